This design comes from an exercise in tuning for small area, a short achievable clock period and few clock cycles per item on the open sky130 flow, not from production work. In this exercise RTL edits were held to simulation tests only and were not proved equivalent to the original. Order is by start time. A run may have started before the one above it ended, and the first run may already hold edits. Some runs may be left out. An edit can pass the tests and still lose a function that they never use.

==> design/flow/design.v <==
module GSIM (                        
	input          i_clk,
	input          i_reset,
	input          i_module_en,
	input  [  4:0] i_matrix_num,
	output         o_proc_done,
	output         o_mem_rreq,
	output [  9:0] o_mem_addr,
	input          i_mem_rrdy,
	input  [255:0] i_mem_dout,
	input          i_mem_dout_vld,
	output 	       o_x_wen,
	output reg [  8:0] o_x_addr,
	output reg [ 31:0] o_x_data  
);
reg  [255:0]	Matrix_Data [15:0];		 
reg  signed[31:0]	X_Data [15:0];
reg  signed[255:0]	B_Data;
reg [4:0]			curr_state, next_state;
reg [9:0]			o_mem_addr_r;
wire				read_finish;
reg [4:0]			index;
wire signed[31:0]	low;
wire signed[31:0]	high;
reg	 signed[47:0] 	AX;
reg  signed[31:0]	aX_1, aX_2, aX_3, aX_4, aX_5, aX_6, aX_7, aX_8, aX_9, aX_10, aX_11, aX_12, aX_13, aX_14, aX_15;
reg  signed[35:0]	B_minus;	 
reg  signed[31:0]	b_minus;	 
reg  signed[15:0]	B_factor;	 
reg [3:0]			counter;
reg [4:0]			counter2;	
wire signed[31:0]	B_factor_16;	
wire [4:0]			matrix_num;
reg	 [5:0]			count_matrix;
reg signed [15:0]	A;
reg signed [31:0]	X;
reg signed [31:0]	set_X;
reg signed [15:0]	aX_X;	
reg signed [15:0]	a16_1, a15_1, a14_1, a13_1, a12_1, a11_1, a10_1, a9_1, a8_1, a7_1, a6_1, a5_1, a4_1, a3_1, a2_1, a1_1;
reg signed [15:0]	a16_2, a15_2, a14_2, a13_2, a12_2, a11_2, a10_2, a9_2, a8_2, a7_2, a6_2, a5_2, a4_2, a3_2, a2_2, a1_2;
reg signed [15:0]	a16_3, a15_3, a14_3, a13_3, a12_3, a11_3, a10_3, a9_3, a8_3, a7_3, a6_3, a5_3, a4_3, a3_3, a2_3, a1_3;
reg signed [15:0]	a16_4, a15_4, a14_4, a13_4, a12_4, a11_4, a10_4, a9_4, a8_4, a7_4, a6_4, a5_4, a4_4, a3_4, a2_4, a1_4;
reg signed [15:0]	a16_5, a15_5, a14_5, a13_5, a12_5, a11_5, a10_5, a9_5, a8_5, a7_5, a6_5, a5_5, a4_5, a3_5, a2_5, a1_5;
reg signed [15:0]	a16_6, a15_6, a14_6, a13_6, a12_6, a11_6, a10_6, a9_6, a8_6, a7_6, a6_6, a5_6, a4_6, a3_6, a2_6, a1_6;
reg signed [15:0]	a16_7, a15_7, a14_7, a13_7, a12_7, a11_7, a10_7, a9_7, a8_7, a7_7, a6_7, a5_7, a4_7, a3_7, a2_7, a1_7;
reg signed [15:0]	a16_8, a15_8, a14_8, a13_8, a12_8, a11_8, a10_8, a9_8, a8_8, a7_8, a6_8, a5_8, a4_8, a3_8, a2_8, a1_8;
reg signed [15:0]	a16_9, a15_9, a14_9, a13_9, a12_9, a11_9, a10_9, a9_9, a8_9, a7_9, a6_9, a5_9, a4_9, a3_9, a2_9, a1_9;
reg signed [15:0]	a16_10, a15_10, a14_10, a13_10, a12_10, a11_10, a10_10, a9_10, a8_10, a7_10, a6_10, a5_10, a4_10, a3_10, a2_10, a1_10;
reg signed [15:0]	a16_11, a15_11, a14_11, a13_11, a12_11, a11_11, a10_11, a9_11, a8_11, a7_11, a6_11, a5_11, a4_11, a3_11, a2_11, a1_11;
reg signed [15:0]	a16_12, a15_12, a14_12, a13_12, a12_12, a11_12, a10_12, a9_12, a8_12, a7_12, a6_12, a5_12, a4_12, a3_12, a2_12, a1_12;
reg signed [15:0]	a16_13, a15_13, a14_13, a13_13, a12_13, a11_13, a10_13, a9_13, a8_13, a7_13, a6_13, a5_13, a4_13, a3_13, a2_13, a1_13;
reg signed [15:0]	a16_14, a15_14, a14_14, a13_14, a12_14, a11_14, a10_14, a9_14, a8_14, a7_14, a6_14, a5_14, a4_14, a3_14, a2_14, a1_14;
reg signed [15:0]	a16_15, a15_15, a14_15, a13_15, a12_15, a11_15, a10_15, a9_15, a8_15, a7_15, a6_15, a5_15, a4_15, a3_15, a2_15, a1_15;
reg signed [15:0]	a16_16, a15_16, a14_16, a13_16, a12_16, a11_16, a10_16, a9_16, a8_16, a7_16, a6_16, a5_16, a4_16, a3_16, a2_16, a1_16;
reg signed [15:0]	b16, b15, b14, b13, b12, b11, b10, b9, b8, b7, b6, b5, b4, b3, b2, b1;
assign	o_mem_rreq  = 	(curr_state == 1 & index != 5'd16)? 1 : 0;
assign	o_mem_addr  = 	o_mem_addr_r;
assign	read_finish	=	(index == 5'd16)?	1 : 0;	 
assign	low			=	32'b1000_0000_0000_0000_0000_0000_0000_0000;	 
assign	high		=	32'b0111_1111_1111_1111_1111_1111_1111_1111;	 
assign	B_factor_16	=	(B_factor << 16);
assign	matrix_num	=	i_matrix_num;
assign	o_proc_done =	(count_matrix != matrix_num)? 0 : (i_module_en)? 1 : 0;
assign	o_x_wen		=	(curr_state == 20 || curr_state == 21)? 1 : 0;
always@(*) begin
    a16_1	=	Matrix_Data[0][255:240];
    a15_1	=	Matrix_Data[0][239:224];
    a14_1	=	Matrix_Data[0][223:208];
    a13_1	=	Matrix_Data[0][207:192];
    a12_1	=	Matrix_Data[0][191:176];
    a11_1	=	Matrix_Data[0][175:160];
    a10_1	=	Matrix_Data[0][159:144];
    a9_1	=	Matrix_Data[0][143:128];
    a8_1	=	Matrix_Data[0][127:112];
    a7_1	=	Matrix_Data[0][111:96];
    a6_1	=	Matrix_Data[0][95:80];
    a5_1	=	Matrix_Data[0][79:64];
    a4_1	=	Matrix_Data[0][63:48];
    a3_1	=	Matrix_Data[0][47:32];
    a2_1	=	Matrix_Data[0][31:16];
    a1_1	=	Matrix_Data[0][15:0];
    a16_2	=	Matrix_Data[1][255:240];
    a15_2	=	Matrix_Data[1][239:224];
    a14_2	=	Matrix_Data[1][223:208];
    a13_2	=	Matrix_Data[1][207:192];
    a12_2	=	Matrix_Data[1][191:176];
    a11_2	=	Matrix_Data[1][175:160];
    a10_2	=	Matrix_Data[1][159:144];
    a9_2	=	Matrix_Data[1][143:128];
    a8_2	=	Matrix_Data[1][127:112];
    a7_2	=	Matrix_Data[1][111:96];
    a6_2	=	Matrix_Data[1][95:80];
    a5_2	=	Matrix_Data[1][79:64];
    a4_2	=	Matrix_Data[1][63:48];
    a3_2	=	Matrix_Data[1][47:32];
    a2_2	=	Matrix_Data[1][31:16];
    a1_2	=	Matrix_Data[1][15:0];
    a16_3	=	Matrix_Data[2][255:240];
    a15_3	=	Matrix_Data[2][239:224];
    a14_3	=	Matrix_Data[2][223:208];
    a13_3	=	Matrix_Data[2][207:192];
    a12_3	=	Matrix_Data[2][191:176];
    a11_3	=	Matrix_Data[2][175:160];
    a10_3	=	Matrix_Data[2][159:144];
    a9_3	=	Matrix_Data[2][143:128];
    a8_3	=	Matrix_Data[2][127:112];
    a7_3	=	Matrix_Data[2][111:96];
    a6_3	=	Matrix_Data[2][95:80];
    a5_3	=	Matrix_Data[2][79:64];
    a4_3	=	Matrix_Data[2][63:48];
    a3_3	=	Matrix_Data[2][47:32];
    a2_3	=	Matrix_Data[2][31:16];
    a1_3	=	Matrix_Data[2][15:0];
    a16_4	=	Matrix_Data[3][255:240];
    a15_4	=	Matrix_Data[3][239:224];
    a14_4	=	Matrix_Data[3][223:208];
    a13_4	=	Matrix_Data[3][207:192];
    a12_4	=	Matrix_Data[3][191:176];
    a11_4	=	Matrix_Data[3][175:160];
    a10_4	=	Matrix_Data[3][159:144];
    a9_4	=	Matrix_Data[3][143:128];
    a8_4	=	Matrix_Data[3][127:112];
    a7_4	=	Matrix_Data[3][111:96];
    a6_4	=	Matrix_Data[3][95:80];
    a5_4	=	Matrix_Data[3][79:64];
    a4_4	=	Matrix_Data[3][63:48];
    a3_4	=	Matrix_Data[3][47:32];
    a2_4	=	Matrix_Data[3][31:16];
    a1_4	=	Matrix_Data[3][15:0];
    a16_5	=	Matrix_Data[4][255:240];
    a15_5	=	Matrix_Data[4][239:224];
    a14_5	=	Matrix_Data[4][223:208];
    a13_5	=	Matrix_Data[4][207:192];
    a12_5	=	Matrix_Data[4][191:176];
    a11_5	=	Matrix_Data[4][175:160];
    a10_5	=	Matrix_Data[4][159:144];
    a9_5	=	Matrix_Data[4][143:128];
    a8_5	=	Matrix_Data[4][127:112];
    a7_5	=	Matrix_Data[4][111:96];
    a6_5	=	Matrix_Data[4][95:80];
    a5_5	=	Matrix_Data[4][79:64];
    a4_5	=	Matrix_Data[4][63:48];
    a3_5	=	Matrix_Data[4][47:32];
    a2_5	=	Matrix_Data[4][31:16];
    a1_5	=	Matrix_Data[4][15:0];
    a16_6	=	Matrix_Data[5][255:240];
    a15_6	=	Matrix_Data[5][239:224];
    a14_6	=	Matrix_Data[5][223:208];
    a13_6	=	Matrix_Data[5][207:192];
    a12_6	=	Matrix_Data[5][191:176];
    a11_6	=	Matrix_Data[5][175:160];
    a10_6	=	Matrix_Data[5][159:144];
    a9_6	=	Matrix_Data[5][143:128];
    a8_6	=	Matrix_Data[5][127:112];
    a7_6	=	Matrix_Data[5][111:96];
    a6_6	=	Matrix_Data[5][95:80];
    a5_6	=	Matrix_Data[5][79:64];
    a4_6	=	Matrix_Data[5][63:48];
    a3_6	=	Matrix_Data[5][47:32];
    a2_6	=	Matrix_Data[5][31:16];
    a1_6	=	Matrix_Data[5][15:0];
    a16_7	=	Matrix_Data[6][255:240];
    a15_7	=	Matrix_Data[6][239:224];
    a14_7	=	Matrix_Data[6][223:208];
    a13_7	=	Matrix_Data[6][207:192];
    a12_7	=	Matrix_Data[6][191:176];
    a11_7	=	Matrix_Data[6][175:160];
    a10_7	=	Matrix_Data[6][159:144];
    a9_7	=	Matrix_Data[6][143:128];
    a8_7	=	Matrix_Data[6][127:112];
    a7_7	=	Matrix_Data[6][111:96];
    a6_7	=	Matrix_Data[6][95:80];
    a5_7	=	Matrix_Data[6][79:64];
    a4_7	=	Matrix_Data[6][63:48];
    a3_7	=	Matrix_Data[6][47:32];
    a2_7	=	Matrix_Data[6][31:16];
    a1_7	=	Matrix_Data[6][15:0];
    a16_8	=	Matrix_Data[7][255:240];
    a15_8	=	Matrix_Data[7][239:224];
    a14_8	=	Matrix_Data[7][223:208];
    a13_8	=	Matrix_Data[7][207:192];
    a12_8	=	Matrix_Data[7][191:176];
    a11_8	=	Matrix_Data[7][175:160];
    a10_8	=	Matrix_Data[7][159:144];
    a9_8	=	Matrix_Data[7][143:128];
    a8_8	=	Matrix_Data[7][127:112];
    a7_8	=	Matrix_Data[7][111:96];
    a6_8	=	Matrix_Data[7][95:80];
    a5_8	=	Matrix_Data[7][79:64];
    a4_8	=	Matrix_Data[7][63:48];
    a3_8	=	Matrix_Data[7][47:32];
    a2_8	=	Matrix_Data[7][31:16];
    a1_8	=	Matrix_Data[7][15:0];
    a16_9	=	Matrix_Data[8][255:240];
    a15_9	=	Matrix_Data[8][239:224];
    a14_9	=	Matrix_Data[8][223:208];
    a13_9	=	Matrix_Data[8][207:192];
    a12_9	=	Matrix_Data[8][191:176];
    a11_9	=	Matrix_Data[8][175:160];
    a10_9	=	Matrix_Data[8][159:144];
    a9_9	=	Matrix_Data[8][143:128];
    a8_9	=	Matrix_Data[8][127:112];
    a7_9	=	Matrix_Data[8][111:96];
    a6_9	=	Matrix_Data[8][95:80];
    a5_9	=	Matrix_Data[8][79:64];
    a4_9	=	Matrix_Data[8][63:48];
    a3_9	=	Matrix_Data[8][47:32];
    a2_9	=	Matrix_Data[8][31:16];
    a1_9	=	Matrix_Data[8][15:0];
    a16_10	=	Matrix_Data[9][255:240];
    a15_10	=	Matrix_Data[9][239:224];
    a14_10	=	Matrix_Data[9][223:208];
    a13_10	=	Matrix_Data[9][207:192];
    a12_10	=	Matrix_Data[9][191:176];
    a11_10	=	Matrix_Data[9][175:160];
    a10_10	=	Matrix_Data[9][159:144];
    a9_10	=	Matrix_Data[9][143:128];
    a8_10	=	Matrix_Data[9][127:112];
    a7_10	=	Matrix_Data[9][111:96];
    a6_10	=	Matrix_Data[9][95:80];
    a5_10	=	Matrix_Data[9][79:64];
    a4_10	=	Matrix_Data[9][63:48];
    a3_10	=	Matrix_Data[9][47:32];
    a2_10	=	Matrix_Data[9][31:16];
    a1_10	=	Matrix_Data[9][15:0];
    a16_11	=	Matrix_Data[10][255:240];
    a15_11	=	Matrix_Data[10][239:224];
    a14_11	=	Matrix_Data[10][223:208];
    a13_11	=	Matrix_Data[10][207:192];
    a12_11	=	Matrix_Data[10][191:176];
    a11_11	=	Matrix_Data[10][175:160];
    a10_11	=	Matrix_Data[10][159:144];
    a9_11	=	Matrix_Data[10][143:128];
    a8_11	=	Matrix_Data[10][127:112];
    a7_11	=	Matrix_Data[10][111:96];
    a6_11	=	Matrix_Data[10][95:80];
    a5_11	=	Matrix_Data[10][79:64];
    a4_11	=	Matrix_Data[10][63:48];
    a3_11	=	Matrix_Data[10][47:32];
    a2_11	=	Matrix_Data[10][31:16];
    a1_11	=	Matrix_Data[10][15:0];
    a16_12	=	Matrix_Data[11][255:240];
    a15_12	=	Matrix_Data[11][239:224];
    a14_12	=	Matrix_Data[11][223:208];
    a13_12	=	Matrix_Data[11][207:192];
    a12_12	=	Matrix_Data[11][191:176];
    a11_12	=	Matrix_Data[11][175:160];
    a10_12	=	Matrix_Data[11][159:144];
    a9_12	=	Matrix_Data[11][143:128];
    a8_12	=	Matrix_Data[11][127:112];
    a7_12	=	Matrix_Data[11][111:96];
    a6_12	=	Matrix_Data[11][95:80];
    a5_12	=	Matrix_Data[11][79:64];
    a4_12	=	Matrix_Data[11][63:48];
    a3_12	=	Matrix_Data[11][47:32];
    a2_12	=	Matrix_Data[11][31:16];
    a1_12	=	Matrix_Data[11][15:0];
    a16_13	=	Matrix_Data[12][255:240];
    a15_13	=	Matrix_Data[12][239:224];
    a14_13	=	Matrix_Data[12][223:208];
    a13_13	=	Matrix_Data[12][207:192];
    a12_13	=	Matrix_Data[12][191:176];
    a11_13	=	Matrix_Data[12][175:160];
    a10_13	=	Matrix_Data[12][159:144];
    a9_13	=	Matrix_Data[12][143:128];
    a8_13	=	Matrix_Data[12][127:112];
    a7_13	=	Matrix_Data[12][111:96];
    a6_13	=	Matrix_Data[12][95:80];
    a5_13	=	Matrix_Data[12][79:64];
    a4_13	=	Matrix_Data[12][63:48];
    a3_13	=	Matrix_Data[12][47:32];
    a2_13	=	Matrix_Data[12][31:16];
    a1_13	=	Matrix_Data[12][15:0];
    a16_14	=	Matrix_Data[13][255:240];
    a15_14	=	Matrix_Data[13][239:224];
    a14_14	=	Matrix_Data[13][223:208];
    a13_14	=	Matrix_Data[13][207:192];
    a12_14	=	Matrix_Data[13][191:176];
    a11_14	=	Matrix_Data[13][175:160];
    a10_14	=	Matrix_Data[13][159:144];
    a9_14	=	Matrix_Data[13][143:128];
    a8_14	=	Matrix_Data[13][127:112];
    a7_14	=	Matrix_Data[13][111:96];
    a6_14	=	Matrix_Data[13][95:80];
    a5_14	=	Matrix_Data[13][79:64];
    a4_14	=	Matrix_Data[13][63:48];
    a3_14	=	Matrix_Data[13][47:32];
    a2_14	=	Matrix_Data[13][31:16];
    a1_14	=	Matrix_Data[13][15:0];
    a16_15	=	Matrix_Data[14][255:240];
    a15_15	=	Matrix_Data[14][239:224];
    a14_15	=	Matrix_Data[14][223:208];
    a13_15	=	Matrix_Data[14][207:192];
    a12_15	=	Matrix_Data[14][191:176];
    a11_15	=	Matrix_Data[14][175:160];
    a10_15	=	Matrix_Data[14][159:144];
    a9_15	=	Matrix_Data[14][143:128];
    a8_15	=	Matrix_Data[14][127:112];
    a7_15	=	Matrix_Data[14][111:96];
    a6_15	=	Matrix_Data[14][95:80];
    a5_15	=	Matrix_Data[14][79:64];
    a4_15	=	Matrix_Data[14][63:48];
    a3_15	=	Matrix_Data[14][47:32];
    a2_15	=	Matrix_Data[14][31:16];
    a1_15	=	Matrix_Data[14][15:0];
    a16_16	=	Matrix_Data[15][255:240];
    a15_16	=	Matrix_Data[15][239:224];
    a14_16	=	Matrix_Data[15][223:208];
    a13_16	=	Matrix_Data[15][207:192];
    a12_16	=	Matrix_Data[15][191:176];
    a11_16	=	Matrix_Data[15][175:160];
    a10_16	=	Matrix_Data[15][159:144];
    a9_16	=	Matrix_Data[15][143:128];
    a8_16	=	Matrix_Data[15][127:112];
    a7_16	=	Matrix_Data[15][111:96];
    a6_16	=	Matrix_Data[15][95:80];
    a5_16	=	Matrix_Data[15][79:64];
    a4_16	=	Matrix_Data[15][63:48];
    a3_16	=	Matrix_Data[15][47:32];
    a2_16	=	Matrix_Data[15][31:16];
    a1_16	=	Matrix_Data[15][15:0];
end
always@(*) begin
    b16		=	B_Data[255:240];
    b15		=	B_Data[239:224];
    b14		=	B_Data[223:208];
    b13		=	B_Data[207:192];
    b12		=	B_Data[191:176];
    b11		=	B_Data[175:160];
    b10 	=	B_Data[159:144];
    b9 		=	B_Data[143:128];
    b8 		=	B_Data[127:112];
    b7 		=	B_Data[111:96];
    b6 		=	B_Data[95:80];
    b5 		=	B_Data[79:64];
    b4		=	B_Data[63:48];
    b3		=	B_Data[47:32];
    b2		=	B_Data[31:16];
    b1		=	B_Data[15:0];
end
always@(*) begin
	case(curr_state)
		0		:	next_state = (i_module_en)? 1 : 0;
		1		:	next_state = (read_finish)? 2	: 1;
		2		:	next_state = (counter == 4'd15)? 3 : 2;
		3	:	next_state = 4;
		4	:	next_state = (counter2 != 5'd17)? 4 : 5;
		5 :	next_state = (counter2 != 5'd17)? 5 : 6;
		6 :	next_state = (counter2 != 5'd17)? 6 : 7;
		7 :	next_state = (counter2 != 5'd17)? 7 : 8;
		8 :	next_state = (counter2 != 5'd17)? 8 : 9;
		9 :	next_state = (counter2 != 5'd17)? 9 : 10;
		10 :	next_state = (counter2 != 5'd17)? 10 : 11;
		11 :	next_state = (counter2 != 5'd17)? 11 : 12;
		12 :	next_state = (counter2 != 5'd17)? 12 : 13;
		13 :	next_state = (counter2 != 5'd17)? 13 : 14;
		14:	next_state = (counter2 != 5'd17)? 14: 15;
		15:	next_state = (counter2 != 5'd17)? 15: 16;
		16:	next_state = (counter2 != 5'd17)? 16: 17;
		17:	next_state = (counter2 != 5'd17)? 17: 18;
		18:	next_state = (counter2 != 5'd17)? 18: 19;
		19:	next_state = (counter2 != 5'd17)? 19: (counter == 0)? 20 : 4;		 
		20 :	next_state = 21;  
		21 :	next_state = (counter == 4'd15)? 0		 : 21;  
		default		:	next_state = 0;
	endcase
end
always@(*) begin
	if(curr_state == 20 | curr_state == 21)
		o_x_data		=	X_Data[counter];
	else 
		o_x_data		=	0;
end
always@(*) begin
	if(curr_state == 2) 
		set_X	=	B_factor * aX_X;
	else 
		set_X	=	0;
end
always@(*)begin
	B_minus	= (counter2 != 5'd15)? 0 : B_factor_16 - ((((aX_1 + aX_2) + (aX_3 + aX_4)) + ((aX_5 + aX_6) + (aX_7 + aX_8))) + ((aX_9 + (aX_10 + aX_11)) + ((aX_12 + aX_13) + (aX_14 + aX_15))));
end
always@(*) begin
	case(curr_state)
		2	: begin
			case(counter)
			0		:	aX_X = 	a1_1;
			1		:	aX_X = 	a2_2;
			2		:	aX_X = 	a3_3;
			3		:	aX_X = 	a4_4;
			4		:	aX_X = 	a5_5;
			5		:	aX_X = 	a6_6;
			6		:	aX_X = 	a7_7;
			7		:	aX_X = 	a8_8;
			8		:	aX_X = 	a9_9;
			9		:	aX_X = 	a10_10;
			10		:	aX_X = 	a11_11;
			11		:	aX_X = 	a12_12;
			12		:	aX_X = 	a13_13;
			13		:	aX_X = 	a14_14;
			14		:	aX_X = 	a15_15;
			15		:	aX_X = 	a16_16;
			endcase
		end
		4	:	aX_X =	a1_1;
		5	:	aX_X =	a2_2;
		6	:	aX_X =	a3_3;
		7	:	aX_X =	a4_4;
		8	:	aX_X =	a5_5;
		9	:	aX_X =	a6_6;
		10	:	aX_X =	a7_7;
		11	:	aX_X =	a8_8;
		12	:	aX_X =	a9_9;
		13	:	aX_X =	a10_10;
		14:	aX_X =	a11_11;
		15:	aX_X =	a12_12;
		16:	aX_X =	a13_13;
		17:	aX_X =	a14_14;
		18:	aX_X =	a15_15;
		19:	aX_X =	a16_16;
		default		:	aX_X =	0;
	endcase
end
always@(*) begin
	if(counter2 != 5'd16)
		AX		=	A * X;
	else
		AX		=	A * b_minus;
end
always@(posedge i_clk or posedge i_reset) begin
	if(i_reset)	begin
		aX_1  <=  0;  aX_2  <=  0;  aX_3  <=  0;  aX_4  <=  0;  aX_5  <=  0;  aX_6  <=  0;  
		aX_7  <=  0;  aX_8  <=  0;  aX_9  <=  0;  aX_10 <=  0;  aX_11 <=  0;  aX_12 <=  0;
		aX_13 <=  0;  aX_14 <=  0;  aX_15 <=  0;  b_minus <=  0;
	end
	else if(i_module_en) begin
		case(counter2)
		5'd0	:	aX_1 <= ((AX[47:31] == {17{1'b1}}) || (AX[47:31] == {17{1'b0}}))? $signed(AX[31:0]) : (AX[47])? low : high;
		5'd1	:	aX_2 <= ((AX[47:31] == {17{1'b1}}) || (AX[47:31] == {17{1'b0}}))? $signed(AX[31:0]) : (AX[47])? low : high;
		5'd2	:	aX_3 <= ((AX[47:31] == {17{1'b1}}) || (AX[47:31] == {17{1'b0}}))? $signed(AX[31:0]) : (AX[47])? low : high;
		5'd3	:	aX_4 <= ((AX[47:31] == {17{1'b1}}) || (AX[47:31] == {17{1'b0}}))? $signed(AX[31:0]) : (AX[47])? low : high;
		5'd4	:	aX_5 <= ((AX[47:31] == {17{1'b1}}) || (AX[47:31] == {17{1'b0}}))? $signed(AX[31:0]) : (AX[47])? low : high;
		5'd5	:	aX_6 <= ((AX[47:31] == {17{1'b1}}) || (AX[47:31] == {17{1'b0}}))? $signed(AX[31:0]) : (AX[47])? low : high;
		5'd6	:	aX_7 <= ((AX[47:31] == {17{1'b1}}) || (AX[47:31] == {17{1'b0}}))? $signed(AX[31:0]) : (AX[47])? low : high;
		5'd7	:	aX_8 <= ((AX[47:31] == {17{1'b1}}) || (AX[47:31] == {17{1'b0}}))? $signed(AX[31:0]) : (AX[47])? low : high;
		5'd8	:	aX_9 <= ((AX[47:31] == {17{1'b1}}) || (AX[47:31] == {17{1'b0}}))? $signed(AX[31:0]) : (AX[47])? low : high;
		5'd9	:	aX_10 <= ((AX[47:31] == {17{1'b1}}) || (AX[47:31] == {17{1'b0}}))? $signed(AX[31:0]) : (AX[47])? low : high;
		5'd10	:	aX_11 <= ((AX[47:31] == {17{1'b1}}) || (AX[47:31] == {17{1'b0}}))? $signed(AX[31:0]) : (AX[47])? low : high;
		5'd11	:	aX_12 <= ((AX[47:31] == {17{1'b1}}) || (AX[47:31] == {17{1'b0}}))? $signed(AX[31:0]) : (AX[47])? low : high;
		5'd12	:	aX_13 <= ((AX[47:31] == {17{1'b1}}) || (AX[47:31] == {17{1'b0}}))? $signed(AX[31:0]) : (AX[47])? low : high;
		5'd13	:	aX_14 <= ((AX[47:31] == {17{1'b1}}) || (AX[47:31] == {17{1'b0}}))? $signed(AX[31:0]) : (AX[47])? low : high;
		5'd14	:	aX_15 <= ((AX[47:31] == {17{1'b1}}) || (AX[47:31] == {17{1'b0}}))? $signed(AX[31:0]) : (AX[47])? low : high;
		5'd15	:	b_minus <=	((B_minus[35:31] == {5{1'b1}}) || (B_minus[35:31] == {5{1'b0}}))? $signed(B_minus[31:0]) : (B_minus[35])? low : high;
		default : 	begin end
		endcase
	end
	else begin
		aX_1  <=  aX_1;  aX_2  <=  aX_2;  aX_3  <=  aX_3;  aX_4  <=  aX_4;  aX_5  <=  aX_5;  aX_6  <=  aX_6;  
		aX_7  <=  aX_7;  aX_8  <=  aX_8;  aX_9  <=  aX_9;  aX_10 <=  aX_10;  aX_11 <=  aX_11;  aX_12 <=  aX_12;
		aX_13 <=  aX_13;  aX_14 <=  aX_14;  aX_15 <=  aX_15;  b_minus <=  b_minus;
	end
end
always@(posedge i_clk or posedge i_reset) begin
	if(i_reset) begin
		counter2	<=	0;
	end
	else if(i_module_en) begin
		case(curr_state)
		4, 5, 6, 7, 8, 9, 10, 11, 12, 13, 14, 15, 16, 17, 18, 19: counter2	<=	(counter2 != 5'd17)? counter2 + 1 : 5'd0;
		default: begin	end
		endcase
	end
	else begin
		counter2	<=	counter2;
	end
end
always@(posedge i_clk or posedge i_reset) begin
	if(i_reset) begin
		A	<=	0;	X	<=	0;
	end
	else if(i_module_en) begin
		case(curr_state)
		3: begin
			A	<=	a1_2;	X	<=	X_Data[1];
		end
		4 : begin
			case(counter2)
			0:  begin	A <= a1_3;  X <= X_Data[2]; end
			1:  begin	A <= a1_4;  X <= X_Data[3]; end
			2:  begin	A <= a1_5;  X <= X_Data[4]; end
			3:  begin	A <= a1_6;  X <= X_Data[5]; end
			4:  begin	A <= a1_7;  X <= X_Data[6]; end
			5:  begin	A <= a1_8;  X <= X_Data[7]; end
			6:  begin	A <= a1_9;  X <= X_Data[8]; end
			7:  begin	A <= a1_10; X <= X_Data[9]; end
			8:  begin	A <= a1_11; X <= X_Data[10]; end
			9:  begin	A <= a1_12; X <= X_Data[11]; end
			10: begin	A <= a1_13; X <= X_Data[12]; end
			11: begin	A <= a1_14; X <= X_Data[13]; end
			12: begin	A <= a1_15; X <= X_Data[14]; end
			13: begin	A <= a1_16; X <= X_Data[15]; end
			15: begin	A <= a1_1;	end
			17: begin	A <= a2_1;  X <= X_Data[0]; end
			default: begin	end
			endcase
		end
		5 : begin
			case(counter2)
			0:  begin	A <= a2_3;  X <= X_Data[2]; end
			1:  begin	A <= a2_4;  X <= X_Data[3]; end
			2:  begin	A <= a2_5;  X <= X_Data[4]; end
			3:  begin	A <= a2_6;  X <= X_Data[5]; end
			4:  begin	A <= a2_7;  X <= X_Data[6]; end
			5:  begin	A <= a2_8;  X <= X_Data[7]; end
			6:  begin	A <= a2_9;  X <= X_Data[8]; end
			7:  begin	A <= a2_10; X <= X_Data[9]; end
			8:  begin	A <= a2_11; X <= X_Data[10]; end
			9:  begin	A <= a2_12; X <= X_Data[11]; end
			10: begin	A <= a2_13; X <= X_Data[12]; end
			11: begin	A <= a2_14; X <= X_Data[13]; end
			12: begin	A <= a2_15; X <= X_Data[14]; end
			13: begin	A <= a2_16; X <= X_Data[15]; end
			15: begin	A <= a2_2;	end
			17: begin	A <= a3_1;  X <= X_Data[0]; end
			default: begin	end
			endcase
		end
		6 : begin
			case(counter2)
			0:  begin	A <= a3_2;  X <= X_Data[1]; end
			1:  begin	A <= a3_4;  X <= X_Data[3]; end
			2:  begin	A <= a3_5;  X <= X_Data[4]; end
			3:  begin	A <= a3_6;  X <= X_Data[5]; end
			4:  begin	A <= a3_7;  X <= X_Data[6]; end
			5:  begin	A <= a3_8;  X <= X_Data[7]; end
			6:  begin	A <= a3_9;  X <= X_Data[8]; end
			7:  begin	A <= a3_10; X <= X_Data[9]; end
			8:  begin	A <= a3_11; X <= X_Data[10]; end
			9:  begin	A <= a3_12; X <= X_Data[11]; end
			10: begin	A <= a3_13; X <= X_Data[12]; end
			11: begin	A <= a3_14; X <= X_Data[13]; end
			12: begin	A <= a3_15; X <= X_Data[14]; end
			13: begin	A <= a3_16; X <= X_Data[15]; end
			15: begin	A <= a3_3;	end
			17: begin	A <= a4_1;  X <= X_Data[0]; end
			default: begin	end
			endcase
		end
		7 : begin
			case(counter2)
			0:  begin	A <= a4_2;  X <= X_Data[1]; end
			1:  begin	A <= a4_3;  X <= X_Data[2]; end
			2:  begin	A <= a4_5;  X <= X_Data[4]; end
			3:  begin	A <= a4_6;  X <= X_Data[5]; end
			4:  begin	A <= a4_7;  X <= X_Data[6]; end
			5:  begin	A <= a4_8;  X <= X_Data[7]; end
			6:  begin	A <= a4_9;  X <= X_Data[8]; end
			7:  begin	A <= a4_10; X <= X_Data[9]; end
			8:  begin	A <= a4_11; X <= X_Data[10]; end
			9:  begin	A <= a4_12; X <= X_Data[11]; end
			10: begin	A <= a4_13; X <= X_Data[12]; end
			11: begin	A <= a4_14; X <= X_Data[13]; end
			12: begin	A <= a4_15; X <= X_Data[14]; end
			13: begin	A <= a4_16; X <= X_Data[15]; end
			15: begin	A <= a4_4;	end
			17: begin	A <= a5_1;  X <= X_Data[0]; end
			default: begin	end
			endcase
		end
		8 : begin
			case(counter2)
			0:  begin	A <= a5_2;  X <= X_Data[1]; end
			1:  begin	A <= a5_3;  X <= X_Data[2]; end
			2:  begin	A <= a5_4;  X <= X_Data[3]; end
			3:  begin	A <= a5_6;  X <= X_Data[5]; end
			4:  begin	A <= a5_7;  X <= X_Data[6]; end
			5:  begin	A <= a5_8;  X <= X_Data[7]; end
			6:  begin	A <= a5_9;  X <= X_Data[8]; end
			7:  begin	A <= a5_10; X <= X_Data[9]; end
			8:  begin	A <= a5_11; X <= X_Data[10]; end
			9:  begin	A <= a5_12; X <= X_Data[11]; end
			10: begin	A <= a5_13; X <= X_Data[12]; end
			11: begin	A <= a5_14; X <= X_Data[13]; end
			12: begin	A <= a5_15; X <= X_Data[14]; end
			13: begin	A <= a5_16; X <= X_Data[15]; end
			15: begin	A <= a5_5;	end
			17: begin	A <= a6_1;  X <= X_Data[0]; end
			default: begin	end
			endcase
		end
		9 : begin
			case(counter2)
			0:  begin	A <= a6_2;  X <= X_Data[1]; end
			1:  begin	A <= a6_3;  X <= X_Data[2]; end
			2:  begin	A <= a6_4;  X <= X_Data[3]; end
			3:  begin	A <= a6_5;  X <= X_Data[4]; end
			4:  begin	A <= a6_7;  X <= X_Data[6]; end
			5:  begin	A <= a6_8;  X <= X_Data[7]; end
			6:  begin	A <= a6_9;  X <= X_Data[8]; end
			7:  begin	A <= a6_10; X <= X_Data[9]; end
			8:  begin	A <= a6_11; X <= X_Data[10]; end
			9:  begin	A <= a6_12; X <= X_Data[11]; end
			10: begin	A <= a6_13; X <= X_Data[12]; end
			11: begin	A <= a6_14; X <= X_Data[13]; end
			12: begin	A <= a6_15; X <= X_Data[14]; end
			13: begin	A <= a6_16; X <= X_Data[15]; end
			15: begin	A <= a6_6;	end
			17: begin	A <= a7_1;  X <= X_Data[0]; end
			default: begin	end
			endcase
		end
		10 : begin
			case(counter2)
			0:  begin	A <= a7_2;  X <= X_Data[1]; end
			1:  begin	A <= a7_3;  X <= X_Data[2]; end
			2:  begin	A <= a7_4;  X <= X_Data[3]; end
			3:  begin	A <= a7_5;  X <= X_Data[4]; end
			4:  begin	A <= a7_6;  X <= X_Data[5]; end
			5:  begin	A <= a7_8;  X <= X_Data[7]; end
			6:  begin	A <= a7_9;  X <= X_Data[8]; end
			7:  begin	A <= a7_10; X <= X_Data[9]; end
			8:  begin	A <= a7_11; X <= X_Data[10]; end
			9:  begin	A <= a7_12; X <= X_Data[11]; end
			10: begin	A <= a7_13; X <= X_Data[12]; end
			11: begin	A <= a7_14; X <= X_Data[13]; end
			12: begin	A <= a7_15; X <= X_Data[14]; end
			13: begin	A <= a7_16; X <= X_Data[15]; end
			15: begin	A <= a7_7;	end
			17: begin	A <= a8_1;  X <= X_Data[0]; end
			default: begin	end
			endcase
		end
		11 : begin
			case(counter2)
			0:  begin	A <= a8_2;  X <= X_Data[1]; end
			1:  begin	A <= a8_3;  X <= X_Data[2]; end
			2:  begin	A <= a8_4;  X <= X_Data[3]; end
			3:  begin	A <= a8_5;  X <= X_Data[4]; end
			4:  begin	A <= a8_6;  X <= X_Data[5]; end
			5:  begin	A <= a8_7;  X <= X_Data[6]; end
			6:  begin	A <= a8_9;  X <= X_Data[8]; end
			7:  begin	A <= a8_10; X <= X_Data[9]; end
			8:  begin	A <= a8_11; X <= X_Data[10]; end
			9:  begin	A <= a8_12; X <= X_Data[11]; end
			10: begin	A <= a8_13; X <= X_Data[12]; end
			11: begin	A <= a8_14; X <= X_Data[13]; end
			12: begin	A <= a8_15; X <= X_Data[14]; end
			13: begin	A <= a8_16; X <= X_Data[15]; end
			15: begin	A <= a8_8;	end
			17: begin	A <= a9_1;  X <= X_Data[0]; end
			default: begin	end
			endcase
		end
		12 : begin
			case(counter2)
			0:  begin	A <= a9_2;  X <= X_Data[1]; end
			1:  begin	A <= a9_3;  X <= X_Data[2]; end
			2:  begin	A <= a9_4;  X <= X_Data[3]; end
			3:  begin	A <= a9_5;  X <= X_Data[4]; end
			4:  begin	A <= a9_6;  X <= X_Data[5]; end
			5:  begin	A <= a9_7;  X <= X_Data[6]; end
			6:  begin	A <= a9_8;  X <= X_Data[7]; end
			7:  begin	A <= a9_10; X <= X_Data[9]; end
			8:  begin	A <= a9_11; X <= X_Data[10]; end
			9:  begin	A <= a9_12; X <= X_Data[11]; end
			10: begin	A <= a9_13; X <= X_Data[12]; end
			11: begin	A <= a9_14; X <= X_Data[13]; end
			12: begin	A <= a9_15; X <= X_Data[14]; end
			13: begin	A <= a9_16; X <= X_Data[15]; end
			15: begin	A <= a9_9;	end
			17: begin	A <= a10_1; X <= X_Data[0]; end
			default: begin	end
			endcase
		end
		13 : begin
			case(counter2)
			0:  begin	A <= a10_2;  X <= X_Data[1]; end
			1:  begin	A <= a10_3;  X <= X_Data[2]; end
			2:  begin	A <= a10_4;  X <= X_Data[3]; end
			3:  begin	A <= a10_5;  X <= X_Data[4]; end
			4:  begin	A <= a10_6;  X <= X_Data[5]; end
			5:  begin	A <= a10_7;  X <= X_Data[6]; end
			6:  begin	A <= a10_8;  X <= X_Data[7]; end
			7:  begin	A <= a10_9;  X <= X_Data[8]; end
			8:  begin	A <= a10_11; X <= X_Data[10]; end
			9:  begin	A <= a10_12; X <= X_Data[11]; end
			10: begin	A <= a10_13; X <= X_Data[12]; end
			11: begin	A <= a10_14; X <= X_Data[13]; end
			12: begin	A <= a10_15; X <= X_Data[14]; end
			13: begin	A <= a10_16; X <= X_Data[15]; end
			15: begin	A <= a10_10;	end
			17: begin	A <= a11_1; X <= X_Data[0]; end
			default: begin	end
			endcase
		end
		14 : begin
			case(counter2)
			0:  begin	A <= a11_2;  X <= X_Data[1]; end
			1:  begin	A <= a11_3;  X <= X_Data[2]; end
			2:  begin	A <= a11_4;  X <= X_Data[3]; end
			3:  begin	A <= a11_5;  X <= X_Data[4]; end
			4:  begin	A <= a11_6;  X <= X_Data[5]; end
			5:  begin	A <= a11_7;  X <= X_Data[6]; end
			6:  begin	A <= a11_8;  X <= X_Data[7]; end
			7:  begin	A <= a11_9;  X <= X_Data[8]; end
			8:  begin	A <= a11_10; X <= X_Data[9]; end
			9:  begin	A <= a11_12; X <= X_Data[11]; end
			10: begin	A <= a11_13; X <= X_Data[12]; end
			11: begin	A <= a11_14; X <= X_Data[13]; end
			12: begin	A <= a11_15; X <= X_Data[14]; end
			13: begin	A <= a11_16; X <= X_Data[15]; end
			15: begin	A <= a11_11;	end
			17: begin	A <= a12_1; X <= X_Data[0]; end
			default: begin	end
			endcase
		end
		15 : begin
			case(counter2)
			0:  begin	A <= a12_2;  X <= X_Data[1]; end
			1:  begin	A <= a12_3;  X <= X_Data[2]; end
			2:  begin	A <= a12_4;  X <= X_Data[3]; end
			3:  begin	A <= a12_5;  X <= X_Data[4]; end
			4:  begin	A <= a12_6;  X <= X_Data[5]; end
			5:  begin	A <= a12_7;  X <= X_Data[6]; end
			6:  begin	A <= a12_8;  X <= X_Data[7]; end
			7:  begin	A <= a12_9;  X <= X_Data[8]; end
			8:  begin	A <= a12_10; X <= X_Data[9]; end
			9:  begin	A <= a12_11; X <= X_Data[10]; end
			10: begin	A <= a12_13; X <= X_Data[12]; end
			11: begin	A <= a12_14; X <= X_Data[13]; end
			12: begin	A <= a12_15; X <= X_Data[14]; end
			13: begin	A <= a12_16; X <= X_Data[15]; end
			15: begin	A <= a12_12;	end
			17: begin	A <= a13_1; X <= X_Data[0]; end
			default: begin	end
			endcase
		end
		16 : begin
			case(counter2)
			0:  begin	A <= a13_2;  X <= X_Data[1]; end
			1:  begin	A <= a13_3;  X <= X_Data[2]; end
			2:  begin	A <= a13_4;  X <= X_Data[3]; end
			3:  begin	A <= a13_5;  X <= X_Data[4]; end
			4:  begin	A <= a13_6;  X <= X_Data[5]; end
			5:  begin	A <= a13_7;  X <= X_Data[6]; end
			6:  begin	A <= a13_8;  X <= X_Data[7]; end
			7:  begin	A <= a13_9;  X <= X_Data[8]; end
			8:  begin	A <= a13_10; X <= X_Data[9]; end
			9:  begin	A <= a13_11; X <= X_Data[10]; end
			10: begin	A <= a13_12; X <= X_Data[11]; end
			11: begin	A <= a13_14; X <= X_Data[13]; end
			12: begin	A <= a13_15; X <= X_Data[14]; end
			13: begin	A <= a13_16; X <= X_Data[15]; end
			15: begin	A <= a13_13;	end
			17: begin	A <= a14_1; X <= X_Data[0]; end
			default: begin	end
			endcase
		end
		17 : begin
			case(counter2)
			0:  begin	A <= a14_2;  X <= X_Data[1]; end
			1:  begin	A <= a14_3;  X <= X_Data[2]; end
			2:  begin	A <= a14_4;  X <= X_Data[3]; end
			3:  begin	A <= a14_5;  X <= X_Data[4]; end
			4:  begin	A <= a14_6;  X <= X_Data[5]; end
			5:  begin	A <= a14_7;  X <= X_Data[6]; end
			6:  begin	A <= a14_8;  X <= X_Data[7]; end
			7:  begin	A <= a14_9;  X <= X_Data[8]; end
			8:  begin	A <= a14_10; X <= X_Data[9]; end
			9:  begin	A <= a14_11; X <= X_Data[10]; end
			10: begin	A <= a14_12; X <= X_Data[11]; end
			11: begin	A <= a14_13; X <= X_Data[12]; end
			12: begin	A <= a14_15; X <= X_Data[14]; end
			13: begin	A <= a14_16; X <= X_Data[15]; end
			15: begin	A <= a14_14;	end
			17: begin	A <= a15_1; X <= X_Data[0]; end
			default: begin	end
			endcase
		end
		18 : begin
			case(counter2)
			0:  begin	A <= a15_2;  X <= X_Data[1]; end
			1:  begin	A <= a15_3;  X <= X_Data[2]; end
			2:  begin	A <= a15_4;  X <= X_Data[3]; end
			3:  begin	A <= a15_5;  X <= X_Data[4]; end
			4:  begin	A <= a15_6;  X <= X_Data[5]; end
			5:  begin	A <= a15_7;  X <= X_Data[6]; end
			6:  begin	A <= a15_8;  X <= X_Data[7]; end
			7:  begin	A <= a15_9;  X <= X_Data[8]; end
			8:  begin	A <= a15_10; X <= X_Data[9]; end
			9:  begin	A <= a15_11; X <= X_Data[10]; end
			10: begin	A <= a15_12; X <= X_Data[11]; end
			11: begin	A <= a15_13; X <= X_Data[12]; end
			12: begin	A <= a15_14; X <= X_Data[13]; end
			13: begin	A <= a15_16; X <= X_Data[15]; end
			15: begin	A <= a15_15;	end
			17: begin	A <= a16_1; X <= X_Data[0]; end
			default: begin	end
			endcase
		end
		19 : begin
			case(counter2)
			0:  begin	A <= a16_2;  X <= X_Data[1]; end
			1:  begin	A <= a16_3;  X <= X_Data[2]; end
			2:  begin	A <= a16_4;  X <= X_Data[3]; end
			3:  begin	A <= a16_5;  X <= X_Data[4]; end
			4:  begin	A <= a16_6;  X <= X_Data[5]; end
			5:  begin	A <= a16_7;  X <= X_Data[6]; end
			6:  begin	A <= a16_8;  X <= X_Data[7]; end
			7:  begin	A <= a16_9;  X <= X_Data[8]; end
			8:  begin	A <= a16_10; X <= X_Data[9]; end
			9:  begin	A <= a16_11; X <= X_Data[10]; end
			10: begin	A <= a16_12; X <= X_Data[11]; end
			11: begin	A <= a16_13; X <= X_Data[12]; end
			12: begin	A <= a16_14; X <= X_Data[13]; end
			13: begin	A <= a16_15; X <= X_Data[14]; end
			15: begin	A <= a16_16;	end
			17: begin	A <= a1_2; X <= X_Data[1]; end
			default: begin	end
			endcase
		end
		default: begin end
		endcase
	end
	else begin
		A	<=	A;	X	<=	X;
	end
end
always@(posedge i_clk or posedge i_reset) begin
	if(i_reset) begin
		B_factor		<=	0;
		counter			<=	0;
		count_matrix	<=	6'b111111;
		X_Data[0]		<=	0;	X_Data[1]		<=	0;	X_Data[2]		<=	0;
		X_Data[3]		<=	0;	X_Data[4]		<=	0;	X_Data[5]		<=	0;
		X_Data[6]		<=	0;	X_Data[7]		<=	0;	X_Data[8]		<=	0;
		X_Data[9]		<=	0;	X_Data[10]		<=	0;	X_Data[11]		<=	0;
		X_Data[12]		<=	0;	X_Data[13]		<=	0;	X_Data[14]		<=	0;
		X_Data[15]		<=	0;
	end	
	else if(i_module_en) begin
		case(curr_state)
		1	: begin
			B_factor	<=	(i_mem_dout_vld && index == 5'd16)? i_mem_dout[15:0] : b1;	 
		end
		2		: begin
			counter		<=	counter	+ 1;
			case(counter)
			0 : begin 
				X_Data[0]	<=	(set_X[31:29] == {3{1'b1}} || set_X[31:29] == {3{1'b0}})? $signed({set_X[29:0], {2{1'b0}}}) : (set_X[31])? low : high;
				B_factor	<=	b2;
			end
			1 : begin
				X_Data[1]	<=	(set_X[31:29] == {3{1'b1}} || set_X[31:29] == {3{1'b0}})? $signed({set_X[29:0], {2{1'b0}}}) : (set_X[31])? low : high;
				B_factor	<=	b3;
			end
			2 : begin
				X_Data[2]	<=	(set_X[31:29] == {3{1'b1}} || set_X[31:29] == {3{1'b0}})? $signed({set_X[29:0], {2{1'b0}}}) : (set_X[31])? low : high;
				B_factor	<=	b4;
			end
			3 : begin
				X_Data[3]	<=	(set_X[31:29] == {3{1'b1}} || set_X[31:29] == {3{1'b0}})? $signed({set_X[29:0], {2{1'b0}}}) : (set_X[31])? low : high;
				B_factor	<=	b5;
			end
			4 : begin
				X_Data[4]	<=	(set_X[31:29] == {3{1'b1}} || set_X[31:29] == {3{1'b0}})? $signed({set_X[29:0], {2{1'b0}}}) : (set_X[31])? low : high;
				B_factor	<=	b6;
			end
			5 : begin
				X_Data[5]	<=	(set_X[31:29] == {3{1'b1}} || set_X[31:29] == {3{1'b0}})? $signed({set_X[29:0], {2{1'b0}}}) : (set_X[31])? low : high;
				B_factor	<=	b7;
			end
			6 : begin
				X_Data[6]	<=	(set_X[31:29] == {3{1'b1}} || set_X[31:29] == {3{1'b0}})? $signed({set_X[29:0], {2{1'b0}}}) : (set_X[31])? low : high;
				B_factor	<=	b8;
			end
			7 : begin
				X_Data[7]	<=	(set_X[31:29] == {3{1'b1}} || set_X[31:29] == {3{1'b0}})? $signed({set_X[29:0], {2{1'b0}}}) : (set_X[31])? low : high;
				B_factor	<=	b9;
			end
			8 : begin
				X_Data[8]	<=	(set_X[31:29] == {3{1'b1}} || set_X[31:29] == {3{1'b0}})? $signed({set_X[29:0], {2{1'b0}}}) : (set_X[31])? low : high;
				B_factor	<=	b10;
			end
			9 : begin
				X_Data[9]	<=	(set_X[31:29] == {3{1'b1}} || set_X[31:29] == {3{1'b0}})? $signed({set_X[29:0], {2{1'b0}}}) : (set_X[31])? low : high;
				B_factor	<=	b11;
			end
			10: begin
				X_Data[10]	<=	(set_X[31:29] == {3{1'b1}} || set_X[31:29] == {3{1'b0}})? $signed({set_X[29:0], {2{1'b0}}}) : (set_X[31])? low : high;
				B_factor	<=	b12;
			end
			11: begin
				X_Data[11]	<=	(set_X[31:29] == {3{1'b1}} || set_X[31:29] == {3{1'b0}})? $signed({set_X[29:0], {2{1'b0}}}) : (set_X[31])? low : high;
				B_factor	<=	b13;
			end
			12: begin
				X_Data[12]	<=	(set_X[31:29] == {3{1'b1}} || set_X[31:29] == {3{1'b0}})? $signed({set_X[29:0], {2{1'b0}}}) : (set_X[31])? low : high;
				B_factor	<=	b14;
			end
			13: begin
				X_Data[13]	<=	(set_X[31:29] == {3{1'b1}} || set_X[31:29] == {3{1'b0}})? $signed({set_X[29:0], {2{1'b0}}}) : (set_X[31])? low : high;
				B_factor	<=	b15;
			end
			14: begin
				X_Data[14]	<=	(set_X[31:29] == {3{1'b1}} || set_X[31:29] == {3{1'b0}})? $signed({set_X[29:0], {2{1'b0}}}) : (set_X[31])? low : high;
				B_factor	<=	b16;
			end
			15: begin
				X_Data[15]	<=	(set_X[31:29] == {3{1'b1}} || set_X[31:29] == {3{1'b0}})? $signed({set_X[29:0], {2{1'b0}}}) : (set_X[31])? low : high;
				B_factor	<=	b1;
			end
			default: begin	end
			endcase
		end
		3 : begin
			count_matrix	<=	count_matrix + 1;
		end
		4	: begin
			if(counter2 == 5'd16) begin
				X_Data[0] <=  ((AX[47:45] == {3{1'b1}}) || (AX[47:45] == {3{1'b0}}))? $signed(AX[45:14]) : (AX[47])? low : high;
				B_factor 	<=	b2;
			end
		end
		5	: begin
			if(counter2 == 5'd16) begin
				X_Data[1] <=  ((AX[47:45] == {3{1'b1}}) || (AX[47:45] == {3{1'b0}}))? $signed(AX[45:14]) : (AX[47])? low : high;
				B_factor 	<=	b3;
			end
		end
		6	: begin
			if(counter2 == 5'd16) begin
				X_Data[2] <=  ((AX[47:45] == {3{1'b1}}) || (AX[47:45] == {3{1'b0}}))? $signed(AX[45:14]) : (AX[47])? low : high;
				B_factor 	<=	b4;
			end
		end
		7	: begin
			if(counter2 == 5'd16) begin
				X_Data[3] <=  ((AX[47:45] == {3{1'b1}}) || (AX[47:45] == {3{1'b0}}))? $signed(AX[45:14]) : (AX[47])? low : high;
				B_factor 	<=	b5;
			end
		end
		8	: begin
			if(counter2 == 5'd16) begin
				X_Data[4] <=  ((AX[47:45] == {3{1'b1}}) || (AX[47:45] == {3{1'b0}}))? $signed(AX[45:14]) : (AX[47])? low : high;
				B_factor 	<=	b6;
			end
		end
		9	: begin
			if(counter2 == 5'd16) begin
				X_Data[5] <=  ((AX[47:45] == {3{1'b1}}) || (AX[47:45] == {3{1'b0}}))? $signed(AX[45:14]) : (AX[47])? low : high;
				B_factor 	<=	b7;
			end
		end
		10	: begin
			if(counter2 == 5'd16) begin
				X_Data[6] <=  ((AX[47:45] == {3{1'b1}}) || (AX[47:45] == {3{1'b0}}))? $signed(AX[45:14]) : (AX[47])? low : high;
				B_factor 	<=	b8;
			end
		end
		11	: begin
			if(counter2 == 5'd16) begin
				X_Data[7] <=  ((AX[47:45] == {3{1'b1}}) || (AX[47:45] == {3{1'b0}}))? $signed(AX[45:14]) : (AX[47])? low : high;
				B_factor 	<=	b9;
			end
		end
		12	: begin
			if(counter2 == 5'd16) begin
				X_Data[8] <=  ((AX[47:45] == {3{1'b1}}) || (AX[47:45] == {3{1'b0}}))? $signed(AX[45:14]) : (AX[47])? low : high;
				B_factor 	<=	b10;
			end
		end
		13	: begin
			if(counter2 == 5'd16) begin
				X_Data[9] <=  ((AX[47:45] == {3{1'b1}}) || (AX[47:45] == {3{1'b0}}))? $signed(AX[45:14]) : (AX[47])? low : high;
				B_factor 	<=	b11;
			end
		end
		14	: begin
			if(counter2 == 5'd16) begin
				X_Data[10] <=  ((AX[47:45] == {3{1'b1}}) || (AX[47:45] == {3{1'b0}}))? $signed(AX[45:14]) : (AX[47])? low : high;
				B_factor 	<=	b12;
			end
		end
		15	: begin	
			if(counter2 == 5'd16) begin
				X_Data[11] <=  ((AX[47:45] == {3{1'b1}}) || (AX[47:45] == {3{1'b0}}))? $signed(AX[45:14]) : (AX[47])? low : high;
				B_factor 	<=	b13;
			end
		end
		16	: begin
			if(counter2 == 5'd16) begin
				X_Data[12] <=  ((AX[47:45] == {3{1'b1}}) || (AX[47:45] == {3{1'b0}}))? $signed(AX[45:14]) : (AX[47])? low : high;
				B_factor 	<=	b14;
			end
		end
		17	: begin	
			if(counter2 == 5'd16) begin
				X_Data[13] <=  ((AX[47:45] == {3{1'b1}}) || (AX[47:45] == {3{1'b0}}))? $signed(AX[45:14]) : (AX[47])? low : high;
				B_factor 	<=	b15;
			end
		end
		18	: begin	
			if(counter2 == 5'd16) begin
				X_Data[14] <=  ((AX[47:45] == {3{1'b1}}) || (AX[47:45] == {3{1'b0}}))? $signed(AX[45:14]) : (AX[47])? low : high;
				B_factor 	<=	b16;
				counter		<=	counter + 1;
			end
		end
		19	: begin
			if(counter2 == 5'd16) begin
				X_Data[15] <=  ((AX[47:45] == {3{1'b1}}) || (AX[47:45] == {3{1'b0}}))? $signed(AX[45:14]) : (AX[47])? low : high;
				B_factor 	<=	b1;
			end
		end
		20, 21: begin
			counter		<=	counter + 1;
		end
		default			: begin
			B_factor		<=	B_factor;
		end
		endcase
	end
	else begin
		B_factor		<=	B_factor;
		counter			<=	counter;
		count_matrix	<=	count_matrix;
		X_Data[0]	<=	X_Data[0];	X_Data[1]	<=	X_Data[1];	X_Data[2]	<=	X_Data[2];
		X_Data[3]	<=	X_Data[3];	X_Data[4]	<=	X_Data[4];	X_Data[5]	<=	X_Data[5];
		X_Data[6]	<=	X_Data[6];	X_Data[7]	<=	X_Data[7];	X_Data[8]	<=	X_Data[8];
		X_Data[9]	<=	X_Data[9];	X_Data[10]	<=	X_Data[10];	X_Data[11]	<=	X_Data[11];
		X_Data[12]	<=	X_Data[12];	X_Data[13]	<=	X_Data[13];	X_Data[14]	<=	X_Data[14];
		X_Data[15]	<=	X_Data[15];
	end
end
always@(posedge i_clk or posedge i_reset) begin
	if(i_reset)	begin
		index			<=	5'b11111;
		o_mem_addr_r	<=	0;
	end
	else if(i_module_en) begin
		if(i_mem_dout_vld) begin
			if(index != 5'd16)
				Matrix_Data[index]	<=	i_mem_dout;
			else
				B_Data				<=	i_mem_dout;
		end
		if(i_mem_rrdy & o_mem_rreq) begin
			index				<=	(index == 5'd16)? 5'b11111 : index + 1;	 
			o_mem_addr_r		<=	o_mem_addr_r + 1;
		end
		else if(curr_state	==	2) begin
			index				<=	5'b11111;
		end
	end
	else begin
		index			<=	index;
		o_mem_addr_r	<=	o_mem_addr_r;
	end
end
always@(posedge i_clk or posedge i_reset) begin
	if(i_reset)	
		o_x_addr	<=	0;
	else if(i_module_en) begin
		if(curr_state == 20 | curr_state == 21)
			o_x_addr	<=	o_x_addr + 1;
	end
	else begin
		o_x_addr	<=	o_x_addr;
	end
end
always@(posedge i_clk or posedge i_reset) begin
	if(i_reset) 
		curr_state		<=	0;
	else if(i_module_en) begin
		curr_state		<=	next_state;
	end
	else begin
		curr_state		<=	curr_state;
	end
end
endmodule
==> design/flow/run.sh <==
#!/bin/bash
# synth_recipe.tcl (not shown) runs the flow's synth.tcl, then flattens the netlist and writes it again
# the make line also repeats each setting of config.mk as NAME=value (left out here)
make -C /OpenROAD-flow-scripts/flow DESIGN_CONFIG=/design/flow/config.mk WORK_HOME=/design/flow/orfs CLKGATE_MAP_FILE= SYNTH_SCRIPT=/design/flow/synth_recipe.tcl finish
==> design/flow/config.mk <==
export PLATFORM = sky130hd
export DESIGN_NAME = GSIM
export DESIGN_NICKNAME = GSIM
export VERILOG_FILES = /design/flow/design.v
export SDC_FILE = /design/flow/constraint.sdc
export NUM_CORES = 8
export LEC_CHECK = 0
export CAP_MARGIN = 20
export CORE_MARGIN = 2
export CORE_UTILIZATION = 40
export SLEW_MARGIN = 20
==> design/flow/constraint.sdc <==
create_clock -name core_clock -period 12.5 [get_ports {i_clk}]
set_input_delay 2.5000 -clock core_clock [delete_from_list [all_inputs] [get_ports {i_clk}]]
set_output_delay 2.5000 -clock core_clock [all_outputs]
set_load 0.01 [all_outputs]
==> summary.txt, run 1 <==
GRT
  • Initial antenna violation count: 219
  • Total overflow reported by the global router: 0
  • Pin count of the biggest net entering global routing: 200
  • Number of global-route vias before repair: 206245
  • Wire length of the first global-routing pass: 1610000 µm
  • Total global routing track utilization: 31.9%

STA
  • Final clock period utilization by the worst path: 97.2%
  • Worst Tran Pin Value: 1.35 ns
  • Layout Skew: 0.101 ns
  • Worst relative slew slack: 9.62%
  • Endpoints failing hold: 0
  • Setup-violating endpoint count in the final report: 0
  • Setup TNS: 0 ns
  • Clock period minus worst slack: 12.14 ns
  • Setup repair after global routing missed its margin: false
  • Final Max Tran Viols: 0
  • Maximum frequency from static timing analysis: 82.3 MHz
  • Hold_ws: 0.475 ns

Die
  • Core footprint: 698000 µm²
  • Number of placed I/O pins: 320
  • Die Width: 841 µm
  • DIE AREA: 707000 µm²
  • Starting density of the core: 40.1%
  • Floorplan row count: 307
  • Chip Height: 841 µm

Critical path
  • End point of the critical path: X_Data[12][2]
  • Endpoint of the worst-slack reg-to-reg timing path: X_Data[12][2]
  • Cell repeated most along the worst path: sky130_fd_sc_hd__fa_1
  • Timing startpoint of the critical path: curr_state[4]
  • Levels on crit path: 32
  • Worst path slowest cell: sky130_fd_sc_hd__or4_2
  • Data required time at the worst endpoint: 13.49 ns
  • Worst Reg-to-Reg Cells: 32
  • Worst R2R Start: curr_state[4]
  • Reg2Reg Setup Slack: 0.36 ns
  • WP buf/inv: 8
  • Worst Path Class, Setup: register to register
  • Crit Path Max Fanout: 21
  • Startpoint class of the critical path: register
  • Kind of cell adding the most delay to the critical path: simple AND/OR/NAND/NOR gates
  • Data arrival time of the critical path: 13.14 ns
  • Sort of element at the end of the critical path: register
  • Largest stage delay, worst path: 1.08 ns

Clocking
  • Setup repair bufs after CTS: 0
  • Post_cts resized: 0
  • Inserted Clock Buffers: 565
  • H-tree level count: 6
  • Root buffer selected by CTS: sky130_fd_sc_hd__clkbuf_16
  • Worst-Skew Late Latency: 1.14 ns
  • Clock input transition at the sequential cells of the worst setup and hold paths: 0.07 ns
  • Clock Path Buffers: 4
  • Hold_buf cts: 0
  • CTS Sinks: 5484
  • TritonCTS clock tree: done

Placement
  • Placed wire-length estimate: 719000 µm
  • Routability Congestion: 0.971
  • Placement Cell Area: 295000 µm²
  • Buffers added on ports: 319
  • Placed cell count: 30987

Route
  • Per-cell via count in the routed design: 6.56
  • Detailed Routing Iterations Pass 1: 14
  • DR vias: 211796
  • Post-route ant nets: 0
  • Total Wirelength: 1150000 µm
  • Routed wire per std cell: 35.8 µm
  • Number of design-rule violations left by the first detailed-router iteration: 34283
  • Count of unresolved DRC violations after routing: 0

Cells and area
  • Finished Layout Cells: 32264
  • Max reg flops: 4096
  • Top Registers: Matrix_Data (4096), X_Data (512), B_Data (256)
  • Fin nets: 24612
  • Register with the most flip-flops: Matrix_Data
  • Most common cell after layout, fill and taps aside: sky130_fd_sc_hd__edfxtp_1
  • Layout cell share with drive strength beyond 1: 7.74%
  • Area growth from synthesis to layout: 12.2%
  • Top library cells by usage in the layout, fill and taps aside: sky130_fd_sc_hd__edfxtp_1 (4352), sky130_fd_sc_hd__a22oi_1 (2280), sky130_fd_sc_hd__nand2_1 (1962)
  • Non-Filler Cell Area, Final: 314000 µm²

Synth
  • Share of the synthesized area in the top cell type: 46.7%
  • Top cell type by total area after synthesis: sky130_fd_sc_hd__edfxtp_1
  • Yosys synthesis warning count: 3
  • Async set-reset flop share out of synthesis: 20.6%
  • Syn avg cell area: 12.5 µm²
  • Distinct cell type count of the synthesized netlist: 91
  • Post-synthesis cell area: 280000 µm²
  • Sequential fraction of the synthesis area: 56.8%
  • Most instantiated flip-flop cell in the synthesis netlist: sky130_fd_sc_hd__edfxtp_1
  • Mapped Cells: 22467
  • Number of synthesized register bits: 5484
  • Number of synthesized flops with an enable pin: 4352
  • Net count after synthesis: 24790
  • Largest cells by area after synthesis: sky130_fd_sc_hd__edfxtp_1 (47%), sky130_fd_sc_hd__fa_1 (12%), sky130_fd_sc_hd__dfrtp_1 (10%)

Flow run
  • Number of max-cap violations: 0

Run status
  • Outcome: complete, no violations

Min path
  • Type of the tightest min-delay check: register to register
## layer usage
metal / vias to the layer above / wire length (µm) / part of all wire (%) / global-route usage (%)
li1: 83717 / - / - / -
met1: 107695 / 415000 / 36 / 40.6
met2: 16372 / 503000 / 44 / 48.1
met3: 3927 / 153000 / 13 / 10.1
met4: 85 / 82300 / 7.1 / 18.3
met5: - / 792 / 0.069 / 0.318
## cell families after synthesis
| family | synth area share [%] |
|---|---|
| AO/OA/AOI/OAI | 15.9 |
| flip-flops | 56.8 |
| AND/OR/NAND/NOR | 8.12 |
| buffers and inverters | 4.62 |
| adder cells (fa/ha/maj) | 13.7 |
| XOR/XNOR | 0.569 |
| multiplexers | 0.299 |
## synth_stat cells (all sizes together) (29+ instances only)
master	number
a21o	58
mux2	29
edfxtp	4352
a22oi	2280
nand2	1979
dfrtp	1121
a211oi	79
inv	1690
a222oi	299
o221a	34
xor2	61
a221o	35
nor4	48
a21boi	78
o21bai	34
a2111oi	60
ha	382
o21a	37
o211ai	62
a221oi	214
o22ai	500
buf	350
a21oi	554
a22o	210
and3	99
and2	528
nand3	542
nor2b	29
mux2i	51
nand2b	101
fa	1675
a31oi	558
clkbuf	1369
xnor2	121
nor3	131
nand4	454
o21ai	1112
o221ai	49
o31ai	35
nor2	790
## worst min path at each step
stage / start / to / slack, ns / cells past startpoint
after global placement: o_mem_addr_r[9] / o_mem_addr_r[9] / 0.46 / 1
after global routing: o_x_addr[8] / o_x_addr[8] / 0.50 / 1
after floorplan: X_Data[0][24] / X_Data[0][24] / 0.46 / 2
after detailed placement: o_mem_addr_r[9] / o_mem_addr_r[9] / 0.47 / 1
final: o_x_addr[8] / o_x_addr[8] / 0.47 / 1
after CTS: o_mem_addr_r[9] / o_mem_addr_r[9] / 0.48 / 1
## metrics by stage
stage	setup slack (ns)	util [%]
after detailed placement	0.665	42.3
after CTS	0.640	44.9
after global placement	0.772	42.3
final	0.355	45.0
after global routing	0.0256	45.0
after floorplan	-5.62	-
## final cells by class
class                   count  area (µm²)
inverters                1690        6350
repair buffers            974        9190
multi-input cells       13574      109000
flip-flops and latches   5484      159000
diodes                    260         651
well taps                9270       11600
fillers                 63120      384000
clock inverters           281        3170
clock buffers             731       15200
Testbench counts, summed over its fixed seeds: cycles 668,164, matrices 143.
Power of run 1 is not shown: default switching activity piles up to over one toggle a cycle in this logic, so the estimate is an artifact.
==> run 2, diff against run 1 <==
==> design/flow/design.v (replaced) <==
module GSIM (
	input          i_clk,
	input          i_reset,
	input          i_module_en,
	input  [  4:0] i_matrix_num,
	output         o_proc_done,
	output         o_mem_rreq,
	output [  9:0] o_mem_addr,
	input          i_mem_rrdy,
	input  [255:0] i_mem_dout,
	input          i_mem_dout_vld,
	output         o_x_wen,
	output [  8:0] o_x_addr,
	output [ 31:0] o_x_data
);
localparam ST_IDLE  = 3'd0;
localparam ST_BIN1  = 3'd1;    
localparam ST_BIN2  = 3'd2;    
localparam ST_RUN   = 3'd3;
localparam ST_DONE  = 3'd4;
reg  [2:0] st;
reg        ph;           
reg  [3:0] j;            
reg  [4:0] p;            
reg  [4:0] m;            
reg        wen_r;
reg  [8:0] xaddr_r;
reg        done_r;
reg  [9:0] f_addr;
reg  [4:0] f_col;        
reg  [4:0] f_pass;
reg  [4:0] f_sys;
reg        f_more;
reg        outst;        
reg        n_full;
reg  [255:0] nw;         
reg  [255:0] ww;         
reg  [255:0] bw;         
reg  signed [35:0] acc [0:15];
reg  signed [31:0] xr;
function [31:0] sat36;
	input [35:0] v;
	begin
		if (v[35:31] == 5'b00000 || v[35:31] == 5'b11111) sat36 = v[31:0];
		else sat36 = v[35] ? 32'h80000000 : 32'h7fffffff;
	end
endfunction
function [31:0] sat48;
	input [47:0] v;
	begin
		if (v[47:31] == 17'h00000 || v[47:31] == 17'h1ffff) sat48 = v[31:0];
		else sat48 = v[47] ? 32'h80000000 : 32'h7fffffff;
	end
endfunction
function [31:0] satd;    
	input [47:0] v;
	begin
		if (v[47:45] == 3'b000 || v[47:45] == 3'b111) satd = v[45:14];
		else satd = v[47] ? 32'h80000000 : 32'h7fffffff;
	end
endfunction
wire is_a     = (st == ST_RUN) & ~ph;
wire is_b     = (st == ST_RUN) &  ph;
wire a_go     = is_a & n_full;
wire bin1_go  = (st == ST_BIN1) & n_full;
wire consume  = a_go | bin1_go;
wire last_col = (p == 5'd17) & (j == 4'd15);
wire last_sys = (m == i_matrix_num - 5'd1);
wire n_next   = (n_full & ~consume) | outst;
wire next_a   = is_b | (st == ST_BIN2) | (is_a & ~n_full) | ((st == ST_BIN1) & ~n_full)
              | (a_go & last_col & ~last_sys);
wire rreq     = f_more & (~n_next | next_a);
wire accept   = rreq & i_mem_rrdy;
wire landing  = outst & i_mem_dout_vld;
assign o_mem_rreq = rreq;
assign o_mem_addr = f_addr;
always @(posedge i_clk or posedge i_reset) begin
	if (i_reset) begin
		f_addr <= 10'd16;
		f_col  <= 5'd16;
		f_pass <= 5'd0;
		f_sys  <= 5'd0;
		f_more <= 1'b0;
		outst  <= 1'b0;
		n_full <= 1'b0;
	end else begin
		outst  <= accept;
		n_full <= landing | (n_full & ~consume);
		if (st == ST_IDLE && i_module_en) f_more <= 1'b1;
		if (accept) begin
			if (f_col == 5'd16) begin
				f_col  <= 5'd0;
				f_pass <= 5'd1;
				f_addr <= f_addr - 10'd16;
			end else if (f_col == 5'd15) begin
				if (f_pass == 5'd17) begin
					if (f_sys == i_matrix_num - 5'd1) f_more <= 1'b0;
					f_sys  <= f_sys + 5'd1;
					f_col  <= 5'd16;
					f_addr <= f_addr + 10'd18;
				end else begin
					f_col  <= 5'd0;
					f_pass <= f_pass + 5'd1;
					f_addr <= f_addr - 10'd15;
				end
			end else begin
				f_col  <= f_col + 5'd1;
				f_addr <= f_addr + 10'd1;
			end
		end
	end
end
always @(posedge i_clk) begin
	if (landing) nw <= i_mem_dout;
end
always @(posedge i_clk or posedge i_reset) begin
	if (i_reset) begin
		st      <= ST_IDLE;
		ph      <= 1'b0;
		j       <= 4'd0;
		p       <= 5'd0;
		m       <= 5'd0;
		wen_r   <= 1'b0;
		xaddr_r <= 9'd0;
		done_r  <= 1'b0;
	end else begin
		wen_r <= 1'b0;
		case (st)
		ST_IDLE: if (i_module_en) st <= ST_BIN1;
		ST_BIN1: if (n_full) st <= ST_BIN2;
		ST_BIN2: begin
			st <= ST_RUN;
			ph <= 1'b0;
			j  <= 4'd0;
			p  <= 5'd1;
		end
		ST_RUN: begin
			if (ph) begin
				ph <= 1'b0;
				j  <= j + 4'd1;
				if (j == 4'd15) p <= p + 5'd1;
			end else if (n_full) begin
				if (p == 5'd17) begin
					wen_r   <= 1'b1;
					xaddr_r <= {m, j};
				end
				if (last_col) begin
					if (last_sys) begin
						st     <= ST_DONE;
						done_r <= 1'b1;
					end else begin
						st <= ST_BIN1;
						m  <= m + 5'd1;
					end
				end else begin
					ph <= 1'b1;
				end
			end
		end
		default: ;
		endcase
	end
end
assign o_x_wen     = wen_r;
assign o_x_addr    = xaddr_r;
assign o_x_data    = xr;
assign o_proc_done = done_r;
wire [15:0] dval = nw[16*j +: 16];
wire [35:0] sval = acc[j];
wire signed [15:0] dop_a = dval;
wire signed [31:0] dop_b = sat36(sval);
wire signed [47:0] dop_p = dop_a * dop_b;
always @(posedge i_clk) begin
	if (a_go) begin
		xr <= satd(dop_p);
		ww <= nw;
	end
	if (bin1_go) bw <= nw;
end
wire [3:0] pc = ph ? j : j - 4'd1;
wire [4:0] pq = (ph || j != 4'd0) ? p : p - 5'd1;
wire       pv = (st == ST_RUN) & (ph | n_full);
genvar k, r;
generate
	for (k = 0; k < 8; k = k + 1) begin : g_mul
		localparam [3:0] KK = k;
		wire [3:0] off = KK - pc - 4'd1;
		wire       hi  = off[3] ^ ~ph;            
		wire [3:0] row = {hi, KK[2:0]};
		wire signed [15:0] aa = hi ? ww[16*(k+8) +: 16] : ww[16*k +: 16];
		wire signed [47:0] pp = aa * xr;
		wire [31:0] ps = sat48(pp);
		wire en = pv & (row != pc) & ((pq >= 5'd2) | ((pq == 5'd1) & (row < pc)));
	end
	for (r = 0; r < 16; r = r + 1) begin : g_acc
		wire       upd = g_mul[r % 8].en & (g_mul[r % 8].hi == (r >= 8));
		wire       rst = (st == ST_BIN2) | (a_go & (j == r));
		always @(posedge i_clk) begin
			if (rst)
				acc[r] <= {{4{bw[16*r+15]}}, bw[16*r +: 16], 16'd0};
			else if (upd)
				acc[r] <= acc[r] - {{4{g_mul[r % 8].ps[31]}}, g_mul[r % 8].ps};
		end
	end
endgenerate
endmodule
==> summary.txt, run 2 <==
STA
  • Final Max Tran Viols: 0
  • Layout Skew: 0.0842 ns
  • Worst Tran Pin Value: 1.17 ns
  • Final clock period utilization by the worst path: 108%
  • Hold_ws: 0.475 ns
  • Setup repair after global routing missed its margin: true
  • Final Worst Setup Slack: -1.04 ns
  • Maximum frequency from static timing analysis: 73.8 MHz
  • Setup-violating endpoint count in the final report: 290
  • Worst relative slew slack: 22.0%
  • Endpoints failing hold: 0
  • Clock period minus worst slack: 13.54 ns

Cells and area
  • Top library cells by usage in the layout, fill and taps aside: sky130_fd_sc_hd__inv_1 (5281), sky130_fd_sc_hd__fa_1 (4338), sky130_fd_sc_hd__buf_4 (4087)
  • Area growth from synthesis to layout: 22.7%
  • Register with the most flip-flops: acc
  • Most common cell after layout, fill and taps aside: sky130_fd_sc_hd__inv_1
  • Max reg flops: 576
  • Fin nets: 37382
  • Layout cell share with drive strength beyond 1: 18.7%
  • Non-Filler Cell Area, Final: 307000 µm²
  • Final core utilization: 49.2%

Synth
  • Share of the synthesized area in the top cell type: 35.1%
  • Top-count cell post-synth: sky130_fd_sc_hd__inv_1
  • Sequential fraction of the synthesis area: 16.1%
  • Fraction of the mapped netlist area in compound gates: 10.8%
  • Fraction of the mapped netlist area in simple logic gates: 15.1%
  • Number of synthesized register bits: 1433
  • Distinct cell type count of the synthesized netlist: 127
  • Post-Synth XOR/XNOR Area: 3.45%
  • Yosys synthesis warning count: 2
  • Syn avg cell area: 9.05 µm²
  • Async set-reset flop share out of synthesis: 3.98%
  • Number of synthesized flops with an enable pin: 1120
  • Most instantiated flip-flop cell in the synthesis netlist: sky130_fd_sc_hd__edfxtp_1
  • Adder-cell area share of the yosys netlist: 43.1%
  • Top cell type by total area after synthesis: sky130_fd_sc_hd__fa_1
  • Multiplexer share of the synthesized area: 1.38%
  • Net count after synthesis: 33801
  • Dominant combinational cell family by area after synthesis: adder cells
  • Largest cells by area after synthesis: sky130_fd_sc_hd__fa_1 (35%), sky130_fd_sc_hd__edfxtp_1 (13%), sky130_fd_sc_hd__inv_1 (8.0%)
  • Mapped Cells: 27610
  • Most used standard cells in the synthesized netlist: sky130_fd_sc_hd__inv_1 (5321), sky130_fd_sc_hd__fa_1 (4384), sky130_fd_sc_hd__nand2_1 (3956), sky130_fd_sc_hd__ha_1 (1541), sky130_fd_sc_hd__clkbuf_1 (1338)
  • Post-synthesis cell area: 250000 µm²

Route
  • Routed wire per std cell: 25.7 µm
  • Total Wirelength: 1020000 µm
  • Number of design-rule violations left by the first detailed-router iteration: 21271
  • Post-route ant nets: 0
  • DR vias: 215427
  • Per-cell via count in the routed design: 5.42
  • Count of unresolved DRC violations after routing: 0
  • Detailed Routing Iterations Pass 1: 11

Clocking
  • Root buffer selected by CTS: sky130_fd_sc_hd__clkbuf_16
  • Inserted Clock Buffers: 181
  • TritonCTS clock tree: done
  • H-tree level count: 4
  • Worst-Skew Late Latency: 0.97 ns
  • Clock input transition at the sequential cells of the worst setup and hold paths: 0.07 ns
  • CTS Sinks: 1433
  • Clock Path Buffers: 4

Critical path
  • Worst path slowest cell: sky130_fd_sc_hd__fa_1
  • Crit Path Max Fanout: 10
  • Largest stage delay, worst path: 0.56 ns
  • Startpoint class of the critical path: register
  • Worst Path Class, Setup: register to register
  • Sort of element at the end of the critical path: register
  • Data required time at the worst endpoint: 13.15 ns
  • Cell repeated most along the worst path: sky130_fd_sc_hd__a21oi_2
  • Data arrival time of the critical path: 14.19 ns

GRT
  • Total overflow reported by the global router: 0
  • Initial antenna violation count: 188
  • Wire length of the first global-routing pass: 1490000 µm
  • Total global routing track utilization: 32.0%
  • Pin count of the biggest net entering global routing: 106
  • Number of global-route vias before repair: 221901

Run status
  • Outcome: finished with violations
  • Layout Check Fails: setup timing

Placement
  • Worst-case setup slack after placement: -1.43 ns
  • Buffers added on ports: 319
  • Placed wire-length estimate: 839000 µm
  • Placement Cell Area: 293000 µm²
  • Routability Congestion: 1.09

Die
  • Number of placed I/O pins: 320
  • Chip Height: 794 µm
  • DIE AREA: 631000 µm²
  • Floorplan row count: 290
  • Core footprint: 623000 µm²
  • Die Width: 794 µm
  • Starting density of the core: 40.1%

Min path
  • Type of the tightest min-delay check: register to register

Flow run
  • Number of max-cap violations: 0
[run 2: cell types whose count changed in the layout (fill, tap and decap cells not counted), sizes merged, moves of 1066 or more]
| cell | previous run | this run |
|---|---|---|
| inv | 1721 | 5334 |
| nand2 | 1979 | 3956 |
| dfrtp | 1121 | 55 |
| buf | 657 | 4454 |
| a22oi | 2280 | 162 |
| ha | 382 | 1541 |
| edfxtp | 4352 | 1120 |
| fa | 1675 | 4384 |
[run 2: cells by family after synthesis]
group,Yosys count
buf+inv,6726
compound gates,4157
simple gates,8097
xor+xnor,981
fa+ha+maj,5978
flops,1433
mux,238
[run 2: worst paths after layout]
path | from | to | slack, ns | cells after the start
setup / recovery | j[1] | acc[8][34] | -1.04 | 68
max in group asynchronous | i_reset | j[1] | 9.59 | 3
hold reg to reg | f_addr[9] | f_addr[9] | 0.48 | 1
setup reg to reg | j[1] | acc[8][34] | -1.04 | 68
hold / removal | f_addr[9] | f_addr[9] | 0.48 | 1
min in group asynchronous | i_reset | xaddr_r[2] | 2.12 | 3
[run 2: timing repair]
action / CTS / global route
endpoints found under the setup margin: 341 / 429
hold buffers: 0 / 0
gates resized for setup: 577 / 391
buffers inserted: 255 / 91
pin swaps: 317 / 268
gates cloned: 15 / 12
[run 2: stage by stage]
stage	setup TNS, ns	instances
after CTS	-90.69	39585
final	-110.42	39782
after global routing	-284.88	39696
after detailed placement	-161.65	38988
after floorplan	-1.57	27610
after global placement	-149.11	38986
[run 2: cell type report]
class | count | area, µm²
fill | 58817 | 316000
timing repair buffer | 4788 | 40800
clock inverter | 120 | 1210
antenna | 120 | 300
tap | 8322 | 10400
multi-input combinational | 19458 | 189000
inverter | 5329 | 20000
sequential | 1433 | 40200
clock buffer | 212 | 4720
[run 2: critical path, delay by kind of cell, from the launching register on]
family | cells | cell delay [ns]
AO/OA/AOI/OAI | 34 | 5.35
XOR/XNOR | 3 | 0.52
adder cells (fa/ha/maj) | 9 | 4.00
buffers and inverters | 15 | 1.43
flip-flops | 1 | 0.49
multiplexers | 1 | 0.25
AND/OR/NAND/NOR | 6 | 1.13
[run 2: metal layers]
metal / routed length [µm] / vias to the layer above / track usage, %
met3: 96900 / 2125 / 7.28
met1: 406000 / 109440 / 41.5
met2: 447000 / 9352 / 49.5
met4: 72200 / 72 / 18.0
met5: 969 / - / 0.529
li1: - / 94438 / -
Testbench counts for the RTL of run 2, summed over its fixed seeds: cycles 81,210, matrices 143.
Power of run 2 is left out for the same reason.

==> afterwards: timing with drivers on the ports <==
In the flow no input, the clock included, has a driving cell. The finished layouts below were timed again as built, in two steps. Step 1, drivers: a clkbuf_16 drives i_clk and a buf_2 each remaining input, both assumed. Step 2 also shifts input and output timing later by t, the mid clock arrival at the registers, as if the neighbouring blocks saw the same clock. a / b / c = ideal ports / drivers / drivers and shift; a / b = the first two.
| run | shift t [ns] | setup WS [ns] | worst setup path after step 2 |
|---|---|---|---|
| run 1 | 1.228 | 0.355 / 0.355 / 0.355 | register to register |
| run 2 | 1.052 | -1.042 / -1.042 / -1.042 | register to register |
